This is an optimization exercise on Yosys and OpenROAD, whose aim is small area, a short achievable clock period and few clock cycles, not a production implementation. In this exercise RTL edits were held to simulation tests only and were not proved equivalent to the original. The runs stand in the order in which they began. Some may have run side by side, so a run need not build on the results above it, and the first need not be the original design. Some runs may be left out. An edit can pass the tests and still lose a function that they never use. Power is estimated from default activity; no workload was simulated.

### flow/run.sh
#!/bin/bash
# synth_recipe.tcl (not shown) runs the flow's synth.tcl, then flattens the netlist and writes it again
# the make line also repeats each setting of config.mk as NAME=value (left out here)
make -C /OpenROAD-flow-scripts/flow DESIGN_CONFIG=/design/flow/config.mk WORK_HOME=/design/flow/orfs CLKGATE_MAP_FILE= SYNTH_SCRIPT=/design/flow/synth_recipe.tcl finish
### flow/config.mk
export PLATFORM = sky130hd
export DESIGN_NAME = LASER
export DESIGN_NICKNAME = LASER
export VERILOG_FILES = /design/flow/design.v
export SDC_FILE = /design/flow/constraint.sdc
export NUM_CORES = 4
export LEC_CHECK = 0
export CAP_MARGIN = 20
export CORE_MARGIN = 2
export CORE_UTILIZATION = 40
export SLEW_MARGIN = 20
### flow/constraint.sdc
create_clock -name core_clock -period 9.0 [get_ports {CLK}]
set_input_delay 1.8000 -clock core_clock [delete_from_list [all_inputs] [get_ports {CLK}]]
set_output_delay 1.8000 -clock core_clock [all_outputs]
set_load 0.01 [all_outputs]
### flow/design.v
module LASER (
	input				CLK,
	input				RST,
	input 		[3:0] 	X,
	input 		[3:0] 	Y,
	output	reg [3:0] 	C1X,
	output	reg [3:0] 	C1Y,
	output	reg [3:0] 	C2X,
	output	reg [3:0] 	C2Y,
	output	reg 		DONE
);
parameter ITEM_NUM 			= 40;
parameter PARALLEL			= 8;	 
parameter SUB_ITEM_NUM		= ITEM_NUM/PARALLEL;
parameter RADIUS 			= 4;
parameter PATTERN_HEIGHT 	= 16;
parameter PATTERN_WIDTH 	= 16;
parameter START_POINT_X 	= 4'd0;
parameter START_POINT_Y 	= 4'd0;
parameter END_POINT_X 		= PATTERN_HEIGHT-1-START_POINT_X;
parameter END_POINT_Y 		= PATTERN_WIDTH-1-START_POINT_Y;
parameter CONVERGE_TIMES	= 4;
localparam IDLE 	= 3'd0;
localparam DATA_IN 	= 3'd1;
localparam FIND_C1 	= 3'd2;
localparam FIND_C2 	= 3'd3;
localparam SYS_DONE = 3'd4;
reg [2:0]	state, next_state;
reg [3:0]	item_X [0:PARALLEL-1][0:SUB_ITEM_NUM-1];
reg [3:0]	item_Y [0:PARALLEL-1][0:SUB_ITEM_NUM-1];
reg [3:0] 	C_addr_X;
reg [3:0] 	C_addr_Y;
reg [3:0] 	item_addr [0:PARALLEL-1];
reg [3:0] 	C1_opt_addr_X;
reg [3:0] 	C1_opt_addr_Y;
reg [3:0] 	C2_opt_addr_X;
reg [3:0] 	C2_opt_addr_Y;
reg [4:0] 	parallel_ptr;	 
reg 		find_c1_done_reg;
reg	[5:0] 	opt_num;
reg	[5:0] 	opt_num_temp;
reg	[5:0] 	opt_num_pre;
reg [2:0] 	converge_times;
reg			iterate_reg;
wire IDLE_wire 			= state == IDLE;
wire DATA_IN_wire 		= state == DATA_IN;
wire FIND_C1_wire 		= state == FIND_C1;
wire FIND_C2_wire 		= state == FIND_C2;
wire DONE_wire 			= state == SYS_DONE;
wire [3:0] C1_X_in = FIND_C1_wire ? C_addr_X : C1_opt_addr_X;
wire [3:0] C1_Y_in = FIND_C1_wire ? C_addr_Y : C1_opt_addr_Y;
wire [3:0] C2_X_in = FIND_C2_wire ? C_addr_X : C2_opt_addr_X;
wire [3:0] C2_Y_in = FIND_C2_wire ? C_addr_Y : C2_opt_addr_Y;
wire is_inside [0:PARALLEL-1];
genvar p;
generate
    for (p=0; p<PARALLEL; p=p+1) begin : gen_determine_inside
        determine_inside #(
            .RADIUS(RADIUS)
        ) 
		determine_inside_inst (
            .C1_X_in	(C1_X_in				),
            .C1_Y_in	(C1_Y_in				),
            .C2_X_in	(C2_X_in				),
            .C2_Y_in	(C2_Y_in				),
            .item_X_in	(item_X[p][item_addr[p]]),
            .item_Y_in	(item_Y[p][item_addr[p]]),
            .is_inside	(is_inside[p]			)
        );
    end
endgenerate
wire [5:0]	next_opt_num_temp = opt_num_temp + is_inside[0] + is_inside[1] + is_inside[2] + is_inside[3]  
											 + is_inside[4] + is_inside[5] + is_inside[6] + is_inside[7];
wire iterate 			= next_opt_num_temp >= opt_num;
wire converge 			= converge_times == CONVERGE_TIMES-1;
wire item_addr_done 	= item_addr[0] == SUB_ITEM_NUM-1;
wire parallel_ptr_done	= parallel_ptr == PARALLEL-1;
wire C_addr_X_done 		= C_addr_X == END_POINT_X;
wire C_addr_Y_done 		= C_addr_Y == END_POINT_Y;
wire data_in_done 		= parallel_ptr_done & item_addr_done;
wire find_c_done 		= C_addr_X_done & C_addr_Y_done & item_addr_done;
wire find_c1_done 		= find_c_done & FIND_C1_wire;
wire find_c2_done 		= find_c_done & FIND_C2_wire;
wire iteration_done 	= converge;
always@(*) begin
	C1X = C1_opt_addr_X;
	C1Y = C1_opt_addr_Y;
	C2X = C2_opt_addr_X;
	C2Y = C2_opt_addr_Y;
	DONE= iteration_done;
end
always@(*) begin
	case(state)
		IDLE 	: next_state = DATA_IN;
		DATA_IN : next_state = data_in_done 	? FIND_C1 	: DATA_IN;
		FIND_C1 : next_state = iteration_done	? SYS_DONE 	: find_c1_done ? FIND_C2 : FIND_C1;
		FIND_C2 : next_state = iteration_done	? SYS_DONE 	: find_c2_done ? FIND_C1 : FIND_C2;
		SYS_DONE: next_state = IDLE;
		default	: next_state = IDLE;
	endcase
end
always@(posedge CLK) begin
	if(RST) begin
		state <= IDLE;
	end
	else begin
		state <= next_state;
	end
end
integer i, j, k;
always@(posedge CLK) begin
	if(RST) begin
		for(i=0; i<SUB_ITEM_NUM; i=i+1) begin
			for(j=0; j<PARALLEL; j=j+1) begin
				item_X[j][i] <= 4'd0;
				item_Y[j][i] <= 4'd0;
			end
		end
	end
	else if(IDLE_wire | DATA_IN_wire) begin
		item_X[parallel_ptr][item_addr[parallel_ptr]] <= X;
		item_Y[parallel_ptr][item_addr[parallel_ptr]] <= Y;
	end
end
always@(posedge CLK) begin
	if(RST) begin
		parallel_ptr <= 5'd0;
	end
	else if(item_addr_done) begin
		parallel_ptr <= parallel_ptr_done ? 5'd0 : parallel_ptr + 5'd1;
	end
end
always@(posedge CLK) begin
	if(RST) begin
		for(k=0; k<PARALLEL; k=k+1) begin
			item_addr[k] <= 4'd0;
			item_addr[k] <= 4'd0;
		end
	end
	else if(IDLE_wire | DATA_IN_wire | FIND_C1_wire | FIND_C2_wire) begin
		for(k=0; k<PARALLEL; k=k+1) begin
			item_addr[k] <= item_addr_done ? 4'd0 : (item_addr[k] + 4'd1);
			item_addr[k] <= item_addr_done ? 4'd0 : (item_addr[k] + 4'd1);
		end
	end
	else if(DONE_wire) begin
		for(k=0; k<PARALLEL; k=k+1) begin
			item_addr[k] <= 4'd0;
			item_addr[k] <= 4'd0;
		end
	end
end
always@(posedge CLK) begin
	if(RST) begin
		C_addr_X <= START_POINT_X;
		C_addr_Y <= START_POINT_Y;
	end
	else if(item_addr_done & (FIND_C1_wire | FIND_C2_wire)) begin
		C_addr_X <= C_addr_X_done ? START_POINT_X : (C_addr_X + 4'd1);
		C_addr_Y <= (C_addr_X_done & C_addr_Y_done) ? START_POINT_Y : (C_addr_X_done ? (C_addr_Y + 4'd1) : C_addr_Y);
	end
	else if(DONE_wire) begin
		C_addr_X <= START_POINT_X;
		C_addr_Y <= START_POINT_Y;
	end
end
always@(posedge CLK) begin
	if(RST) begin
		opt_num <= 6'd0;
	end
	else if(item_addr_done & iterate) begin	
		opt_num <= next_opt_num_temp;
	end
	else if(DONE) begin	
		opt_num <= 6'd0;
	end
end
always@(posedge CLK) begin
	if(RST) begin
		opt_num_temp <= 6'd0;
	end
	else if(item_addr_done | DONE) begin	
		opt_num_temp <= 6'd0;
	end
	else if(FIND_C1_wire | FIND_C2_wire) begin	
		opt_num_temp <= next_opt_num_temp;
	end
end
always@(posedge CLK) begin
	if(RST) begin
		opt_num_pre <= 6'd0;
	end
	else if(find_c1_done | find_c2_done) begin	
		opt_num_pre <= opt_num;
	end
	else if(DONE) begin	
		opt_num_pre <= 6'd0;
	end
end
always@(posedge CLK) begin
	if(RST) begin
		converge_times <= 3'd0;
	end
	else if(find_c1_done | find_c2_done) begin	
		converge_times <= (opt_num_pre == opt_num) ? converge_times + 3'd1 : 3'd0;
	end
	else if(DONE_wire) begin	
		converge_times <= 3'd0;
	end
end
always@(posedge CLK) begin
	if(RST) begin
		C1_opt_addr_X <= 4'd0;
		C1_opt_addr_Y <= 4'd0;
	end
	else if(FIND_C1_wire & iterate) begin	
		C1_opt_addr_X <= C1_X_in;
		C1_opt_addr_Y <= C1_Y_in;
	end
	else if(DONE) begin	
		C1_opt_addr_X <= 4'd0;
		C1_opt_addr_Y <= 4'd0;
	end
end
always@(posedge CLK) begin
	if(RST) begin
		C2_opt_addr_X <= 4'd0;
		C2_opt_addr_Y <= 4'd0;
	end
	else if(FIND_C2_wire & iterate) begin	
		C2_opt_addr_X <= C2_X_in;
		C2_opt_addr_Y <= C2_Y_in;
	end
	else if(DONE) begin	
		C2_opt_addr_X <= 4'd0;
		C2_opt_addr_Y <= 4'd0;
	end
end
always@(posedge CLK) begin
	if(RST) begin
		find_c1_done_reg <= 1'b0;
	end
	else if(find_c1_done) begin	
		find_c1_done_reg <= 1'b1;
	end
	else if(DONE) begin	
		find_c1_done_reg <= 1'b0;
	end
end
always@(posedge CLK) begin
	if(RST) begin
		iterate_reg <= 1'b0;
	end
	else if(find_c1_done | find_c2_done) begin	
		iterate_reg <= 1'b0;
	end
	else if(item_addr_done & iterate) begin	
		iterate_reg <= 1'b1;
	end
	else if(DONE) begin	
		iterate_reg <= 1'b0;
	end
end
endmodule
module determine_inside #(
	parameter RADIUS = 4
)
(
	input [3:0]	C1_X_in,
	input [3:0]	C1_Y_in,
	input [3:0]	C2_X_in,
	input [3:0]	C2_Y_in,
	input [3:0]	item_X_in,
	input [3:0]	item_Y_in,
	output		is_inside
);
wire signed [4:0] C1_X_dist = C1_X_in - item_X_in;
wire signed [4:0] C1_Y_dist = C1_Y_in - item_Y_in;
wire signed [4:0] C2_X_dist = C2_X_in - item_X_in;
wire signed [4:0] C2_Y_dist = C2_Y_in - item_Y_in;
wire [3:0] C1_X_dist_abs = C1_X_dist[4] ? ~C1_X_dist + 5'b1 : C1_X_dist;
wire [3:0] C1_Y_dist_abs = C1_Y_dist[4] ? ~C1_Y_dist + 5'b1 : C1_Y_dist;
wire [3:0] C2_X_dist_abs = C2_X_dist[4] ? ~C2_X_dist + 5'b1 : C2_X_dist;
wire [3:0] C2_Y_dist_abs = C2_Y_dist[4] ? ~C2_Y_dist + 5'b1 : C2_Y_dist;
wire is_inside_C1 = ((C1_X_dist_abs == RADIUS) & (C1_Y_dist_abs == 4'd0)) | 	 
					((C1_X_dist_abs == 4'd0) & (C1_Y_dist_abs == RADIUS)) | 	 
					(((C1_X_dist_abs <= RADIUS-1) & (C1_Y_dist_abs <= RADIUS-1)) & ~((C1_X_dist_abs == RADIUS-1) & (C1_Y_dist_abs == RADIUS-1)));
wire is_inside_C2 = ((C2_X_dist_abs == RADIUS) & (C2_Y_dist_abs == 4'd0)) | 	 
					((C2_X_dist_abs == 4'd0) & (C2_Y_dist_abs == RADIUS)) | 	 
					(((C2_X_dist_abs <= RADIUS-1) & (C2_Y_dist_abs <= RADIUS-1)) & ~((C2_X_dist_abs == RADIUS-1) & (C2_Y_dist_abs == RADIUS-1)));
assign is_inside 	= is_inside_C1 | is_inside_C2;	 
endmodule
==> results of run 1 <==
-- how the worst min path moves through the flow --
stage | startpoint | endpoint | slack (ps) | depth (start not counted)
floorplan | opt_num_temp[2] | opt_num_temp[2] | 440 | 2
global placement | opt_num_temp[3] | opt_num_temp[3] | 450 | 2
detailed placement | opt_num_temp[2] | opt_num_temp[2] | 460 | 2
CTS | opt_num_temp[2] | opt_num_temp[2] | 470 | 2
global route | opt_num_temp[3] | opt_num_temp[3] | 520 | 2
finish | opt_num_temp[2] | opt_num_temp[2] | 470 | 2
-- state kept, by name, summed over array words and instances (netlist names), 5 cells and up, named ones only --
register      count
item_Y          244
item_X          244
opt_num_temp      6
parallel_ptr      5
opt_num           6
opt_num_pre       6
item_addr        32
-- critical path, delay by kind of cell, from the launching register on --
| family | cells | cell delay (ps) |
|---|---|---|
| buffers and inverters | 8 | 980 |
| DFF | 1 | 430 |
| and+or+nand+nor | 4 | 940 |
| AOI/OAI and AO/OA | 7 | 1030 |
| xor gates and xnor gates | 1 | 180 |
| adders and majority gates | 9 | 3540 |
| muxes | 3 | 1310 |
-- cells by family after synthesis --
logic type	Yosys count
buf+inv	387
fa+ha+maj	249
flops	577
mux	642
xor+xnor	128
compound gates	620
simple gates	966
-- cell usage after synthesis (6+ instances only) --
library cell,instances,area share
nand2b_1,45,0.0065
nand2_1,166,0.014
o21bai_1,8,0.0014
o31ai_1,10,0.0017
nor2b_1,35,0.0051
a22oi_1,20,0.0035
o32ai_1,13,0.0026
a221oi_1,16,0.0032
xor2_1,40,0.0081
o21ai_0,109,0.013
mux2i_1,112,0.026
fa_1,39,0.018
a31oi_1,37,0.0053
a21oi_1,193,0.022
buf_2,76,0.0088
o22a_1,11,0.0022
clkbuf_1,149,0.013
dfxtp_1,161,0.074
and2_1,10,0.0014
edfxtp_1,416,0.29
o21ai_2,17,0.0034
o22ai_1,15,0.0022
o21ai_1,6,0.00069
o2bb2ai_1,6,0.0012
nand2_2,18,0.0026
nor2_1,446,0.039
buf_4,8,0.0014
mux2_2,19,0.0049
nand3b_1,84,0.015
nand3_1,64,0.0074
a211oi_1,65,0.011
or3_1,14,0.0020
nor3b_1,12,0.0021
a21o_1,41,0.0071
inv_1,137,0.012
mux4_2,506,0.26
xnor2_1,84,0.017
nor3_1,21,0.0024
and3_1,8,0.0012
a311oi_1,12,0.0024
buf_1,14,0.0012
nand4_1,18,0.0026
ha_1,205,0.059
-- where the power goes --
part,leakage (uW),internal [uW],switching (uW)
logic,0.0105,2570,3370
registers,0.00540,2930,169
clock network,0.00114,1760,1200
-- routing by layer --
layer	up-vias	share of wire	track usage
met4	12	0.053	0.115
met5	-	0.0011	0.00651
met1	16517	0.38	0.350
li1	13973	-	-
met3	414	0.12	0.0709
met2	2205	0.45	0.405
-- metrics by stage --
step | hold slack [ps] | cell area (um^2) | cells
finish | 470 | 48000 | 5015
global route | 516 | 48000 | 5013
floorplan | 441 | 43300 | 3569
global placement | 452 | 45500 | 4883
detailed placement | 463 | 45500 | 4883
CTS | 472 | 47900 | 5006
-- final cells by class --
class	count	area (um^2)	share of cell area
antenna	2	5.00	0.000104
tap	1403	1760	0.0365
multi-input combinational	2605	26100	0.544
inverter	137	514	0.0107
sequential	577	15700	0.328
clock inverter	48	593	0.0123
timing repair buffer	168	1550	0.0323
clock buffer	75	1750	0.0364
-- what timing repair did --
| action | in CTS | in global routing |
|---|---|---|
| endpoints found under the setup margin | 0 | 22 |
| gates resized for setup | 0 | 11 |
| buffers inserted | 0 | 5 |
==> results.ini, run 1 <==
[clock_network]
cts_tree=done
cts.sinks=577
h-tree-depth=3
cts_root_buf=clkbuf_16
insertion_delay_ps=640
cts_buffer_depth=3
clkTransAtPathRegs_ps=60
numCtsBuffers=68
ctsHoldBuffers=0

[die]
pin_count=27
die-area_um2=111000
fp.dieW_um=333
start_util=0.404
core_um2=107000
die-height_um=333
num_rows=120

[synthesis]
seq_area_frac_synth=0.363
synthArstFlopShare=0
syn_inst=3569
synth_fa_ha_area_frac=0.0784
synth_mux_area_frac=0.297
synthFlopType=edfxtp_1
synth_compound_area_frac=0.0917
synth-seq-cells=577
syn-num-nets=3823
synth_edf_count=416
synth_area_um2=43300
yosys.area_share.simple=0.106
synth_xor_area_frac=0.0266
syn_area_per_cell_um2=12.1
yosysWarnings=3
synth_cell_types=79
synth_top_family_by_area=multiplexers

[worst_setup_path]
rr_worst_depth=32
cpPeakStageDelay_ps=590
rrSetupSlack_ps=500
crit_fanout=14
crit_slowest_cell=mux4_2
r2r-end=C2_opt_addr_X[3]
crit_required_ps=9560
cp-start-kind=flip-flop
worstSetupPathType=reg2reg
end_kind=flip-flop
critPathCapture=C2_opt_addr_X[3]
cp.arrival_ps=9060

[cells_and_area]
fin_util=0.448
final_cell_mix=mux4_2 (506), nor2_1 (443), edfxtp_1 (416)
fill_cells=9752
final_layout_size_suffix_gt1_frac=0.239
nNetsFinal=3811
syn_to_final_growth_pct=10.9
layout_commonest_cell=mux4_2

[run_status]
status=timing/DRC/antenna clean

[timing]
setup_ws_ps=500
worstMarginPinSlew_ps=1200
fin_worst_skew_ps=32.4
relSlewSlack=0.191
setup_viol=0
fin_crit_ps=8500
fmax_mhz=118
drv_slew=0
hold_violations=0
fin_setup_tns_ps=0
post-route-period-util=0.944

[place]
numPortBuffers=26
dp_slack_ps=70.9
hpwl_mm=109
place_congestion=1.00

[routing]
drc_errors=0
via_per_inst=6.60
antenna_left=0
wl_mm=148
first_pass_iters=6
drt_iter0_drc=4433
vias=33121
wl_per_cell_um=29.5

[hold_path]
worstHoldPathType=reg2reg

[global_route]
grt_max_degree=69
grt.overflow.total=0
grt_pass1_vias=31321
grt_usage=0.264
grt_first_pass_wirelength_mm=217
antenna_found_initial=8

[power_and_ir_drop]
p_per_area_nw_per_um2=250
p_leak_uw=0.0170
irDropWorstVdd_mv=0.629
totalPowerFinal_uw=12000

[job]
cap_violations=0

Testbench counts, summed over its fixed seeds: cycles 997,368.
## Run 2: large edit since run 1, in outline
flow/design.v: 292 -> 2907 lines; modules unchanged: 0
  LASER: edited, 264 -> 2907 lines, shown in part
  removed: determine_inside
==> module LASER, changes in run 2, first 56 of 3153 lines <==
@@ -3,262 +3,2905 @@
 	input				RST,
 	input 		[3:0] 	X,
 	input 		[3:0] 	Y,
-	output	reg [3:0] 	C1X,
-	output	reg [3:0] 	C1Y,
-	output	reg [3:0] 	C2X,
-	output	reg [3:0] 	C2Y,
+	output	 	[3:0] 	C1X,
+	output	 	[3:0] 	C1Y,
+	output	 	[3:0] 	C2X,
+	output	 	[3:0] 	C2Y,
 	output	reg 		DONE
 );
-parameter ITEM_NUM 			= 40;
-parameter PARALLEL			= 8;	 
-parameter SUB_ITEM_NUM		= ITEM_NUM/PARALLEL;
-parameter RADIUS 			= 4;
-parameter PATTERN_HEIGHT 	= 16;
-parameter PATTERN_WIDTH 	= 16;
-parameter START_POINT_X 	= 4'd0;
-parameter START_POINT_Y 	= 4'd0;
-parameter END_POINT_X 		= PATTERN_HEIGHT-1-START_POINT_X;
-parameter END_POINT_Y 		= PATTERN_WIDTH-1-START_POINT_Y;
-parameter CONVERGE_TIMES	= 4;
-localparam IDLE 	= 3'd0;
-localparam DATA_IN 	= 3'd1;
-localparam FIND_C1 	= 3'd2;
-localparam FIND_C2 	= 3'd3;
-localparam SYS_DONE = 3'd4;
-reg [2:0]	state, next_state;
-reg [3:0]	item_X [0:PARALLEL-1][0:SUB_ITEM_NUM-1];
-reg [3:0]	item_Y [0:PARALLEL-1][0:SUB_ITEM_NUM-1];
-reg [3:0] 	C_addr_X;
-reg [3:0] 	C_addr_Y;
-reg [3:0] 	item_addr [0:PARALLEL-1];
-reg [3:0] 	C1_opt_addr_X;
-reg [3:0] 	C1_opt_addr_Y;
-reg [3:0] 	C2_opt_addr_X;
-reg [3:0] 	C2_opt_addr_Y;
-reg [4:0] 	parallel_ptr;	 
-reg 		find_c1_done_reg;
-reg	[5:0] 	opt_num;
-reg	[5:0] 	opt_num_temp;
-reg	[5:0] 	opt_num_pre;
-reg [2:0] 	converge_times;
-reg			iterate_reg;
-wire IDLE_wire 			= state == IDLE;
-wire DATA_IN_wire 		= state == DATA_IN;
-wire FIND_C1_wire 		= state == FIND_C1;
-wire FIND_C2_wire 		= state == FIND_C2;
-wire DONE_wire 			= state == SYS_DONE;
-wire [3:0] C1_X_in = FIND_C1_wire ? C_addr_X : C1_opt_addr_X;
-wire [3:0] C1_Y_in = FIND_C1_wire ? C_addr_Y : C1_opt_addr_Y;
-wire [3:0] C2_X_in = FIND_C2_wire ? C_addr_X : C2_opt_addr_X;
-wire [3:0] C2_Y_in = FIND_C2_wire ? C_addr_Y : C2_opt_addr_Y;
==> run 2 against run 1 <==
Flip-flop and latch count grew 129. Combinational power rose by 120%. Fmax increased by 4.7%. Largest cell class unchanged. Final cell count grew 110%. Utilization shrank 1.9 points. Clock-buffer cell count up 34. Register-to-register slack gained 380 ps. Cell area up 53%. Global-route usage grew 5.6 points. Synthesized cell count grew 140%.
==> results.ini, run 2 <==
[synthesis]
synth_area_um2=68800  ; +59%
synthTopCellsByCount=nand2_1 (1007), nor2_1 (887), inv_1 (701), fa_1 (668), dfxtp_1 (650)
syn-num-nets=9615  ; +150%
syn_inst=8689  ; +140%
synth_cell_types=102  ; +29%
synth-seq-cells=706  ; +22%
synthFlopType=dfxtp_1
yosysTopAreaCell=fa_1
synth_edf_count=56  ; -87%
yosysWarnings=4  ; +1
syn_area_per_cell_um2=7.92  ; -35%
synthArstFlopShare=0  ; unchanged
seq_area_frac_synth=0.214  ; -0.149
synth_area_leaders=fa_1 (19%), dfxtp_1 (19%), nand2_1 (5.5%)
yosysTopAreaCellShare=0.194  ; -0.0941
synth_most_common_cell=nand2_1

[cells_and_area]
stdcell_count=10585  ; +110%
final_layout_size_suffix_gt1_frac=0.0472  ; -0.192
layout_commonest_cell=nand2_1
reg.largest.list=px (160), py (160), ycr (160)
fill_cells=17075  ; +75%
syn_to_final_growth_pct=6.67
multi_input_area_um2=49200  ; +89%
regArea_um2=14700  ; -6.7%
fin_area_um2=73400  ; +53%
final_cell_mix=nand2_1 (1004), nor2_1 (878), inv_1 (698)
nNetsFinal=9206  ; +140%

[worst_setup_path]
rrSetupSlack_ps=880  ; +380 ps
cp-start-kind=flip-flop
cp.arrival_ps=8580  ; -480 ps
path_cells=nor3_1, nand4_4, o21bai_1, a2111oi_0, and3_2, o22a_1, a2111oi_0, and4_1, o21a_1, a2111oi_0, and4b_1, o221ai_1, o2111ai_1, nor4_2, buf_4, o21ai_0, nand4_1, nor3_1, xor2_1, a21oi_1, a21boi_2, buf_12, mux2i_1
rr_worst_depth=23  ; -28%
crit_fanout=28  ; +14
crit_slowest_cell=and4b_1
crit_required_ps=9460  ; -100 ps
timing.rr.start=c6[5]
cp_common_cell=a2111oi_0
r2r-end=mv
cpPeakStageDelay_ps=850  ; +260 ps
worstSetupPathType=reg2reg
end_kind=flip-flop

[timing]
drv_slew=0  ; unchanged
fmax_mhz=123  ; +4.7%
fin_worst_skew_ps=70.9  ; +38.5 ps
worstMarginPinSlew_ps=1140  ; -55.9 ps
relSlewSlack=0.227  ; +0.0360
setup_viol=0  ; unchanged
post-route-period-util=0.902  ; -0.0426
fin_crit_ps=8120  ; -383 ps
hold_violations=0  ; unchanged
rsz0062_at_grt=false
fin_setup_tns_ps=0  ; unchanged

[clock_network]
cts_root_buf=clkbuf_16
cts_setup_buffers=0  ; unchanged
insertion_delay_ps=770  ; +130 ps
clkTransAtPathRegs_ps=60  ; about the same
cts_tree=done
cts_buffer_depth=3  ; unchanged
cts.sinks=706  ; +22%
h-tree-depth=3  ; unchanged
numCtsBuffers=89  ; +31%

[place]
place_congestion=1.03  ; +2.9%
place_inst=10422  ; +110%
dpl_cell_area_um2=70300  ; +54%
hpwl_mm=219  ; +100%
numPortBuffers=26  ; unchanged

[die]
pin_count=27  ; unchanged
core_um2=171000  ; +60%
fp.dieW_um=419  ; +26%
die-area_um2=175000  ; +58%
die-height_um=419  ; +26%
num_rows=152  ; +27%
start_util=0.402  ; -0.00194

[global_route]
grt_max_degree=42  ; -39%
antenna_found_initial=3  ; -5
grt_usage=0.320  ; +0.0559
grt.overflow.total=0  ; unchanged
grt_first_pass_wirelength_mm=421  ; +94%
grt_pass1_vias=63948  ; +100%

[hold_path]
worstHoldPathType=reg2reg
min_from=y1[1]
holdPathStages=0  ; -2
holdPathEnd=y2[1]

[routing]
first_pass_iters=8  ; +2
drt_iter0_drc=9658  ; +120%
wl_per_cell_um=27.1  ; -8.3%
drc_errors=0  ; unchanged
antenna_left=0  ; unchanged
via_per_inst=6.33  ; -4.1%
wl_mm=286  ; +93%
vias=67018  ; +100%

[power_and_ir_drop]
totalPowerFinal_uw=21200  ; +76%
p_per_area_nw_per_um2=288  ; +15%
irDropWorstVdd_mv=0.337  ; -47%
p_leak_uw=0.0311  ; +83%

[job]
cap_violations=0  ; unchanged

[run_status]
status=timing/DRC/antenna clean

-- run 2: final cells by class --
type	instances	area share
clock inverter	52	0.00948
timing repair buffer	100	0.0116
clock buffer	109	0.0330
sequential	706	0.200
tap	2233	0.0381
inverter	712	0.0365
antenna	2	0.0000682
multi-input combinational	6671	0.671
-- run 2: repair_timing --
action	4_1_cts	5_1_grt
resized for setup	0	1
hold buffers	0	0
setup endpoints to repair	0	1
-- run 2: how the worst max path moves through the flow --
stage | start | to | cells past startpoint
final | c6[5] | mv | 23
after global placement | c6[5] | mv | 23
after floorplan | s1c | c2[4] | 25
after detailed placement | c6[5] | mv | 23
after global routing | c6[5] | B[2] | 23
after CTS | c6[5] | mv | 23
-- run 2: routing by layer --
metal  GRT usage  share of wire
met2       0.481           0.43
met1       0.408           0.40
met4       0.189          0.069
met5     0.00139              0
met3      0.0881           0.10
-- run 2: where the power goes --
part / switching (uW) / total, uW / internal, uW / leakage, uW
Sequential: 871 / 4500 / 3630 / 0.00593
Clock: 1600 / 3840 / 2230 / 0.00150
Combinational: 8300 / 12800 / 4510 / 0.0237
-- run 2: logic make-up after synthesis --
group                      after synthesis  share of synthesized area
DFF                                    706                      0.214
and+or+nand+nor                       2848                      0.188
AOI/OAI and AO/OA                     2778                      0.268
adders and majority gates              916                      0.239
muxes                                   51                    0.00773
buffers and inverters                 1312                     0.0728
xor gates and xnor gates                78                    0.00993
-- run 2: stage by stage --
step                      setup WS, ps  hold slack, ps  utilization
after detailed placement           749             313        0.411
final                              884             325        0.429
after floorplan                   2550             310            -
after global placement             833             310        0.411
after global routing               363             336        0.429
after CTS                          761             327        0.429
-- run 2: critical path, delay by kind of cell (launching register included) --
kind	cells	cell delay (ps)
AO/OA/AOI/OAI	11	3500
multiplexers	1	90
flip-flops	1	620
XOR/XNOR	1	160
buffers and inverters	2	390
AND/OR/NAND/NOR	8	3040
Testbench counts for the RTL of run 2, summed over its fixed seeds: cycles 15,755.
==> run 3, diff against run 2 <==
--- a/flow/design.v
+++ b/flow/design.v
@@ -12,7 +12,7 @@
 reg [3:0]  px [0:39];	 
 reg [3:0]  py [0:39];
 reg [3:0]  ycr [0:39];	 
-reg [39:0] cov;			 
+reg [39:0] en;			 
 reg        loading;		 
 reg [5:0]  lcnt;		 
 reg        s0c, s0v;	 
@@ -21,6 +21,11 @@
 reg [3:0]  y1;			 
 reg        s2c, s2v;	 
 reg [3:0]  y2;			 
+reg        s3v;			 
+reg [3:0]  y3;			 
+reg [5:0]  m16;			 
+reg [3:0]  x16;			 
+reg [5:0]  m15;			 
 reg [5:0]  K;			 
 reg [7:0]  A;			 
 reg [7:0]  B;			 
@@ -508,7 +513,7 @@
 wire [15:0] m3_15 = 16'hf000;
 wire [15:0] m4_15 = 16'hf800;
 wire [15:0] axoh = 16'd1 << A[7:4];
-wire [3:0] yc0 = ycr[0] & {4{s1c | ~cov[0]}};
+wire [3:0] yc0 = ycr[0];
 wire b0_0 = (yc0[3] & m4_0[px[0]]) | (yc0[2] & m3_0[px[0]]) | (yc0[1] & m2_0[px[0]]) | (yc0[0] & m0_0[px[0]]);
 wire b0_1 = (yc0[3] & m4_1[px[0]]) | (yc0[2] & m3_1[px[0]]) | (yc0[1] & m2_1[px[0]]) | (yc0[0] & m0_1[px[0]]);
 wire b0_2 = (yc0[3] & m4_2[px[0]]) | (yc0[2] & m3_2[px[0]]) | (yc0[1] & m2_2[px[0]]) | (yc0[0] & m0_2[px[0]]);
@@ -527,7 +532,7 @@
 wire b0_15 = (yc0[3] & m4_15[px[0]]) | (yc0[2] & m3_15[px[0]]) | (yc0[1] & m2_15[px[0]]) | (yc0[0] & m0_15[px[0]]);
 wire [15:0] bv0 = {b0_15, b0_14, b0_13, b0_12, b0_11, b0_10, b0_9, b0_8, b0_7, b0_6, b0_5, b0_4, b0_3, b0_2, b0_1, b0_0};
 wire cap0 = |(bv0 & axoh);
-wire [3:0] yc1 = ycr[1] & {4{s1c | ~cov[1]}};
+wire [3:0] yc1 = ycr[1];
 wire b1_0 = (yc1[3] & m4_0[px[1]]) | (yc1[2] & m3_0[px[1]]) | (yc1[1] & m2_0[px[1]]) | (yc1[0] & m0_0[px[1]]);
 wire b1_1 = (yc1[3] & m4_1[px[1]]) | (yc1[2] & m3_1[px[1]]) | (yc1[1] & m2_1[px[1]]) | (yc1[0] & m0_1[px[1]]);
 wire b1_2 = (yc1[3] & m4_2[px[1]]) | (yc1[2] & m3_2[px[1]]) | (yc1[1] & m2_2[px[1]]) | (yc1[0] & m0_2[px[1]]);
@@ -546,7 +551,7 @@
 wire b1_15 = (yc1[3] & m4_15[px[1]]) | (yc1[2] & m3_15[px[1]]) | (yc1[1] & m2_15[px[1]]) | (yc1[0] & m0_15[px[1]]);
 wire [15:0] bv1 = {b1_15, b1_14, b1_13, b1_12, b1_11, b1_10, b1_9, b1_8, b1_7, b1_6, b1_5, b1_4, b1_3, b1_2, b1_1, b1_0};
 wire cap1 = |(bv1 & axoh);
-wire [3:0] yc2 = ycr[2] & {4{s1c | ~cov[2]}};
+wire [3:0] yc2 = ycr[2];
 wire b2_0 = (yc2[3] & m4_0[px[2]]) | (yc2[2] & m3_0[px[2]]) | (yc2[1] & m2_0[px[2]]) | (yc2[0] & m0_0[px[2]]);
 wire b2_1 = (yc2[3] & m4_1[px[2]]) | (yc2[2] & m3_1[px[2]]) | (yc2[1] & m2_1[px[2]]) | (yc2[0] & m0_1[px[2]]);
 wire b2_2 = (yc2[3] & m4_2[px[2]]) | (yc2[2] & m3_2[px[2]]) | (yc2[1] & m2_2[px[2]]) | (yc2[0] & m0_2[px[2]]);
@@ -565,7 +570,7 @@
 wire b2_15 = (yc2[3] & m4_15[px[2]]) | (yc2[2] & m3_15[px[2]]) | (yc2[1] & m2_15[px[2]]) | (yc2[0] & m0_15[px[2]]);
 wire [15:0] bv2 = {b2_15, b2_14, b2_13, b2_12, b2_11, b2_10, b2_9, b2_8, b2_7, b2_6, b2_5, b2_4, b2_3, b2_2, b2_1, b2_0};
 wire cap2 = |(bv2 & axoh);
-wire [3:0] yc3 = ycr[3] & {4{s1c | ~cov[3]}};
+wire [3:0] yc3 = ycr[3];
 wire b3_0 = (yc3[3] & m4_0[px[3]]) | (yc3[2] & m3_0[px[3]]) | (yc3[1] & m2_0[px[3]]) | (yc3[0] & m0_0[px[3]]);
 wire b3_1 = (yc3[3] & m4_1[px[3]]) | (yc3[2] & m3_1[px[3]]) | (yc3[1] & m2_1[px[3]]) | (yc3[0] & m0_1[px[3]]);
 wire b3_2 = (yc3[3] & m4_2[px[3]]) | (yc3[2] & m3_2[px[3]]) | (yc3[1] & m2_2[px[3]]) | (yc3[0] & m0_2[px[3]]);
@@ -584,7 +589,7 @@
 wire b3_15 = (yc3[3] & m4_15[px[3]]) | (yc3[2] & m3_15[px[3]]) | (yc3[1] & m2_15[px[3]]) | (yc3[0] & m0_15[px[3]]);
 wire [15:0] bv3 = {b3_15, b3_14, b3_13, b3_12, b3_11, b3_10, b3_9, b3_8, b3_7, b3_6, b3_5, b3_4, b3_3, b3_2, b3_1, b3_0};
 wire cap3 = |(bv3 & axoh);
-wire [3:0] yc4 = ycr[4] & {4{s1c | ~cov[4]}};
+wire [3:0] yc4 = ycr[4];
 wire b4_0 = (yc4[3] & m4_0[px[4]]) | (yc4[2] & m3_0[px[4]]) | (yc4[1] & m2_0[px[4]]) | (yc4[0] & m0_0[px[4]]);
 wire b4_1 = (yc4[3] & m4_1[px[4]]) | (yc4[2] & m3_1[px[4]]) | (yc4[1] & m2_1[px[4]]) | (yc4[0] & m0_1[px[4]]);
 wire b4_2 = (yc4[3] & m4_2[px[4]]) | (yc4[2] & m3_2[px[4]]) | (yc4[1] & m2_2[px[4]]) | (yc4[0] & m0_2[px[4]]);
@@ -603,7 +608,7 @@
 wire b4_15 = (yc4[3] & m4_15[px[4]]) | (yc4[2] & m3_15[px[4]]) | (yc4[1] & m2_15[px[4]]) | (yc4[0] & m0_15[px[4]]);
 wire [15:0] bv4 = {b4_15, b4_14, b4_13, b4_12, b4_11, b4_10, b4_9, b4_8, b4_7, b4_6, b4_5, b4_4, b4_3, b4_2, b4_1, b4_0};
 wire cap4 = |(bv4 & axoh);
-wire [3:0] yc5 = ycr[5] & {4{s1c | ~cov[5]}};
+wire [3:0] yc5 = ycr[5];
 wire b5_0 = (yc5[3] & m4_0[px[5]]) | (yc5[2] & m3_0[px[5]]) | (yc5[1] & m2_0[px[5]]) | (yc5[0] & m0_0[px[5]]);
 wire b5_1 = (yc5[3] & m4_1[px[5]]) | (yc5[2] & m3_1[px[5]]) | (yc5[1] & m2_1[px[5]]) | (yc5[0] & m0_1[px[5]]);
 wire b5_2 = (yc5[3] & m4_2[px[5]]) | (yc5[2] & m3_2[px[5]]) | (yc5[1] & m2_2[px[5]]) | (yc5[0] & m0_2[px[5]]);
@@ -622,7 +627,7 @@
 wire b5_15 = (yc5[3] & m4_15[px[5]]) | (yc5[2] & m3_15[px[5]]) | (yc5[1] & m2_15[px[5]]) | (yc5[0] & m0_15[px[5]]);
 wire [15:0] bv5 = {b5_15, b5_14, b5_13, b5_12, b5_11, b5_10, b5_9, b5_8, b5_7, b5_6, b5_5, b5_4, b5_3, b5_2, b5_1, b5_0};
 wire cap5 = |(bv5 & axoh);
-wire [3:0] yc6 = ycr[6] & {4{s1c | ~cov[6]}};
+wire [3:0] yc6 = ycr[6];
 wire b6_0 = (yc6[3] & m4_0[px[6]]) | (yc6[2] & m3_0[px[6]]) | (yc6[1] & m2_0[px[6]]) | (yc6[0] & m0_0[px[6]]);
 wire b6_1 = (yc6[3] & m4_1[px[6]]) | (yc6[2] & m3_1[px[6]]) | (yc6[1] & m2_1[px[6]]) | (yc6[0] & m0_1[px[6]]);
 wire b6_2 = (yc6[3] & m4_2[px[6]]) | (yc6[2] & m3_2[px[6]]) | (yc6[1] & m2_2[px[6]]) | (yc6[0] & m0_2[px[6]]);
@@ -641,7 +646,7 @@
 wire b6_15 = (yc6[3] & m4_15[px[6]]) | (yc6[2] & m3_15[px[6]]) | (yc6[1] & m2_15[px[6]]) | (yc6[0] & m0_15[px[6]]);
 wire [15:0] bv6 = {b6_15, b6_14, b6_13, b6_12, b6_11, b6_10, b6_9, b6_8, b6_7, b6_6, b6_5, b6_4, b6_3, b6_2, b6_1, b6_0};
 wire cap6 = |(bv6 & axoh);
-wire [3:0] yc7 = ycr[7] & {4{s1c | ~cov[7]}};
+wire [3:0] yc7 = ycr[7];
 wire b7_0 = (yc7[3] & m4_0[px[7]]) | (yc7[2] & m3_0[px[7]]) | (yc7[1] & m2_0[px[7]]) | (yc7[0] & m0_0[px[7]]);
 wire b7_1 = (yc7[3] & m4_1[px[7]]) | (yc7[2] & m3_1[px[7]]) | (yc7[1] & m2_1[px[7]]) | (yc7[0] & m0_1[px[7]]);
 wire b7_2 = (yc7[3] & m4_2[px[7]]) | (yc7[2] & m3_2[px[7]]) | (yc7[1] & m2_2[px[7]]) | (yc7[0] & m0_2[px[7]]);
@@ -660,7 +665,7 @@
 wire b7_15 = (yc7[3] & m4_15[px[7]]) | (yc7[2] & m3_15[px[7]]) | (yc7[1] & m2_15[px[7]]) | (yc7[0] & m0_15[px[7]]);
 wire [15:0] bv7 = {b7_15, b7_14, b7_13, b7_12, b7_11, b7_10, b7_9, b7_8, b7_7, b7_6, b7_5, b7_4, b7_3, b7_2, b7_1, b7_0};
 wire cap7 = |(bv7 & axoh);
-wire [3:0] yc8 = ycr[8] & {4{s1c | ~cov[8]}};
+wire [3:0] yc8 = ycr[8];
 wire b8_0 = (yc8[3] & m4_0[px[8]]) | (yc8[2] & m3_0[px[8]]) | (yc8[1] & m2_0[px[8]]) | (yc8[0] & m0_0[px[8]]);
 wire b8_1 = (yc8[3] & m4_1[px[8]]) | (yc8[2] & m3_1[px[8]]) | (yc8[1] & m2_1[px[8]]) | (yc8[0] & m0_1[px[8]]);
 wire b8_2 = (yc8[3] & m4_2[px[8]]) | (yc8[2] & m3_2[px[8]]) | (yc8[1] & m2_2[px[8]]) | (yc8[0] & m0_2[px[8]]);
@@ -679,7 +684,7 @@
 wire b8_15 = (yc8[3] & m4_15[px[8]]) | (yc8[2] & m3_15[px[8]]) | (yc8[1] & m2_15[px[8]]) | (yc8[0] & m0_15[px[8]]);
 wire [15:0] bv8 = {b8_15, b8_14, b8_13, b8_12, b8_11, b8_10, b8_9, b8_8, b8_7, b8_6, b8_5, b8_4, b8_3, b8_2, b8_1, b8_0};
 wire cap8 = |(bv8 & axoh);
-wire [3:0] yc9 = ycr[9] & {4{s1c | ~cov[9]}};
+wire [3:0] yc9 = ycr[9];
 wire b9_0 = (yc9[3] & m4_0[px[9]]) | (yc9[2] & m3_0[px[9]]) | (yc9[1] & m2_0[px[9]]) | (yc9[0] & m0_0[px[9]]);
 wire b9_1 = (yc9[3] & m4_1[px[9]]) | (yc9[2] & m3_1[px[9]]) | (yc9[1] & m2_1[px[9]]) | (yc9[0] & m0_1[px[9]]);
 wire b9_2 = (yc9[3] & m4_2[px[9]]) | (yc9[2] & m3_2[px[9]]) | (yc9[1] & m2_2[px[9]]) | (yc9[0] & m0_2[px[9]]);
@@ -698,7 +703,7 @@
 wire b9_15 = (yc9[3] & m4_15[px[9]]) | (yc9[2] & m3_15[px[9]]) | (yc9[1] & m2_15[px[9]]) | (yc9[0] & m0_15[px[9]]);
 wire [15:0] bv9 = {b9_15, b9_14, b9_13, b9_12, b9_11, b9_10, b9_9, b9_8, b9_7, b9_6, b9_5, b9_4, b9_3, b9_2, b9_1, b9_0};
 wire cap9 = |(bv9 & axoh);
-wire [3:0] yc10 = ycr[10] & {4{s1c | ~cov[10]}};
+wire [3:0] yc10 = ycr[10];
 wire b10_0 = (yc10[3] & m4_0[px[10]]) | (yc10[2] & m3_0[px[10]]) | (yc10[1] & m2_0[px[10]]) | (yc10[0] & m0_0[px[10]]);
 wire b10_1 = (yc10[3] & m4_1[px[10]]) | (yc10[2] & m3_1[px[10]]) | (yc10[1] & m2_1[px[10]]) | (yc10[0] & m0_1[px[10]]);
 wire b10_2 = (yc10[3] & m4_2[px[10]]) | (yc10[2] & m3_2[px[10]]) | (yc10[1] & m2_2[px[10]]) | (yc10[0] & m0_2[px[10]]);
@@ -717,7 +722,7 @@
 wire b10_15 = (yc10[3] & m4_15[px[10]]) | (yc10[2] & m3_15[px[10]]) | (yc10[1] & m2_15[px[10]]) | (yc10[0] & m0_15[px[10]]);
 wire [15:0] bv10 = {b10_15, b10_14, b10_13, b10_12, b10_11, b10_10, b10_9, b10_8, b10_7, b10_6, b10_5, b10_4, b10_3, b10_2, b10_1, b10_0};
 wire cap10 = |(bv10 & axoh);
-wire [3:0] yc11 = ycr[11] & {4{s1c | ~cov[11]}};
+wire [3:0] yc11 = ycr[11];
 wire b11_0 = (yc11[3] & m4_0[px[11]]) | (yc11[2] & m3_0[px[11]]) | (yc11[1] & m2_0[px[11]]) | (yc11[0] & m0_0[px[11]]);
 wire b11_1 = (yc11[3] & m4_1[px[11]]) | (yc11[2] & m3_1[px[11]]) | (yc11[1] & m2_1[px[11]]) | (yc11[0] & m0_1[px[11]]);
 wire b11_2 = (yc11[3] & m4_2[px[11]]) | (yc11[2] & m3_2[px[11]]) | (yc11[1] & m2_2[px[11]]) | (yc11[0] & m0_2[px[11]]);
@@ -736,7 +741,7 @@
 wire b11_15 = (yc11[3] & m4_15[px[11]]) | (yc11[2] & m3_15[px[11]]) | (yc11[1] & m2_15[px[11]]) | (yc11[0] & m0_15[px[11]]);
 wire [15:0] bv11 = {b11_15, b11_14, b11_13, b11_12, b11_11, b11_10, b11_9, b11_8, b11_7, b11_6, b11_5, b11_4, b11_3, b11_2, b11_1, b11_0};
 wire cap11 = |(bv11 & axoh);
-wire [3:0] yc12 = ycr[12] & {4{s1c | ~cov[12]}};
+wire [3:0] yc12 = ycr[12];
 wire b12_0 = (yc12[3] & m4_0[px[12]]) | (yc12[2] & m3_0[px[12]]) | (yc12[1] & m2_0[px[12]]) | (yc12[0] & m0_0[px[12]]);
 wire b12_1 = (yc12[3] & m4_1[px[12]]) | (yc12[2] & m3_1[px[12]]) | (yc12[1] & m2_1[px[12]]) | (yc12[0] & m0_1[px[12]]);
 wire b12_2 = (yc12[3] & m4_2[px[12]]) | (yc12[2] & m3_2[px[12]]) | (yc12[1] & m2_2[px[12]]) | (yc12[0] & m0_2[px[12]]);
@@ -755,7 +760,7 @@
 wire b12_15 = (yc12[3] & m4_15[px[12]]) | (yc12[2] & m3_15[px[12]]) | (yc12[1] & m2_15[px[12]]) | (yc12[0] & m0_15[px[12]]);
 wire [15:0] bv12 = {b12_15, b12_14, b12_13, b12_12, b12_11, b12_10, b12_9, b12_8, b12_7, b12_6, b12_5, b12_4, b12_3, b12_2, b12_1, b12_0};
 wire cap12 = |(bv12 & axoh);
-wire [3:0] yc13 = ycr[13] & {4{s1c | ~cov[13]}};
+wire [3:0] yc13 = ycr[13];
 wire b13_0 = (yc13[3] & m4_0[px[13]]) | (yc13[2] & m3_0[px[13]]) | (yc13[1] & m2_0[px[13]]) | (yc13[0] & m0_0[px[13]]);
 wire b13_1 = (yc13[3] & m4_1[px[13]]) | (yc13[2] & m3_1[px[13]]) | (yc13[1] & m2_1[px[13]]) | (yc13[0] & m0_1[px[13]]);
 wire b13_2 = (yc13[3] & m4_2[px[13]]) | (yc13[2] & m3_2[px[13]]) | (yc13[1] & m2_2[px[13]]) | (yc13[0] & m0_2[px[13]]);
@@ -774,7 +779,7 @@
 wire b13_15 = (yc13[3] & m4_15[px[13]]) | (yc13[2] & m3_15[px[13]]) | (yc13[1] & m2_15[px[13]]) | (yc13[0] & m0_15[px[13]]);
 wire [15:0] bv13 = {b13_15, b13_14, b13_13, b13_12, b13_11, b13_10, b13_9, b13_8, b13_7, b13_6, b13_5, b13_4, b13_3, b13_2, b13_1, b13_0};
 wire cap13 = |(bv13 & axoh);
-wire [3:0] yc14 = ycr[14] & {4{s1c | ~cov[14]}};
+wire [3:0] yc14 = ycr[14];
 wire b14_0 = (yc14[3] & m4_0[px[14]]) | (yc14[2] & m3_0[px[14]]) | (yc14[1] & m2_0[px[14]]) | (yc14[0] & m0_0[px[14]]);
 wire b14_1 = (yc14[3] & m4_1[px[14]]) | (yc14[2] & m3_1[px[14]]) | (yc14[1] & m2_1[px[14]]) | (yc14[0] & m0_1[px[14]]);
 wire b14_2 = (yc14[3] & m4_2[px[14]]) | (yc14[2] & m3_2[px[14]]) | (yc14[1] & m2_2[px[14]]) | (yc14[0] & m0_2[px[14]]);
@@ -793,7 +798,7 @@
 wire b14_15 = (yc14[3] & m4_15[px[14]]) | (yc14[2] & m3_15[px[14]]) | (yc14[1] & m2_15[px[14]]) | (yc14[0] & m0_15[px[14]]);
 wire [15:0] bv14 = {b14_15, b14_14, b14_13, b14_12, b14_11, b14_10, b14_9, b14_8, b14_7, b14_6, b14_5, b14_4, b14_3, b14_2, b14_1, b14_0};
 wire cap14 = |(bv14 & axoh);
-wire [3:0] yc15 = ycr[15] & {4{s1c | ~cov[15]}};
+wire [3:0] yc15 = ycr[15];
 wire b15_0 = (yc15[3] & m4_0[px[15]]) | (yc15[2] & m3_0[px[15]]) | (yc15[1] & m2_0[px[15]]) | (yc15[0] & m0_0[px[15]]);
 wire b15_1 = (yc15[3] & m4_1[px[15]]) | (yc15[2] & m3_1[px[15]]) | (yc15[1] & m2_1[px[15]]) | (yc15[0] & m0_1[px[15]]);
 wire b15_2 = (yc15[3] & m4_2[px[15]]) | (yc15[2] & m3_2[px[15]]) | (yc15[1] & m2_2[px[15]]) | (yc15[0] & m0_2[px[15]]);
@@ -812,7 +817,7 @@
 wire b15_15 = (yc15[3] & m4_15[px[15]]) | (yc15[2] & m3_15[px[15]]) | (yc15[1] & m2_15[px[15]]) | (yc15[0] & m0_15[px[15]]);
 wire [15:0] bv15 = {b15_15, b15_14, b15_13, b15_12, b15_11, b15_10, b15_9, b15_8, b15_7, b15_6, b15_5, b15_4, b15_3, b15_2, b15_1, b15_0};
 wire cap15 = |(bv15 & axoh);
-wire [3:0] yc16 = ycr[16] & {4{s1c | ~cov[16]}};
+wire [3:0] yc16 = ycr[16];
 wire b16_0 = (yc16[3] & m4_0[px[16]]) | (yc16[2] & m3_0[px[16]]) | (yc16[1] & m2_0[px[16]]) | (yc16[0] & m0_0[px[16]]);
 wire b16_1 = (yc16[3] & m4_1[px[16]]) | (yc16[2] & m3_1[px[16]]) | (yc16[1] & m2_1[px[16]]) | (yc16[0] & m0_1[px[16]]);
 wire b16_2 = (yc16[3] & m4_2[px[16]]) | (yc16[2] & m3_2[px[16]]) | (yc16[1] & m2_2[px[16]]) | (yc16[0] & m0_2[px[16]]);
@@ -831,7 +836,7 @@
 wire b16_15 = (yc16[3] & m4_15[px[16]]) | (yc16[2] & m3_15[px[16]]) | (yc16[1] & m2_15[px[16]]) | (yc16[0] & m0_15[px[16]]);
 wire [15:0] bv16 = {b16_15, b16_14, b16_13, b16_12, b16_11, b16_10, b16_9, b16_8, b16_7, b16_6, b16_5, b16_4, b16_3, b16_2, b16_1, b16_0};
 wire cap16 = |(bv16 & axoh);
-wire [3:0] yc17 = ycr[17] & {4{s1c | ~cov[17]}};
+wire [3:0] yc17 = ycr[17];
 wire b17_0 = (yc17[3] & m4_0[px[17]]) | (yc17[2] & m3_0[px[17]]) | (yc17[1] & m2_0[px[17]]) | (yc17[0] & m0_0[px[17]]);
 wire b17_1 = (yc17[3] & m4_1[px[17]]) | (yc17[2] & m3_1[px[17]]) | (yc17[1] & m2_1[px[17]]) | (yc17[0] & m0_1[px[17]]);
 wire b17_2 = (yc17[3] & m4_2[px[17]]) | (yc17[2] & m3_2[px[17]]) | (yc17[1] & m2_2[px[17]]) | (yc17[0] & m0_2[px[17]]);
@@ -850,7 +855,7 @@
 wire b17_15 = (yc17[3] & m4_15[px[17]]) | (yc17[2] & m3_15[px[17]]) | (yc17[1] & m2_15[px[17]]) | (yc17[0] & m0_15[px[17]]);
 wire [15:0] bv17 = {b17_15, b17_14, b17_13, b17_12, b17_11, b17_10, b17_9, b17_8, b17_7, b17_6, b17_5, b17_4, b17_3, b17_2, b17_1, b17_0};
 wire cap17 = |(bv17 & axoh);
-wire [3:0] yc18 = ycr[18] & {4{s1c | ~cov[18]}};
+wire [3:0] yc18 = ycr[18];
 wire b18_0 = (yc18[3] & m4_0[px[18]]) | (yc18[2] & m3_0[px[18]]) | (yc18[1] & m2_0[px[18]]) | (yc18[0] & m0_0[px[18]]);
 wire b18_1 = (yc18[3] & m4_1[px[18]]) | (yc18[2] & m3_1[px[18]]) | (yc18[1] & m2_1[px[18]]) | (yc18[0] & m0_1[px[18]]);
 wire b18_2 = (yc18[3] & m4_2[px[18]]) | (yc18[2] & m3_2[px[18]]) | (yc18[1] & m2_2[px[18]]) | (yc18[0] & m0_2[px[18]]);
@@ -869,7 +874,7 @@
 wire b18_15 = (yc18[3] & m4_15[px[18]]) | (yc18[2] & m3_15[px[18]]) | (yc18[1] & m2_15[px[18]]) | (yc18[0] & m0_15[px[18]]);
 wire [15:0] bv18 = {b18_15, b18_14, b18_13, b18_12, b18_11, b18_10, b18_9, b18_8, b18_7, b18_6, b18_5, b18_4, b18_3, b18_2, b18_1, b18_0};
 wire cap18 = |(bv18 & axoh);
-wire [3:0] yc19 = ycr[19] & {4{s1c | ~cov[19]}};
+wire [3:0] yc19 = ycr[19];
 wire b19_0 = (yc19[3] & m4_0[px[19]]) | (yc19[2] & m3_0[px[19]]) | (yc19[1] & m2_0[px[19]]) | (yc19[0] & m0_0[px[19]]);
 wire b19_1 = (yc19[3] & m4_1[px[19]]) | (yc19[2] & m3_1[px[19]]) | (yc19[1] & m2_1[px[19]]) | (yc19[0] & m0_1[px[19]]);
 wire b19_2 = (yc19[3] & m4_2[px[19]]) | (yc19[2] & m3_2[px[19]]) | (yc19[1] & m2_2[px[19]]) | (yc19[0] & m0_2[px[19]]);
@@ -888,7 +893,7 @@
 wire b19_15 = (yc19[3] & m4_15[px[19]]) | (yc19[2] & m3_15[px[19]]) | (yc19[1] & m2_15[px[19]]) | (yc19[0] & m0_15[px[19]]);
 wire [15:0] bv19 = {b19_15, b19_14, b19_13, b19_12, b19_11, b19_10, b19_9, b19_8, b19_7, b19_6, b19_5, b19_4, b19_3, b19_2, b19_1, b19_0};
 wire cap19 = |(bv19 & axoh);
-wire [3:0] yc20 = ycr[20] & {4{s1c | ~cov[20]}};
+wire [3:0] yc20 = ycr[20];
 wire b20_0 = (yc20[3] & m4_0[px[20]]) | (yc20[2] & m3_0[px[20]]) | (yc20[1] & m2_0[px[20]]) | (yc20[0] & m0_0[px[20]]);
 wire b20_1 = (yc20[3] & m4_1[px[20]]) | (yc20[2] & m3_1[px[20]]) | (yc20[1] & m2_1[px[20]]) | (yc20[0] & m0_1[px[20]]);
 wire b20_2 = (yc20[3] & m4_2[px[20]]) | (yc20[2] & m3_2[px[20]]) | (yc20[1] & m2_2[px[20]]) | (yc20[0] & m0_2[px[20]]);
@@ -907,7 +912,7 @@
 wire b20_15 = (yc20[3] & m4_15[px[20]]) | (yc20[2] & m3_15[px[20]]) | (yc20[1] & m2_15[px[20]]) | (yc20[0] & m0_15[px[20]]);
 wire [15:0] bv20 = {b20_15, b20_14, b20_13, b20_12, b20_11, b20_10, b20_9, b20_8, b20_7, b20_6, b20_5, b20_4, b20_3, b20_2, b20_1, b20_0};
 wire cap20 = |(bv20 & axoh);
-wire [3:0] yc21 = ycr[21] & {4{s1c | ~cov[21]}};
+wire [3:0] yc21 = ycr[21];
 wire b21_0 = (yc21[3] & m4_0[px[21]]) | (yc21[2] & m3_0[px[21]]) | (yc21[1] & m2_0[px[21]]) | (yc21[0] & m0_0[px[21]]);
 wire b21_1 = (yc21[3] & m4_1[px[21]]) | (yc21[2] & m3_1[px[21]]) | (yc21[1] & m2_1[px[21]]) | (yc21[0] & m0_1[px[21]]);
 wire b21_2 = (yc21[3] & m4_2[px[21]]) | (yc21[2] & m3_2[px[21]]) | (yc21[1] & m2_2[px[21]]) | (yc21[0] & m0_2[px[21]]);
@@ -926,7 +931,7 @@
 wire b21_15 = (yc21[3] & m4_15[px[21]]) | (yc21[2] & m3_15[px[21]]) | (yc21[1] & m2_15[px[21]]) | (yc21[0] & m0_15[px[21]]);
 wire [15:0] bv21 = {b21_15, b21_14, b21_13, b21_12, b21_11, b21_10, b21_9, b21_8, b21_7, b21_6, b21_5, b21_4, b21_3, b21_2, b21_1, b21_0};
 wire cap21 = |(bv21 & axoh);
-wire [3:0] yc22 = ycr[22] & {4{s1c | ~cov[22]}};
+wire [3:0] yc22 = ycr[22];
 wire b22_0 = (yc22[3] & m4_0[px[22]]) | (yc22[2] & m3_0[px[22]]) | (yc22[1] & m2_0[px[22]]) | (yc22[0] & m0_0[px[22]]);
 wire b22_1 = (yc22[3] & m4_1[px[22]]) | (yc22[2] & m3_1[px[22]]) | (yc22[1] & m2_1[px[22]]) | (yc22[0] & m0_1[px[22]]);
 wire b22_2 = (yc22[3] & m4_2[px[22]]) | (yc22[2] & m3_2[px[22]]) | (yc22[1] & m2_2[px[22]]) | (yc22[0] & m0_2[px[22]]);
@@ -945,7 +950,7 @@
 wire b22_15 = (yc22[3] & m4_15[px[22]]) | (yc22[2] & m3_15[px[22]]) | (yc22[1] & m2_15[px[22]]) | (yc22[0] & m0_15[px[22]]);
 wire [15:0] bv22 = {b22_15, b22_14, b22_13, b22_12, b22_11, b22_10, b22_9, b22_8, b22_7, b22_6, b22_5, b22_4, b22_3, b22_2, b22_1, b22_0};
 wire cap22 = |(bv22 & axoh);
-wire [3:0] yc23 = ycr[23] & {4{s1c | ~cov[23]}};
+wire [3:0] yc23 = ycr[23];
 wire b23_0 = (yc23[3] & m4_0[px[23]]) | (yc23[2] & m3_0[px[23]]) | (yc23[1] & m2_0[px[23]]) | (yc23[0] & m0_0[px[23]]);
 wire b23_1 = (yc23[3] & m4_1[px[23]]) | (yc23[2] & m3_1[px[23]]) | (yc23[1] & m2_1[px[23]]) | (yc23[0] & m0_1[px[23]]);
 wire b23_2 = (yc23[3] & m4_2[px[23]]) | (yc23[2] & m3_2[px[23]]) | (yc23[1] & m2_2[px[23]]) | (yc23[0] & m0_2[px[23]]);
@@ -964,7 +969,7 @@
 wire b23_15 = (yc23[3] & m4_15[px[23]]) | (yc23[2] & m3_15[px[23]]) | (yc23[1] & m2_15[px[23]]) | (yc23[0] & m0_15[px[23]]);
 wire [15:0] bv23 = {b23_15, b23_14, b23_13, b23_12, b23_11, b23_10, b23_9, b23_8, b23_7, b23_6, b23_5, b23_4, b23_3, b23_2, b23_1, b23_0};
 wire cap23 = |(bv23 & axoh);
-wire [3:0] yc24 = ycr[24] & {4{s1c | ~cov[24]}};
+wire [3:0] yc24 = ycr[24];
 wire b24_0 = (yc24[3] & m4_0[px[24]]) | (yc24[2] & m3_0[px[24]]) | (yc24[1] & m2_0[px[24]]) | (yc24[0] & m0_0[px[24]]);
 wire b24_1 = (yc24[3] & m4_1[px[24]]) | (yc24[2] & m3_1[px[24]]) | (yc24[1] & m2_1[px[24]]) | (yc24[0] & m0_1[px[24]]);
 wire b24_2 = (yc24[3] & m4_2[px[24]]) | (yc24[2] & m3_2[px[24]]) | (yc24[1] & m2_2[px[24]]) | (yc24[0] & m0_2[px[24]]);
@@ -983,7 +988,7 @@
 wire b24_15 = (yc24[3] & m4_15[px[24]]) | (yc24[2] & m3_15[px[24]]) | (yc24[1] & m2_15[px[24]]) | (yc24[0] & m0_15[px[24]]);
 wire [15:0] bv24 = {b24_15, b24_14, b24_13, b24_12, b24_11, b24_10, b24_9, b24_8, b24_7, b24_6, b24_5, b24_4, b24_3, b24_2, b24_1, b24_0};
 wire cap24 = |(bv24 & axoh);
-wire [3:0] yc25 = ycr[25] & {4{s1c | ~cov[25]}};
+wire [3:0] yc25 = ycr[25];
 wire b25_0 = (yc25[3] & m4_0[px[25]]) | (yc25[2] & m3_0[px[25]]) | (yc25[1] & m2_0[px[25]]) | (yc25[0] & m0_0[px[25]]);
 wire b25_1 = (yc25[3] & m4_1[px[25]]) | (yc25[2] & m3_1[px[25]]) | (yc25[1] & m2_1[px[25]]) | (yc25[0] & m0_1[px[25]]);
 wire b25_2 = (yc25[3] & m4_2[px[25]]) | (yc25[2] & m3_2[px[25]]) | (yc25[1] & m2_2[px[25]]) | (yc25[0] & m0_2[px[25]]);
@@ -1002,7 +1007,7 @@
 wire b25_15 = (yc25[3] & m4_15[px[25]]) | (yc25[2] & m3_15[px[25]]) | (yc25[1] & m2_15[px[25]]) | (yc25[0] & m0_15[px[25]]);
 wire [15:0] bv25 = {b25_15, b25_14, b25_13, b25_12, b25_11, b25_10, b25_9, b25_8, b25_7, b25_6, b25_5, b25_4, b25_3, b25_2, b25_1, b25_0};
 wire cap25 = |(bv25 & axoh);
-wire [3:0] yc26 = ycr[26] & {4{s1c | ~cov[26]}};
+wire [3:0] yc26 = ycr[26];
 wire b26_0 = (yc26[3] & m4_0[px[26]]) | (yc26[2] & m3_0[px[26]]) | (yc26[1] & m2_0[px[26]]) | (yc26[0] & m0_0[px[26]]);
 wire b26_1 = (yc26[3] & m4_1[px[26]]) | (yc26[2] & m3_1[px[26]]) | (yc26[1] & m2_1[px[26]]) | (yc26[0] & m0_1[px[26]]);
 wire b26_2 = (yc26[3] & m4_2[px[26]]) | (yc26[2] & m3_2[px[26]]) | (yc26[1] & m2_2[px[26]]) | (yc26[0] & m0_2[px[26]]);
@@ -1021,7 +1026,7 @@
 wire b26_15 = (yc26[3] & m4_15[px[26]]) | (yc26[2] & m3_15[px[26]]) | (yc26[1] & m2_15[px[26]]) | (yc26[0] & m0_15[px[26]]);
 wire [15:0] bv26 = {b26_15, b26_14, b26_13, b26_12, b26_11, b26_10, b26_9, b26_8, b26_7, b26_6, b26_5, b26_4, b26_3, b26_2, b26_1, b26_0};
 wire cap26 = |(bv26 & axoh);
-wire [3:0] yc27 = ycr[27] & {4{s1c | ~cov[27]}};
+wire [3:0] yc27 = ycr[27];
 wire b27_0 = (yc27[3] & m4_0[px[27]]) | (yc27[2] & m3_0[px[27]]) | (yc27[1] & m2_0[px[27]]) | (yc27[0] & m0_0[px[27]]);
 wire b27_1 = (yc27[3] & m4_1[px[27]]) | (yc27[2] & m3_1[px[27]]) | (yc27[1] & m2_1[px[27]]) | (yc27[0] & m0_1[px[27]]);
 wire b27_2 = (yc27[3] & m4_2[px[27]]) | (yc27[2] & m3_2[px[27]]) | (yc27[1] & m2_2[px[27]]) | (yc27[0] & m0_2[px[27]]);
@@ -1040,7 +1045,7 @@
 wire b27_15 = (yc27[3] & m4_15[px[27]]) | (yc27[2] & m3_15[px[27]]) | (yc27[1] & m2_15[px[27]]) | (yc27[0] & m0_15[px[27]]);
 wire [15:0] bv27 = {b27_15, b27_14, b27_13, b27_12, b27_11, b27_10, b27_9, b27_8, b27_7, b27_6, b27_5, b27_4, b27_3, b27_2, b27_1, b27_0};
 wire cap27 = |(bv27 & axoh);
-wire [3:0] yc28 = ycr[28] & {4{s1c | ~cov[28]}};
+wire [3:0] yc28 = ycr[28];
 wire b28_0 = (yc28[3] & m4_0[px[28]]) | (yc28[2] & m3_0[px[28]]) | (yc28[1] & m2_0[px[28]]) | (yc28[0] & m0_0[px[28]]);
 wire b28_1 = (yc28[3] & m4_1[px[28]]) | (yc28[2] & m3_1[px[28]]) | (yc28[1] & m2_1[px[28]]) | (yc28[0] & m0_1[px[28]]);
 wire b28_2 = (yc28[3] & m4_2[px[28]]) | (yc28[2] & m3_2[px[28]]) | (yc28[1] & m2_2[px[28]]) | (yc28[0] & m0_2[px[28]]);
@@ -1059,7 +1064,7 @@
 wire b28_15 = (yc28[3] & m4_15[px[28]]) | (yc28[2] & m3_15[px[28]]) | (yc28[1] & m2_15[px[28]]) | (yc28[0] & m0_15[px[28]]);
 wire [15:0] bv28 = {b28_15, b28_14, b28_13, b28_12, b28_11, b28_10, b28_9, b28_8, b28_7, b28_6, b28_5, b28_4, b28_3, b28_2, b28_1, b28_0};
 wire cap28 = |(bv28 & axoh);
-wire [3:0] yc29 = ycr[29] & {4{s1c | ~cov[29]}};
+wire [3:0] yc29 = ycr[29];
 wire b29_0 = (yc29[3] & m4_0[px[29]]) | (yc29[2] & m3_0[px[29]]) | (yc29[1] & m2_0[px[29]]) | (yc29[0] & m0_0[px[29]]);
 wire b29_1 = (yc29[3] & m4_1[px[29]]) | (yc29[2] & m3_1[px[29]]) | (yc29[1] & m2_1[px[29]]) | (yc29[0] & m0_1[px[29]]);
 wire b29_2 = (yc29[3] & m4_2[px[29]]) | (yc29[2] & m3_2[px[29]]) | (yc29[1] & m2_2[px[29]]) | (yc29[0] & m0_2[px[29]]);
@@ -1078,7 +1083,7 @@
 wire b29_15 = (yc29[3] & m4_15[px[29]]) | (yc29[2] & m3_15[px[29]]) | (yc29[1] & m2_15[px[29]]) | (yc29[0] & m0_15[px[29]]);
 wire [15:0] bv29 = {b29_15, b29_14, b29_13, b29_12, b29_11, b29_10, b29_9, b29_8, b29_7, b29_6, b29_5, b29_4, b29_3, b29_2, b29_1, b29_0};
 wire cap29 = |(bv29 & axoh);
-wire [3:0] yc30 = ycr[30] & {4{s1c | ~cov[30]}};
+wire [3:0] yc30 = ycr[30];
 wire b30_0 = (yc30[3] & m4_0[px[30]]) | (yc30[2] & m3_0[px[30]]) | (yc30[1] & m2_0[px[30]]) | (yc30[0] & m0_0[px[30]]);
 wire b30_1 = (yc30[3] & m4_1[px[30]]) | (yc30[2] & m3_1[px[30]]) | (yc30[1] & m2_1[px[30]]) | (yc30[0] & m0_1[px[30]]);
 wire b30_2 = (yc30[3] & m4_2[px[30]]) | (yc30[2] & m3_2[px[30]]) | (yc30[1] & m2_2[px[30]]) | (yc30[0] & m0_2[px[30]]);
@@ -1097,7 +1102,7 @@
 wire b30_15 = (yc30[3] & m4_15[px[30]]) | (yc30[2] & m3_15[px[30]]) | (yc30[1] & m2_15[px[30]]) | (yc30[0] & m0_15[px[30]]);
 wire [15:0] bv30 = {b30_15, b30_14, b30_13, b30_12, b30_11, b30_10, b30_9, b30_8, b30_7, b30_6, b30_5, b30_4, b30_3, b30_2, b30_1, b30_0};
 wire cap30 = |(bv30 & axoh);
-wire [3:0] yc31 = ycr[31] & {4{s1c | ~cov[31]}};
+wire [3:0] yc31 = ycr[31];
 wire b31_0 = (yc31[3] & m4_0[px[31]]) | (yc31[2] & m3_0[px[31]]) | (yc31[1] & m2_0[px[31]]) | (yc31[0] & m0_0[px[31]]);
 wire b31_1 = (yc31[3] & m4_1[px[31]]) | (yc31[2] & m3_1[px[31]]) | (yc31[1] & m2_1[px[31]]) | (yc31[0] & m0_1[px[31]]);
 wire b31_2 = (yc31[3] & m4_2[px[31]]) | (yc31[2] & m3_2[px[31]]) | (yc31[1] & m2_2[px[31]]) | (yc31[0] & m0_2[px[31]]);
@@ -1116,7 +1121,7 @@
 wire b31_15 = (yc31[3] & m4_15[px[31]]) | (yc31[2] & m3_15[px[31]]) | (yc31[1] & m2_15[px[31]]) | (yc31[0] & m0_15[px[31]]);
 wire [15:0] bv31 = {b31_15, b31_14, b31_13, b31_12, b31_11, b31_10, b31_9, b31_8, b31_7, b31_6, b31_5, b31_4, b31_3, b31_2, b31_1, b31_0};
 wire cap31 = |(bv31 & axoh);
-wire [3:0] yc32 = ycr[32] & {4{s1c | ~cov[32]}};
+wire [3:0] yc32 = ycr[32];
 wire b32_0 = (yc32[3] & m4_0[px[32]]) | (yc32[2] & m3_0[px[32]]) | (yc32[1] & m2_0[px[32]]) | (yc32[0] & m0_0[px[32]]);
 wire b32_1 = (yc32[3] & m4_1[px[32]]) | (yc32[2] & m3_1[px[32]]) | (yc32[1] & m2_1[px[32]]) | (yc32[0] & m0_1[px[32]]);
 wire b32_2 = (yc32[3] & m4_2[px[32]]) | (yc32[2] & m3_2[px[32]]) | (yc32[1] & m2_2[px[32]]) | (yc32[0] & m0_2[px[32]]);
@@ -1135,7 +1140,7 @@
 wire b32_15 = (yc32[3] & m4_15[px[32]]) | (yc32[2] & m3_15[px[32]]) | (yc32[1] & m2_15[px[32]]) | (yc32[0] & m0_15[px[32]]);
 wire [15:0] bv32 = {b32_15, b32_14, b32_13, b32_12, b32_11, b32_10, b32_9, b32_8, b32_7, b32_6, b32_5, b32_4, b32_3, b32_2, b32_1, b32_0};
 wire cap32 = |(bv32 & axoh);
-wire [3:0] yc33 = ycr[33] & {4{s1c | ~cov[33]}};
+wire [3:0] yc33 = ycr[33];
 wire b33_0 = (yc33[3] & m4_0[px[33]]) | (yc33[2] & m3_0[px[33]]) | (yc33[1] & m2_0[px[33]]) | (yc33[0] & m0_0[px[33]]);
 wire b33_1 = (yc33[3] & m4_1[px[33]]) | (yc33[2] & m3_1[px[33]]) | (yc33[1] & m2_1[px[33]]) | (yc33[0] & m0_1[px[33]]);
 wire b33_2 = (yc33[3] & m4_2[px[33]]) | (yc33[2] & m3_2[px[33]]) | (yc33[1] & m2_2[px[33]]) | (yc33[0] & m0_2[px[33]]);
@@ -1154,7 +1159,7 @@
 wire b33_15 = (yc33[3] & m4_15[px[33]]) | (yc33[2] & m3_15[px[33]]) | (yc33[1] & m2_15[px[33]]) | (yc33[0] & m0_15[px[33]]);
 wire [15:0] bv33 = {b33_15, b33_14, b33_13, b33_12, b33_11, b33_10, b33_9, b33_8, b33_7, b33_6, b33_5, b33_4, b33_3, b33_2, b33_1, b33_0};
 wire cap33 = |(bv33 & axoh);
-wire [3:0] yc34 = ycr[34] & {4{s1c | ~cov[34]}};
+wire [3:0] yc34 = ycr[34];
 wire b34_0 = (yc34[3] & m4_0[px[34]]) | (yc34[2] & m3_0[px[34]]) | (yc34[1] & m2_0[px[34]]) | (yc34[0] & m0_0[px[34]]);
 wire b34_1 = (yc34[3] & m4_1[px[34]]) | (yc34[2] & m3_1[px[34]]) | (yc34[1] & m2_1[px[34]]) | (yc34[0] & m0_1[px[34]]);
 wire b34_2 = (yc34[3] & m4_2[px[34]]) | (yc34[2] & m3_2[px[34]]) | (yc34[1] & m2_2[px[34]]) | (yc34[0] & m0_2[px[34]]);
@@ -1173,7 +1178,7 @@
 wire b34_15 = (yc34[3] & m4_15[px[34]]) | (yc34[2] & m3_15[px[34]]) | (yc34[1] & m2_15[px[34]]) | (yc34[0] & m0_15[px[34]]);
 wire [15:0] bv34 = {b34_15, b34_14, b34_13, b34_12, b34_11, b34_10, b34_9, b34_8, b34_7, b34_6, b34_5, b34_4, b34_3, b34_2, b34_1, b34_0};
 wire cap34 = |(bv34 & axoh);
-wire [3:0] yc35 = ycr[35] & {4{s1c | ~cov[35]}};
+wire [3:0] yc35 = ycr[35];
 wire b35_0 = (yc35[3] & m4_0[px[35]]) | (yc35[2] & m3_0[px[35]]) | (yc35[1] & m2_0[px[35]]) | (yc35[0] & m0_0[px[35]]);
 wire b35_1 = (yc35[3] & m4_1[px[35]]) | (yc35[2] & m3_1[px[35]]) | (yc35[1] & m2_1[px[35]]) | (yc35[0] & m0_1[px[35]]);
 wire b35_2 = (yc35[3] & m4_2[px[35]]) | (yc35[2] & m3_2[px[35]]) | (yc35[1] & m2_2[px[35]]) | (yc35[0] & m0_2[px[35]]);
@@ -1192,7 +1197,7 @@
 wire b35_15 = (yc35[3] & m4_15[px[35]]) | (yc35[2] & m3_15[px[35]]) | (yc35[1] & m2_15[px[35]]) | (yc35[0] & m0_15[px[35]]);
 wire [15:0] bv35 = {b35_15, b35_14, b35_13, b35_12, b35_11, b35_10, b35_9, b35_8, b35_7, b35_6, b35_5, b35_4, b35_3, b35_2, b35_1, b35_0};
 wire cap35 = |(bv35 & axoh);
-wire [3:0] yc36 = ycr[36] & {4{s1c | ~cov[36]}};
+wire [3:0] yc36 = ycr[36];
 wire b36_0 = (yc36[3] & m4_0[px[36]]) | (yc36[2] & m3_0[px[36]]) | (yc36[1] & m2_0[px[36]]) | (yc36[0] & m0_0[px[36]]);
 wire b36_1 = (yc36[3] & m4_1[px[36]]) | (yc36[2] & m3_1[px[36]]) | (yc36[1] & m2_1[px[36]]) | (yc36[0] & m0_1[px[36]]);
 wire b36_2 = (yc36[3] & m4_2[px[36]]) | (yc36[2] & m3_2[px[36]]) | (yc36[1] & m2_2[px[36]]) | (yc36[0] & m0_2[px[36]]);
@@ -1211,7 +1216,7 @@
 wire b36_15 = (yc36[3] & m4_15[px[36]]) | (yc36[2] & m3_15[px[36]]) | (yc36[1] & m2_15[px[36]]) | (yc36[0] & m0_15[px[36]]);
 wire [15:0] bv36 = {b36_15, b36_14, b36_13, b36_12, b36_11, b36_10, b36_9, b36_8, b36_7, b36_6, b36_5, b36_4, b36_3, b36_2, b36_1, b36_0};
 wire cap36 = |(bv36 & axoh);
-wire [3:0] yc37 = ycr[37] & {4{s1c | ~cov[37]}};
+wire [3:0] yc37 = ycr[37];
 wire b37_0 = (yc37[3] & m4_0[px[37]]) | (yc37[2] & m3_0[px[37]]) | (yc37[1] & m2_0[px[37]]) | (yc37[0] & m0_0[px[37]]);
 wire b37_1 = (yc37[3] & m4_1[px[37]]) | (yc37[2] & m3_1[px[37]]) | (yc37[1] & m2_1[px[37]]) | (yc37[0] & m0_1[px[37]]);
 wire b37_2 = (yc37[3] & m4_2[px[37]]) | (yc37[2] & m3_2[px[37]]) | (yc37[1] & m2_2[px[37]]) | (yc37[0] & m0_2[px[37]]);
@@ -1230,7 +1235,7 @@
 wire b37_15 = (yc37[3] & m4_15[px[37]]) | (yc37[2] & m3_15[px[37]]) | (yc37[1] & m2_15[px[37]]) | (yc37[0] & m0_15[px[37]]);
 wire [15:0] bv37 = {b37_15, b37_14, b37_13, b37_12, b37_11, b37_10, b37_9, b37_8, b37_7, b37_6, b37_5, b37_4, b37_3, b37_2, b37_1, b37_0};
 wire cap37 = |(bv37 & axoh);
-wire [3:0] yc38 = ycr[38] & {4{s1c | ~cov[38]}};
+wire [3:0] yc38 = ycr[38];
 wire b38_0 = (yc38[3] & m4_0[px[38]]) | (yc38[2] & m3_0[px[38]]) | (yc38[1] & m2_0[px[38]]) | (yc38[0] & m0_0[px[38]]);
 wire b38_1 = (yc38[3] & m4_1[px[38]]) | (yc38[2] & m3_1[px[38]]) | (yc38[1] & m2_1[px[38]]) | (yc38[0] & m0_1[px[38]]);
 wire b38_2 = (yc38[3] & m4_2[px[38]]) | (yc38[2] & m3_2[px[38]]) | (yc38[1] & m2_2[px[38]]) | (yc38[0] & m0_2[px[38]]);
@@ -1249,7 +1254,7 @@
 wire b38_15 = (yc38[3] & m4_15[px[38]]) | (yc38[2] & m3_15[px[38]]) | (yc38[1] & m2_15[px[38]]) | (yc38[0] & m0_15[px[38]]);
 wire [15:0] bv38 = {b38_15, b38_14, b38_13, b38_12, b38_11, b38_10, b38_9, b38_8, b38_7, b38_6, b38_5, b38_4, b38_3, b38_2, b38_1, b38_0};
 wire cap38 = |(bv38 & axoh);
-wire [3:0] yc39 = ycr[39] & {4{s1c | ~cov[39]}};
+wire [3:0] yc39 = ycr[39];
 wire b39_0 = (yc39[3] & m4_0[px[39]]) | (yc39[2] & m3_0[px[39]]) | (yc39[1] & m2_0[px[39]]) | (yc39[0] & m0_0[px[39]]);
 wire b39_1 = (yc39[3] & m4_1[px[39]]) | (yc39[2] & m3_1[px[39]]) | (yc39[1] & m2_1[px[39]]) | (yc39[0] & m0_1[px[39]]);
 wire b39_2 = (yc39[3] & m4_2[px[39]]) | (yc39[2] & m3_2[px[39]]) | (yc39[1] & m2_2[px[39]]) | (yc39[0] & m0_2[px[39]]);
@@ -2533,220 +2538,207 @@
 assign c[13] = c13;
 assign c[14] = c14;
 assign c[15] = c15;
-wire r1_any5 = brel[5] | c0[5] | c1[5] | c2[5] | c3[5] | c4[5] | c5[5] | c6[5] | c7[5] | c8[5] | c9[5] | c10[5] | c11[5] | c12[5] | c13[5] | c14[5] | c15[5];
-wire r1_al5_0 = (brel[5] | ~r1_any5);
-wire r1_al5_1 = (c0[5] | ~r1_any5);
-wire r1_al5_2 = (c1[5] | ~r1_any5);
-wire r1_al5_3 = (c2[5] | ~r1_any5);
-wire r1_al5_4 = (c3[5] | ~r1_any5);
-wire r1_al5_5 = (c4[5] | ~r1_any5);
-wire r1_al5_6 = (c5[5] | ~r1_any5);
-wire r1_al5_7 = (c6[5] | ~r1_any5);
-wire r1_al5_8 = (c7[5] | ~r1_any5);
-wire r1_al5_9 = (c8[5] | ~r1_any5);
-wire r1_al5_10 = (c9[5] | ~r1_any5);
-wire r1_al5_11 = (c10[5] | ~r1_any5);
-wire r1_al5_12 = (c11[5] | ~r1_any5);
-wire r1_al5_13 = (c12[5] | ~r1_any5);
-wire r1_al5_14 = (c13[5] | ~r1_any5);
-wire r1_al5_15 = (c14[5] | ~r1_any5);
-wire r1_al5_16 = (c15[5] | ~r1_any5);
-wire r1_any4 = (r1_al5_0 & brel[4]) | (r1_al5_1 & c0[4]) | (r1_al5_2 & c1[4]) | (r1_al5_3 & c2[4]) | (r1_al5_4 & c3[4]) | (r1_al5_5 & c4[4]) | (r1_al5_6 & c5[4]) | (r1_al5_7 & c6[4]) | (r1_al5_8 & c7[4]) | (r1_al5_9 & c8[4]) | (r1_al5_10 & c9[4]) | (r1_al5_11 & c10[4]) | (r1_al5_12 & c11[4]) | (r1_al5_13 & c12[4]) | (r1_al5_14 & c13[4]) | (r1_al5_15 & c14[4]) | (r1_al5_16 & c15[4]);
-wire r1_al4_0 = r1_al5_0 & (brel[4] | ~r1_any4);
-wire r1_al4_1 = r1_al5_1 & (c0[4] | ~r1_any4);
-wire r1_al4_2 = r1_al5_2 & (c1[4] | ~r1_any4);
-wire r1_al4_3 = r1_al5_3 & (c2[4] | ~r1_any4);
-wire r1_al4_4 = r1_al5_4 & (c3[4] | ~r1_any4);
-wire r1_al4_5 = r1_al5_5 & (c4[4] | ~r1_any4);
-wire r1_al4_6 = r1_al5_6 & (c5[4] | ~r1_any4);
-wire r1_al4_7 = r1_al5_7 & (c6[4] | ~r1_any4);
-wire r1_al4_8 = r1_al5_8 & (c7[4] | ~r1_any4);
-wire r1_al4_9 = r1_al5_9 & (c8[4] | ~r1_any4);
-wire r1_al4_10 = r1_al5_10 & (c9[4] | ~r1_any4);
-wire r1_al4_11 = r1_al5_11 & (c10[4] | ~r1_any4);
-wire r1_al4_12 = r1_al5_12 & (c11[4] | ~r1_any4);
-wire r1_al4_13 = r1_al5_13 & (c12[4] | ~r1_any4);
-wire r1_al4_14 = r1_al5_14 & (c13[4] | ~r1_any4);
-wire r1_al4_15 = r1_al5_15 & (c14[4] | ~r1_any4);
-wire r1_al4_16 = r1_al5_16 & (c15[4] | ~r1_any4);
-wire r1_any3 = (r1_al4_0 & brel[3]) | (r1_al4_1 & c0[3]) | (r1_al4_2 & c1[3]) | (r1_al4_3 & c2[3]) | (r1_al4_4 & c3[3]) | (r1_al4_5 & c4[3]) | (r1_al4_6 & c5[3]) | (r1_al4_7 & c6[3]) | (r1_al4_8 & c7[3]) | (r1_al4_9 & c8[3]) | (r1_al4_10 & c9[3]) | (r1_al4_11 & c10[3]) | (r1_al4_12 & c11[3]) | (r1_al4_13 & c12[3]) | (r1_al4_14 & c13[3]) | (r1_al4_15 & c14[3]) | (r1_al4_16 & c15[3]);
-wire r1_al3_0 = r1_al4_0 & (brel[3] | ~r1_any3);
-wire r1_al3_1 = r1_al4_1 & (c0[3] | ~r1_any3);
-wire r1_al3_2 = r1_al4_2 & (c1[3] | ~r1_any3);
-wire r1_al3_3 = r1_al4_3 & (c2[3] | ~r1_any3);
-wire r1_al3_4 = r1_al4_4 & (c3[3] | ~r1_any3);
-wire r1_al3_5 = r1_al4_5 & (c4[3] | ~r1_any3);
-wire r1_al3_6 = r1_al4_6 & (c5[3] | ~r1_any3);
-wire r1_al3_7 = r1_al4_7 & (c6[3] | ~r1_any3);
-wire r1_al3_8 = r1_al4_8 & (c7[3] | ~r1_any3);
-wire r1_al3_9 = r1_al4_9 & (c8[3] | ~r1_any3);
-wire r1_al3_10 = r1_al4_10 & (c9[3] | ~r1_any3);
-wire r1_al3_11 = r1_al4_11 & (c10[3] | ~r1_any3);
-wire r1_al3_12 = r1_al4_12 & (c11[3] | ~r1_any3);
-wire r1_al3_13 = r1_al4_13 & (c12[3] | ~r1_any3);
-wire r1_al3_14 = r1_al4_14 & (c13[3] | ~r1_any3);
-wire r1_al3_15 = r1_al4_15 & (c14[3] | ~r1_any3);
-wire r1_al3_16 = r1_al4_16 & (c15[3] | ~r1_any3);
-wire r1_any2 = (r1_al3_0 & brel[2]) | (r1_al3_1 & c0[2]) | (r1_al3_2 & c1[2]) | (r1_al3_3 & c2[2]) | (r1_al3_4 & c3[2]) | (r1_al3_5 & c4[2]) | (r1_al3_6 & c5[2]) | (r1_al3_7 & c6[2]) | (r1_al3_8 & c7[2]) | (r1_al3_9 & c8[2]) | (r1_al3_10 & c9[2]) | (r1_al3_11 & c10[2]) | (r1_al3_12 & c11[2]) | (r1_al3_13 & c12[2]) | (r1_al3_14 & c13[2]) | (r1_al3_15 & c14[2]) | (r1_al3_16 & c15[2]);
-wire r1_al2_0 = r1_al3_0 & (brel[2] | ~r1_any2);
-wire r1_al2_1 = r1_al3_1 & (c0[2] | ~r1_any2);
-wire r1_al2_2 = r1_al3_2 & (c1[2] | ~r1_any2);
-wire r1_al2_3 = r1_al3_3 & (c2[2] | ~r1_any2);
-wire r1_al2_4 = r1_al3_4 & (c3[2] | ~r1_any2);
-wire r1_al2_5 = r1_al3_5 & (c4[2] | ~r1_any2);
-wire r1_al2_6 = r1_al3_6 & (c5[2] | ~r1_any2);
-wire r1_al2_7 = r1_al3_7 & (c6[2] | ~r1_any2);
-wire r1_al2_8 = r1_al3_8 & (c7[2] | ~r1_any2);
-wire r1_al2_9 = r1_al3_9 & (c8[2] | ~r1_any2);
-wire r1_al2_10 = r1_al3_10 & (c9[2] | ~r1_any2);
-wire r1_al2_11 = r1_al3_11 & (c10[2] | ~r1_any2);
-wire r1_al2_12 = r1_al3_12 & (c11[2] | ~r1_any2);
-wire r1_al2_13 = r1_al3_13 & (c12[2] | ~r1_any2);
-wire r1_al2_14 = r1_al3_14 & (c13[2] | ~r1_any2);
-wire r1_al2_15 = r1_al3_15 & (c14[2] | ~r1_any2);
-wire r1_al2_16 = r1_al3_16 & (c15[2] | ~r1_any2);
-wire r1_any1 = (r1_al2_0 & brel[1]) | (r1_al2_1 & c0[1]) | (r1_al2_2 & c1[1]) | (r1_al2_3 & c2[1]) | (r1_al2_4 & c3[1]) | (r1_al2_5 & c4[1]) | (r1_al2_6 & c5[1]) | (r1_al2_7 & c6[1]) | (r1_al2_8 & c7[1]) | (r1_al2_9 & c8[1]) | (r1_al2_10 & c9[1]) | (r1_al2_11 & c10[1]) | (r1_al2_12 & c11[1]) | (r1_al2_13 & c12[1]) | (r1_al2_14 & c13[1]) | (r1_al2_15 & c14[1]) | (r1_al2_16 & c15[1]);
-wire r1_al1_0 = r1_al2_0 & (brel[1] | ~r1_any1);
-wire r1_al1_1 = r1_al2_1 & (c0[1] | ~r1_any1);
-wire r1_al1_2 = r1_al2_2 & (c1[1] | ~r1_any1);
-wire r1_al1_3 = r1_al2_3 & (c2[1] | ~r1_any1);
-wire r1_al1_4 = r1_al2_4 & (c3[1] | ~r1_any1);
-wire r1_al1_5 = r1_al2_5 & (c4[1] | ~r1_any1);
-wire r1_al1_6 = r1_al2_6 & (c5[1] | ~r1_any1);
-wire r1_al1_7 = r1_al2_7 & (c6[1] | ~r1_any1);
-wire r1_al1_8 = r1_al2_8 & (c7[1] | ~r1_any1);
-wire r1_al1_9 = r1_al2_9 & (c8[1] | ~r1_any1);
-wire r1_al1_10 = r1_al2_10 & (c9[1] | ~r1_any1);
-wire r1_al1_11 = r1_al2_11 & (c10[1] | ~r1_any1);
-wire r1_al1_12 = r1_al2_12 & (c11[1] | ~r1_any1);
-wire r1_al1_13 = r1_al2_13 & (c12[1] | ~r1_any1);
-wire r1_al1_14 = r1_al2_14 & (c13[1] | ~r1_any1);
-wire r1_al1_15 = r1_al2_15 & (c14[1] | ~r1_any1);
-wire r1_al1_16 = r1_al2_16 & (c15[1] | ~r1_any1);
-wire r1_any0 = (r1_al1_0 & brel[0]) | (r1_al1_1 & c0[0]) | (r1_al1_2 & c1[0]) | (r1_al1_3 & c2[0]) | (r1_al1_4 & c3[0]) | (r1_al1_5 & c4[0]) | (r1_al1_6 & c5[0]) | (r1_al1_7 & c6[0]) | (r1_al1_8 & c7[0]) | (r1_al1_9 & c8[0]) | (r1_al1_10 & c9[0]) | (r1_al1_11 & c10[0]) | (r1_al1_12 & c11[0]) | (r1_al1_13 & c12[0]) | (r1_al1_14 & c13[0]) | (r1_al1_15 & c14[0]) | (r1_al1_16 & c15[0]);
-wire r1_al0_0 = r1_al1_0 & (brel[0] | ~r1_any0);
-wire r1_al0_1 = r1_al1_1 & (c0[0] | ~r1_any0);
-wire r1_al0_2 = r1_al1_2 & (c1[0] | ~r1_any0);
-wire r1_al0_3 = r1_al1_3 & (c2[0] | ~r1_any0);
-wire r1_al0_4 = r1_al1_4 & (c3[0] | ~r1_any0);
-wire r1_al0_5 = r1_al1_5 & (c4[0] | ~r1_any0);
-wire r1_al0_6 = r1_al1_6 & (c5[0] | ~r1_any0);
-wire r1_al0_7 = r1_al1_7 & (c6[0] | ~r1_any0);
-wire r1_al0_8 = r1_al1_8 & (c7[0] | ~r1_any0);
-wire r1_al0_9 = r1_al1_9 & (c8[0] | ~r1_any0);
-wire r1_al0_10 = r1_al1_10 & (c9[0] | ~r1_any0);
-wire r1_al0_11 = r1_al1_11 & (c10[0] | ~r1_any0);
-wire r1_al0_12 = r1_al1_12 & (c11[0] | ~r1_any0);
-wire r1_al0_13 = r1_al1_13 & (c12[0] | ~r1_any0);
-wire r1_al0_14 = r1_al1_14 & (c13[0] | ~r1_any0);
-wire r1_al0_15 = r1_al1_15 & (c14[0] | ~r1_any0);
-wire r1_al0_16 = r1_al1_16 & (c15[0] | ~r1_any0);
-wire r2_any5 = brel[5] | c0[5] | c1[5] | c2[5] | c3[5] | c4[5] | c5[5] | c6[5] | c7[5] | c8[5] | c9[5] | c10[5] | c11[5] | c12[5] | c13[5] | c14[5];
-wire r2_al5_0 = (brel[5] | ~r2_any5);
-wire r2_al5_1 = (c0[5] | ~r2_any5);
-wire r2_al5_2 = (c1[5] | ~r2_any5);
-wire r2_al5_3 = (c2[5] | ~r2_any5);
-wire r2_al5_4 = (c3[5] | ~r2_any5);
-wire r2_al5_5 = (c4[5] | ~r2_any5);
-wire r2_al5_6 = (c5[5] | ~r2_any5);
-wire r2_al5_7 = (c6[5] | ~r2_any5);
-wire r2_al5_8 = (c7[5] | ~r2_any5);
-wire r2_al5_9 = (c8[5] | ~r2_any5);
-wire r2_al5_10 = (c9[5] | ~r2_any5);
-wire r2_al5_11 = (c10[5] | ~r2_any5);
-wire r2_al5_12 = (c11[5] | ~r2_any5);
-wire r2_al5_13 = (c12[5] | ~r2_any5);
-wire r2_al5_14 = (c13[5] | ~r2_any5);
-wire r2_al5_15 = (c14[5] | ~r2_any5);
-wire r2_any4 = (r2_al5_0 & brel[4]) | (r2_al5_1 & c0[4]) | (r2_al5_2 & c1[4]) | (r2_al5_3 & c2[4]) | (r2_al5_4 & c3[4]) | (r2_al5_5 & c4[4]) | (r2_al5_6 & c5[4]) | (r2_al5_7 & c6[4]) | (r2_al5_8 & c7[4]) | (r2_al5_9 & c8[4]) | (r2_al5_10 & c9[4]) | (r2_al5_11 & c10[4]) | (r2_al5_12 & c11[4]) | (r2_al5_13 & c12[4]) | (r2_al5_14 & c13[4]) | (r2_al5_15 & c14[4]);
-wire r2_al4_0 = r2_al5_0 & (brel[4] | ~r2_any4);
-wire r2_al4_1 = r2_al5_1 & (c0[4] | ~r2_any4);
-wire r2_al4_2 = r2_al5_2 & (c1[4] | ~r2_any4);
-wire r2_al4_3 = r2_al5_3 & (c2[4] | ~r2_any4);
-wire r2_al4_4 = r2_al5_4 & (c3[4] | ~r2_any4);
-wire r2_al4_5 = r2_al5_5 & (c4[4] | ~r2_any4);
-wire r2_al4_6 = r2_al5_6 & (c5[4] | ~r2_any4);
-wire r2_al4_7 = r2_al5_7 & (c6[4] | ~r2_any4);
-wire r2_al4_8 = r2_al5_8 & (c7[4] | ~r2_any4);
-wire r2_al4_9 = r2_al5_9 & (c8[4] | ~r2_any4);
-wire r2_al4_10 = r2_al5_10 & (c9[4] | ~r2_any4);
-wire r2_al4_11 = r2_al5_11 & (c10[4] | ~r2_any4);
-wire r2_al4_12 = r2_al5_12 & (c11[4] | ~r2_any4);
-wire r2_al4_13 = r2_al5_13 & (c12[4] | ~r2_any4);
-wire r2_al4_14 = r2_al5_14 & (c13[4] | ~r2_any4);
-wire r2_al4_15 = r2_al5_15 & (c14[4] | ~r2_any4);
-wire r2_any3 = (r2_al4_0 & brel[3]) | (r2_al4_1 & c0[3]) | (r2_al4_2 & c1[3]) | (r2_al4_3 & c2[3]) | (r2_al4_4 & c3[3]) | (r2_al4_5 & c4[3]) | (r2_al4_6 & c5[3]) | (r2_al4_7 & c6[3]) | (r2_al4_8 & c7[3]) | (r2_al4_9 & c8[3]) | (r2_al4_10 & c9[3]) | (r2_al4_11 & c10[3]) | (r2_al4_12 & c11[3]) | (r2_al4_13 & c12[3]) | (r2_al4_14 & c13[3]) | (r2_al4_15 & c14[3]);
-wire r2_al3_0 = r2_al4_0 & (brel[3] | ~r2_any3);
-wire r2_al3_1 = r2_al4_1 & (c0[3] | ~r2_any3);
-wire r2_al3_2 = r2_al4_2 & (c1[3] | ~r2_any3);
-wire r2_al3_3 = r2_al4_3 & (c2[3] | ~r2_any3);
-wire r2_al3_4 = r2_al4_4 & (c3[3] | ~r2_any3);
-wire r2_al3_5 = r2_al4_5 & (c4[3] | ~r2_any3);
-wire r2_al3_6 = r2_al4_6 & (c5[3] | ~r2_any3);
-wire r2_al3_7 = r2_al4_7 & (c6[3] | ~r2_any3);
-wire r2_al3_8 = r2_al4_8 & (c7[3] | ~r2_any3);
-wire r2_al3_9 = r2_al4_9 & (c8[3] | ~r2_any3);
-wire r2_al3_10 = r2_al4_10 & (c9[3] | ~r2_any3);
-wire r2_al3_11 = r2_al4_11 & (c10[3] | ~r2_any3);
-wire r2_al3_12 = r2_al4_12 & (c11[3] | ~r2_any3);
-wire r2_al3_13 = r2_al4_13 & (c12[3] | ~r2_any3);
-wire r2_al3_14 = r2_al4_14 & (c13[3] | ~r2_any3);
-wire r2_al3_15 = r2_al4_15 & (c14[3] | ~r2_any3);
-wire r2_any2 = (r2_al3_0 & brel[2]) | (r2_al3_1 & c0[2]) | (r2_al3_2 & c1[2]) | (r2_al3_3 & c2[2]) | (r2_al3_4 & c3[2]) | (r2_al3_5 & c4[2]) | (r2_al3_6 & c5[2]) | (r2_al3_7 & c6[2]) | (r2_al3_8 & c7[2]) | (r2_al3_9 & c8[2]) | (r2_al3_10 & c9[2]) | (r2_al3_11 & c10[2]) | (r2_al3_12 & c11[2]) | (r2_al3_13 & c12[2]) | (r2_al3_14 & c13[2]) | (r2_al3_15 & c14[2]);
-wire r2_al2_0 = r2_al3_0 & (brel[2] | ~r2_any2);
-wire r2_al2_1 = r2_al3_1 & (c0[2] | ~r2_any2);
-wire r2_al2_2 = r2_al3_2 & (c1[2] | ~r2_any2);
-wire r2_al2_3 = r2_al3_3 & (c2[2] | ~r2_any2);
-wire r2_al2_4 = r2_al3_4 & (c3[2] | ~r2_any2);
-wire r2_al2_5 = r2_al3_5 & (c4[2] | ~r2_any2);
-wire r2_al2_6 = r2_al3_6 & (c5[2] | ~r2_any2);
-wire r2_al2_7 = r2_al3_7 & (c6[2] | ~r2_any2);
-wire r2_al2_8 = r2_al3_8 & (c7[2] | ~r2_any2);
-wire r2_al2_9 = r2_al3_9 & (c8[2] | ~r2_any2);
-wire r2_al2_10 = r2_al3_10 & (c9[2] | ~r2_any2);
-wire r2_al2_11 = r2_al3_11 & (c10[2] | ~r2_any2);
-wire r2_al2_12 = r2_al3_12 & (c11[2] | ~r2_any2);
-wire r2_al2_13 = r2_al3_13 & (c12[2] | ~r2_any2);
-wire r2_al2_14 = r2_al3_14 & (c13[2] | ~r2_any2);
-wire r2_al2_15 = r2_al3_15 & (c14[2] | ~r2_any2);
-wire r2_any1 = (r2_al2_0 & brel[1]) | (r2_al2_1 & c0[1]) | (r2_al2_2 & c1[1]) | (r2_al2_3 & c2[1]) | (r2_al2_4 & c3[1]) | (r2_al2_5 & c4[1]) | (r2_al2_6 & c5[1]) | (r2_al2_7 & c6[1]) | (r2_al2_8 & c7[1]) | (r2_al2_9 & c8[1]) | (r2_al2_10 & c9[1]) | (r2_al2_11 & c10[1]) | (r2_al2_12 & c11[1]) | (r2_al2_13 & c12[1]) | (r2_al2_14 & c13[1]) | (r2_al2_15 & c14[1]);
-wire r2_al1_0 = r2_al2_0 & (brel[1] | ~r2_any1);
-wire r2_al1_1 = r2_al2_1 & (c0[1] | ~r2_any1);
-wire r2_al1_2 = r2_al2_2 & (c1[1] | ~r2_any1);
-wire r2_al1_3 = r2_al2_3 & (c2[1] | ~r2_any1);
-wire r2_al1_4 = r2_al2_4 & (c3[1] | ~r2_any1);
-wire r2_al1_5 = r2_al2_5 & (c4[1] | ~r2_any1);
-wire r2_al1_6 = r2_al2_6 & (c5[1] | ~r2_any1);
-wire r2_al1_7 = r2_al2_7 & (c6[1] | ~r2_any1);
-wire r2_al1_8 = r2_al2_8 & (c7[1] | ~r2_any1);
-wire r2_al1_9 = r2_al2_9 & (c8[1] | ~r2_any1);
-wire r2_al1_10 = r2_al2_10 & (c9[1] | ~r2_any1);
-wire r2_al1_11 = r2_al2_11 & (c10[1] | ~r2_any1);
-wire r2_al1_12 = r2_al2_12 & (c11[1] | ~r2_any1);
-wire r2_al1_13 = r2_al2_13 & (c12[1] | ~r2_any1);
-wire r2_al1_14 = r2_al2_14 & (c13[1] | ~r2_any1);
-wire r2_al1_15 = r2_al2_15 & (c14[1] | ~r2_any1);
-wire r2_any0 = (r2_al1_0 & brel[0]) | (r2_al1_1 & c0[0]) | (r2_al1_2 & c1[0]) | (r2_al1_3 & c2[0]) | (r2_al1_4 & c3[0]) | (r2_al1_5 & c4[0]) | (r2_al1_6 & c5[0]) | (r2_al1_7 & c6[0]) | (r2_al1_8 & c7[0]) | (r2_al1_9 & c8[0]) | (r2_al1_10 & c9[0]) | (r2_al1_11 & c10[0]) | (r2_al1_12 & c11[0]) | (r2_al1_13 & c12[0]) | (r2_al1_14 & c13[0]) | (r2_al1_15 & c14[0]);
-wire r2_al0_0 = r2_al1_0 & (brel[0] | ~r2_any0);
-wire r2_al0_1 = r2_al1_1 & (c0[0] | ~r2_any0);
-wire r2_al0_2 = r2_al1_2 & (c1[0] | ~r2_any0);
-wire r2_al0_3 = r2_al1_3 & (c2[0] | ~r2_any0);
-wire r2_al0_4 = r2_al1_4 & (c3[0] | ~r2_any0);
-wire r2_al0_5 = r2_al1_5 & (c4[0] | ~r2_any0);
-wire r2_al0_6 = r2_al1_6 & (c5[0] | ~r2_any0);
-wire r2_al0_7 = r2_al1_7 & (c6[0] | ~r2_any0);
-wire r2_al0_8 = r2_al1_8 & (c7[0] | ~r2_any0);
-wire r2_al0_9 = r2_al1_9 & (c8[0] | ~r2_any0);
-wire r2_al0_10 = r2_al1_10 & (c9[0] | ~r2_any0);
-wire r2_al0_11 = r2_al1_11 & (c10[0] | ~r2_any0);
-wire r2_al0_12 = r2_al1_12 & (c11[0] | ~r2_any0);
-wire r2_al0_13 = r2_al1_13 & (c12[0] | ~r2_any0);
-wire r2_al0_14 = r2_al1_14 & (c13[0] | ~r2_any0);
-wire r2_al0_15 = r2_al1_15 & (c14[0] | ~r2_any0);
-wire [5:0] mfull = {r1_any5, r1_any4, r1_any3, r1_any2, r1_any1, r1_any0};
-wire [5:0] mp = {r2_any5, r2_any4, r2_any3, r2_any2, r2_any1, r2_any0};    
-wire [15:0] alc = {r1_al0_16, r1_al0_15, r1_al0_14, r1_al0_13, r1_al0_12, r1_al0_11, r1_al0_10, r1_al0_9, r1_al0_8, r1_al0_7, r1_al0_6, r1_al0_5, r1_al0_4, r1_al0_3, r1_al0_2, r1_al0_1};
-wire       upd = |alc;
+wire r1_any5 = c0[5] | c1[5] | c2[5] | c3[5] | c4[5] | c5[5] | c6[5] | c7[5] | c8[5] | c9[5] | c10[5] | c11[5] | c12[5] | c13[5] | c14[5] | c15[5];
+wire r1_al5_0 = (c0[5] | ~r1_any5);
+wire r1_al5_1 = (c1[5] | ~r1_any5);
+wire r1_al5_2 = (c2[5] | ~r1_any5);
+wire r1_al5_3 = (c3[5] | ~r1_any5);
+wire r1_al5_4 = (c4[5] | ~r1_any5);
+wire r1_al5_5 = (c5[5] | ~r1_any5);
+wire r1_al5_6 = (c6[5] | ~r1_any5);
+wire r1_al5_7 = (c7[5] | ~r1_any5);
+wire r1_al5_8 = (c8[5] | ~r1_any5);
+wire r1_al5_9 = (c9[5] | ~r1_any5);
+wire r1_al5_10 = (c10[5] | ~r1_any5);
+wire r1_al5_11 = (c11[5] | ~r1_any5);
+wire r1_al5_12 = (c12[5] | ~r1_any5);
+wire r1_al5_13 = (c13[5] | ~r1_any5);
+wire r1_al5_14 = (c14[5] | ~r1_any5);
+wire r1_al5_15 = (c15[5] | ~r1_any5);
+wire r1_any4 = (r1_al5_0 & c0[4]) | (r1_al5_1 & c1[4]) | (r1_al5_2 & c2[4]) | (r1_al5_3 & c3[4]) | (r1_al5_4 & c4[4]) | (r1_al5_5 & c5[4]) | (r1_al5_6 & c6[4]) | (r1_al5_7 & c7[4]) | (r1_al5_8 & c8[4]) | (r1_al5_9 & c9[4]) | (r1_al5_10 & c10[4]) | (r1_al5_11 & c11[4]) | (r1_al5_12 & c12[4]) | (r1_al5_13 & c13[4]) | (r1_al5_14 & c14[4]) | (r1_al5_15 & c15[4]);
+wire r1_al4_0 = r1_al5_0 & (c0[4] | ~r1_any4);
+wire r1_al4_1 = r1_al5_1 & (c1[4] | ~r1_any4);
+wire r1_al4_2 = r1_al5_2 & (c2[4] | ~r1_any4);
+wire r1_al4_3 = r1_al5_3 & (c3[4] | ~r1_any4);
+wire r1_al4_4 = r1_al5_4 & (c4[4] | ~r1_any4);
+wire r1_al4_5 = r1_al5_5 & (c5[4] | ~r1_any4);
+wire r1_al4_6 = r1_al5_6 & (c6[4] | ~r1_any4);
+wire r1_al4_7 = r1_al5_7 & (c7[4] | ~r1_any4);
+wire r1_al4_8 = r1_al5_8 & (c8[4] | ~r1_any4);
+wire r1_al4_9 = r1_al5_9 & (c9[4] | ~r1_any4);
+wire r1_al4_10 = r1_al5_10 & (c10[4] | ~r1_any4);
+wire r1_al4_11 = r1_al5_11 & (c11[4] | ~r1_any4);
+wire r1_al4_12 = r1_al5_12 & (c12[4] | ~r1_any4);
+wire r1_al4_13 = r1_al5_13 & (c13[4] | ~r1_any4);
+wire r1_al4_14 = r1_al5_14 & (c14[4] | ~r1_any4);
+wire r1_al4_15 = r1_al5_15 & (c15[4] | ~r1_any4);
+wire r1_any3 = (r1_al4_0 & c0[3]) | (r1_al4_1 & c1[3]) | (r1_al4_2 & c2[3]) | (r1_al4_3 & c3[3]) | (r1_al4_4 & c4[3]) | (r1_al4_5 & c5[3]) | (r1_al4_6 & c6[3]) | (r1_al4_7 & c7[3]) | (r1_al4_8 & c8[3]) | (r1_al4_9 & c9[3]) | (r1_al4_10 & c10[3]) | (r1_al4_11 & c11[3]) | (r1_al4_12 & c12[3]) | (r1_al4_13 & c13[3]) | (r1_al4_14 & c14[3]) | (r1_al4_15 & c15[3]);
+wire r1_al3_0 = r1_al4_0 & (c0[3] | ~r1_any3);
+wire r1_al3_1 = r1_al4_1 & (c1[3] | ~r1_any3);
+wire r1_al3_2 = r1_al4_2 & (c2[3] | ~r1_any3);
+wire r1_al3_3 = r1_al4_3 & (c3[3] | ~r1_any3);
+wire r1_al3_4 = r1_al4_4 & (c4[3] | ~r1_any3);
+wire r1_al3_5 = r1_al4_5 & (c5[3] | ~r1_any3);
+wire r1_al3_6 = r1_al4_6 & (c6[3] | ~r1_any3);
+wire r1_al3_7 = r1_al4_7 & (c7[3] | ~r1_any3);
+wire r1_al3_8 = r1_al4_8 & (c8[3] | ~r1_any3);
+wire r1_al3_9 = r1_al4_9 & (c9[3] | ~r1_any3);
+wire r1_al3_10 = r1_al4_10 & (c10[3] | ~r1_any3);
+wire r1_al3_11 = r1_al4_11 & (c11[3] | ~r1_any3);
+wire r1_al3_12 = r1_al4_12 & (c12[3] | ~r1_any3);
+wire r1_al3_13 = r1_al4_13 & (c13[3] | ~r1_any3);
+wire r1_al3_14 = r1_al4_14 & (c14[3] | ~r1_any3);
+wire r1_al3_15 = r1_al4_15 & (c15[3] | ~r1_any3);
+wire r1_any2 = (r1_al3_0 & c0[2]) | (r1_al3_1 & c1[2]) | (r1_al3_2 & c2[2]) | (r1_al3_3 & c3[2]) | (r1_al3_4 & c4[2]) | (r1_al3_5 & c5[2]) | (r1_al3_6 & c6[2]) | (r1_al3_7 & c7[2]) | (r1_al3_8 & c8[2]) | (r1_al3_9 & c9[2]) | (r1_al3_10 & c10[2]) | (r1_al3_11 & c11[2]) | (r1_al3_12 & c12[2]) | (r1_al3_13 & c13[2]) | (r1_al3_14 & c14[2]) | (r1_al3_15 & c15[2]);
+wire r1_al2_0 = r1_al3_0 & (c0[2] | ~r1_any2);
+wire r1_al2_1 = r1_al3_1 & (c1[2] | ~r1_any2);
+wire r1_al2_2 = r1_al3_2 & (c2[2] | ~r1_any2);
+wire r1_al2_3 = r1_al3_3 & (c3[2] | ~r1_any2);
+wire r1_al2_4 = r1_al3_4 & (c4[2] | ~r1_any2);
+wire r1_al2_5 = r1_al3_5 & (c5[2] | ~r1_any2);
+wire r1_al2_6 = r1_al3_6 & (c6[2] | ~r1_any2);
+wire r1_al2_7 = r1_al3_7 & (c7[2] | ~r1_any2);
+wire r1_al2_8 = r1_al3_8 & (c8[2] | ~r1_any2);
+wire r1_al2_9 = r1_al3_9 & (c9[2] | ~r1_any2);
+wire r1_al2_10 = r1_al3_10 & (c10[2] | ~r1_any2);
+wire r1_al2_11 = r1_al3_11 & (c11[2] | ~r1_any2);
+wire r1_al2_12 = r1_al3_12 & (c12[2] | ~r1_any2);
+wire r1_al2_13 = r1_al3_13 & (c13[2] | ~r1_any2);
+wire r1_al2_14 = r1_al3_14 & (c14[2] | ~r1_any2);
+wire r1_al2_15 = r1_al3_15 & (c15[2] | ~r1_any2);
+wire r1_any1 = (r1_al2_0 & c0[1]) | (r1_al2_1 & c1[1]) | (r1_al2_2 & c2[1]) | (r1_al2_3 & c3[1]) | (r1_al2_4 & c4[1]) | (r1_al2_5 & c5[1]) | (r1_al2_6 & c6[1]) | (r1_al2_7 & c7[1]) | (r1_al2_8 & c8[1]) | (r1_al2_9 & c9[1]) | (r1_al2_10 & c10[1]) | (r1_al2_11 & c11[1]) | (r1_al2_12 & c12[1]) | (r1_al2_13 & c13[1]) | (r1_al2_14 & c14[1]) | (r1_al2_15 & c15[1]);
+wire r1_al1_0 = r1_al2_0 & (c0[1] | ~r1_any1);
+wire r1_al1_1 = r1_al2_1 & (c1[1] | ~r1_any1);
+wire r1_al1_2 = r1_al2_2 & (c2[1] | ~r1_any1);
+wire r1_al1_3 = r1_al2_3 & (c3[1] | ~r1_any1);
+wire r1_al1_4 = r1_al2_4 & (c4[1] | ~r1_any1);
+wire r1_al1_5 = r1_al2_5 & (c5[1] | ~r1_any1);
+wire r1_al1_6 = r1_al2_6 & (c6[1] | ~r1_any1);
+wire r1_al1_7 = r1_al2_7 & (c7[1] | ~r1_any1);
+wire r1_al1_8 = r1_al2_8 & (c8[1] | ~r1_any1);
+wire r1_al1_9 = r1_al2_9 & (c9[1] | ~r1_any1);
+wire r1_al1_10 = r1_al2_10 & (c10[1] | ~r1_any1);
+wire r1_al1_11 = r1_al2_11 & (c11[1] | ~r1_any1);
+wire r1_al1_12 = r1_al2_12 & (c12[1] | ~r1_any1);
+wire r1_al1_13 = r1_al2_13 & (c13[1] | ~r1_any1);
+wire r1_al1_14 = r1_al2_14 & (c14[1] | ~r1_any1);
+wire r1_al1_15 = r1_al2_15 & (c15[1] | ~r1_any1);
+wire r1_any0 = (r1_al1_0 & c0[0]) | (r1_al1_1 & c1[0]) | (r1_al1_2 & c2[0]) | (r1_al1_3 & c3[0]) | (r1_al1_4 & c4[0]) | (r1_al1_5 & c5[0]) | (r1_al1_6 & c6[0]) | (r1_al1_7 & c7[0]) | (r1_al1_8 & c8[0]) | (r1_al1_9 & c9[0]) | (r1_al1_10 & c10[0]) | (r1_al1_11 & c11[0]) | (r1_al1_12 & c12[0]) | (r1_al1_13 & c13[0]) | (r1_al1_14 & c14[0]) | (r1_al1_15 & c15[0]);
+wire r1_al0_0 = r1_al1_0 & (c0[0] | ~r1_any0);
+wire r1_al0_1 = r1_al1_1 & (c1[0] | ~r1_any0);
+wire r1_al0_2 = r1_al1_2 & (c2[0] | ~r1_any0);
+wire r1_al0_3 = r1_al1_3 & (c3[0] | ~r1_any0);
+wire r1_al0_4 = r1_al1_4 & (c4[0] | ~r1_any0);
+wire r1_al0_5 = r1_al1_5 & (c5[0] | ~r1_any0);
+wire r1_al0_6 = r1_al1_6 & (c6[0] | ~r1_any0);
+wire r1_al0_7 = r1_al1_7 & (c7[0] | ~r1_any0);
+wire r1_al0_8 = r1_al1_8 & (c8[0] | ~r1_any0);
+wire r1_al0_9 = r1_al1_9 & (c9[0] | ~r1_any0);
+wire r1_al0_10 = r1_al1_10 & (c10[0] | ~r1_any0);
+wire r1_al0_11 = r1_al1_11 & (c11[0] | ~r1_any0);
+wire r1_al0_12 = r1_al1_12 & (c12[0] | ~r1_any0);
+wire r1_al0_13 = r1_al1_13 & (c13[0] | ~r1_any0);
+wire r1_al0_14 = r1_al1_14 & (c14[0] | ~r1_any0);
+wire r1_al0_15 = r1_al1_15 & (c15[0] | ~r1_any0);
+wire r2_any5 = c0[5] | c1[5] | c2[5] | c3[5] | c4[5] | c5[5] | c6[5] | c7[5] | c8[5] | c9[5] | c10[5] | c11[5] | c12[5] | c13[5] | c14[5];
+wire r2_al5_0 = (c0[5] | ~r2_any5);
+wire r2_al5_1 = (c1[5] | ~r2_any5);
+wire r2_al5_2 = (c2[5] | ~r2_any5);
+wire r2_al5_3 = (c3[5] | ~r2_any5);
+wire r2_al5_4 = (c4[5] | ~r2_any5);
+wire r2_al5_5 = (c5[5] | ~r2_any5);
+wire r2_al5_6 = (c6[5] | ~r2_any5);
+wire r2_al5_7 = (c7[5] | ~r2_any5);
+wire r2_al5_8 = (c8[5] | ~r2_any5);
+wire r2_al5_9 = (c9[5] | ~r2_any5);
+wire r2_al5_10 = (c10[5] | ~r2_any5);
+wire r2_al5_11 = (c11[5] | ~r2_any5);
+wire r2_al5_12 = (c12[5] | ~r2_any5);
+wire r2_al5_13 = (c13[5] | ~r2_any5);
+wire r2_al5_14 = (c14[5] | ~r2_any5);
+wire r2_any4 = (r2_al5_0 & c0[4]) | (r2_al5_1 & c1[4]) | (r2_al5_2 & c2[4]) | (r2_al5_3 & c3[4]) | (r2_al5_4 & c4[4]) | (r2_al5_5 & c5[4]) | (r2_al5_6 & c6[4]) | (r2_al5_7 & c7[4]) | (r2_al5_8 & c8[4]) | (r2_al5_9 & c9[4]) | (r2_al5_10 & c10[4]) | (r2_al5_11 & c11[4]) | (r2_al5_12 & c12[4]) | (r2_al5_13 & c13[4]) | (r2_al5_14 & c14[4]);
+wire r2_al4_0 = r2_al5_0 & (c0[4] | ~r2_any4);
+wire r2_al4_1 = r2_al5_1 & (c1[4] | ~r2_any4);
+wire r2_al4_2 = r2_al5_2 & (c2[4] | ~r2_any4);
+wire r2_al4_3 = r2_al5_3 & (c3[4] | ~r2_any4);
+wire r2_al4_4 = r2_al5_4 & (c4[4] | ~r2_any4);
+wire r2_al4_5 = r2_al5_5 & (c5[4] | ~r2_any4);
+wire r2_al4_6 = r2_al5_6 & (c6[4] | ~r2_any4);
+wire r2_al4_7 = r2_al5_7 & (c7[4] | ~r2_any4);
+wire r2_al4_8 = r2_al5_8 & (c8[4] | ~r2_any4);
+wire r2_al4_9 = r2_al5_9 & (c9[4] | ~r2_any4);
+wire r2_al4_10 = r2_al5_10 & (c10[4] | ~r2_any4);
+wire r2_al4_11 = r2_al5_11 & (c11[4] | ~r2_any4);
+wire r2_al4_12 = r2_al5_12 & (c12[4] | ~r2_any4);
+wire r2_al4_13 = r2_al5_13 & (c13[4] | ~r2_any4);
+wire r2_al4_14 = r2_al5_14 & (c14[4] | ~r2_any4);
+wire r2_any3 = (r2_al4_0 & c0[3]) | (r2_al4_1 & c1[3]) | (r2_al4_2 & c2[3]) | (r2_al4_3 & c3[3]) | (r2_al4_4 & c4[3]) | (r2_al4_5 & c5[3]) | (r2_al4_6 & c6[3]) | (r2_al4_7 & c7[3]) | (r2_al4_8 & c8[3]) | (r2_al4_9 & c9[3]) | (r2_al4_10 & c10[3]) | (r2_al4_11 & c11[3]) | (r2_al4_12 & c12[3]) | (r2_al4_13 & c13[3]) | (r2_al4_14 & c14[3]);
+wire r2_al3_0 = r2_al4_0 & (c0[3] | ~r2_any3);
+wire r2_al3_1 = r2_al4_1 & (c1[3] | ~r2_any3);
+wire r2_al3_2 = r2_al4_2 & (c2[3] | ~r2_any3);
+wire r2_al3_3 = r2_al4_3 & (c3[3] | ~r2_any3);
+wire r2_al3_4 = r2_al4_4 & (c4[3] | ~r2_any3);
+wire r2_al3_5 = r2_al4_5 & (c5[3] | ~r2_any3);
+wire r2_al3_6 = r2_al4_6 & (c6[3] | ~r2_any3);
+wire r2_al3_7 = r2_al4_7 & (c7[3] | ~r2_any3);
+wire r2_al3_8 = r2_al4_8 & (c8[3] | ~r2_any3);
+wire r2_al3_9 = r2_al4_9 & (c9[3] | ~r2_any3);
+wire r2_al3_10 = r2_al4_10 & (c10[3] | ~r2_any3);
+wire r2_al3_11 = r2_al4_11 & (c11[3] | ~r2_any3);
+wire r2_al3_12 = r2_al4_12 & (c12[3] | ~r2_any3);
+wire r2_al3_13 = r2_al4_13 & (c13[3] | ~r2_any3);
+wire r2_al3_14 = r2_al4_14 & (c14[3] | ~r2_any3);
+wire r2_any2 = (r2_al3_0 & c0[2]) | (r2_al3_1 & c1[2]) | (r2_al3_2 & c2[2]) | (r2_al3_3 & c3[2]) | (r2_al3_4 & c4[2]) | (r2_al3_5 & c5[2]) | (r2_al3_6 & c6[2]) | (r2_al3_7 & c7[2]) | (r2_al3_8 & c8[2]) | (r2_al3_9 & c9[2]) | (r2_al3_10 & c10[2]) | (r2_al3_11 & c11[2]) | (r2_al3_12 & c12[2]) | (r2_al3_13 & c13[2]) | (r2_al3_14 & c14[2]);
+wire r2_al2_0 = r2_al3_0 & (c0[2] | ~r2_any2);
+wire r2_al2_1 = r2_al3_1 & (c1[2] | ~r2_any2);
+wire r2_al2_2 = r2_al3_2 & (c2[2] | ~r2_any2);
+wire r2_al2_3 = r2_al3_3 & (c3[2] | ~r2_any2);
+wire r2_al2_4 = r2_al3_4 & (c4[2] | ~r2_any2);
+wire r2_al2_5 = r2_al3_5 & (c5[2] | ~r2_any2);
+wire r2_al2_6 = r2_al3_6 & (c6[2] | ~r2_any2);
+wire r2_al2_7 = r2_al3_7 & (c7[2] | ~r2_any2);
+wire r2_al2_8 = r2_al3_8 & (c8[2] | ~r2_any2);
+wire r2_al2_9 = r2_al3_9 & (c9[2] | ~r2_any2);
+wire r2_al2_10 = r2_al3_10 & (c10[2] | ~r2_any2);
+wire r2_al2_11 = r2_al3_11 & (c11[2] | ~r2_any2);
+wire r2_al2_12 = r2_al3_12 & (c12[2] | ~r2_any2);
+wire r2_al2_13 = r2_al3_13 & (c13[2] | ~r2_any2);
+wire r2_al2_14 = r2_al3_14 & (c14[2] | ~r2_any2);
+wire r2_any1 = (r2_al2_0 & c0[1]) | (r2_al2_1 & c1[1]) | (r2_al2_2 & c2[1]) | (r2_al2_3 & c3[1]) | (r2_al2_4 & c4[1]) | (r2_al2_5 & c5[1]) | (r2_al2_6 & c6[1]) | (r2_al2_7 & c7[1]) | (r2_al2_8 & c8[1]) | (r2_al2_9 & c9[1]) | (r2_al2_10 & c10[1]) | (r2_al2_11 & c11[1]) | (r2_al2_12 & c12[1]) | (r2_al2_13 & c13[1]) | (r2_al2_14 & c14[1]);
+wire r2_al1_0 = r2_al2_0 & (c0[1] | ~r2_any1);
+wire r2_al1_1 = r2_al2_1 & (c1[1] | ~r2_any1);
+wire r2_al1_2 = r2_al2_2 & (c2[1] | ~r2_any1);
+wire r2_al1_3 = r2_al2_3 & (c3[1] | ~r2_any1);
+wire r2_al1_4 = r2_al2_4 & (c4[1] | ~r2_any1);
+wire r2_al1_5 = r2_al2_5 & (c5[1] | ~r2_any1);
+wire r2_al1_6 = r2_al2_6 & (c6[1] | ~r2_any1);
+wire r2_al1_7 = r2_al2_7 & (c7[1] | ~r2_any1);
+wire r2_al1_8 = r2_al2_8 & (c8[1] | ~r2_any1);
+wire r2_al1_9 = r2_al2_9 & (c9[1] | ~r2_any1);
+wire r2_al1_10 = r2_al2_10 & (c10[1] | ~r2_any1);
+wire r2_al1_11 = r2_al2_11 & (c11[1] | ~r2_any1);
+wire r2_al1_12 = r2_al2_12 & (c12[1] | ~r2_any1);
+wire r2_al1_13 = r2_al2_13 & (c13[1] | ~r2_any1);
+wire r2_al1_14 = r2_al2_14 & (c14[1] | ~r2_any1);
+wire r2_any0 = (r2_al1_0 & c0[0]) | (r2_al1_1 & c1[0]) | (r2_al1_2 & c2[0]) | (r2_al1_3 & c3[0]) | (r2_al1_4 & c4[0]) | (r2_al1_5 & c5[0]) | (r2_al1_6 & c6[0]) | (r2_al1_7 & c7[0]) | (r2_al1_8 & c8[0]) | (r2_al1_9 & c9[0]) | (r2_al1_10 & c10[0]) | (r2_al1_11 & c11[0]) | (r2_al1_12 & c12[0]) | (r2_al1_13 & c13[0]) | (r2_al1_14 & c14[0]);
+wire r2_al0_0 = r2_al1_0 & (c0[0] | ~r2_any0);
+wire r2_al0_1 = r2_al1_1 & (c1[0] | ~r2_any0);
+wire r2_al0_2 = r2_al1_2 & (c2[0] | ~r2_any0);
+wire r2_al0_3 = r2_al1_3 & (c3[0] | ~r2_any0);
+wire r2_al0_4 = r2_al1_4 & (c4[0] | ~r2_any0);
+wire r2_al0_5 = r2_al1_5 & (c5[0] | ~r2_any0);
+wire r2_al0_6 = r2_al1_6 & (c6[0] | ~r2_any0);
+wire r2_al0_7 = r2_al1_7 & (c7[0] | ~r2_any0);
+wire r2_al0_8 = r2_al1_8 & (c8[0] | ~r2_any0);
+wire r2_al0_9 = r2_al1_9 & (c9[0] | ~r2_any0);
+wire r2_al0_10 = r2_al1_10 & (c10[0] | ~r2_any0);
+wire r2_al0_11 = r2_al1_11 & (c11[0] | ~r2_any0);
+wire r2_al0_12 = r2_al1_12 & (c12[0] | ~r2_any0);
+wire r2_al0_13 = r2_al1_13 & (c13[0] | ~r2_any0);
+wire r2_al0_14 = r2_al1_14 & (c14[0] | ~r2_any0);
+wire [5:0] mrow = {r1_any5, r1_any4, r1_any3, r1_any2, r1_any1, r1_any0};
+wire [5:0] mr15 = {r2_any5, r2_any4, r2_any3, r2_any2, r2_any1, r2_any0};
+wire [15:0] alc = {r1_al0_15, r1_al0_14, r1_al0_13, r1_al0_12, r1_al0_11, r1_al0_10, r1_al0_9, r1_al0_8, r1_al0_7, r1_al0_6, r1_al0_5, r1_al0_4, r1_al0_3, r1_al0_2, r1_al0_1, r1_al0_0};
 reg  [3:0] xrow;
 integer pj;
 always @(*) begin
@@ -2754,17 +2746,22 @@
 	for (pj = 0; pj < 16; pj = pj + 1)
 		if (alc[pj]) xrow = pj[3:0];
 end
-wire [7:0] np_new = upd ? {xrow, y2} : NP;
+wire       upd    = m16 >= brel;
+wire [5:0] mfull  = m16;
+wire [5:0] mp     = (m15 > brel) ? m15 : brel;    
+wire [7:0] np_new = upd ? {x16, y3} : NP;
 wire [1:0] same_n = (prevrel == {1'b0, mp}) ? same + 2'd1 : 2'd0;
-wire       last   = s2v && (&y2);
+wire       last   = s3v && (&y3);
 wire       finish = last && (same_n == 2'd3 || np_new == B);
 wire [5:0] kn     = c[A[7:4]];
 wire [6:0] bsub   = {1'b0, best} - {1'b0, kn};
 wire [6:0] psub   = {1'b0, prev} - {1'b0, kn};
-assign C1X = mv ? A[7:4]  : NP[7:4];
-assign C1Y = mv ? A[3:0]  : NP[3:0];
-assign C2X = mv ? NP[7:4] : A[7:4];
-assign C2Y = mv ? NP[3:0] : A[3:0];
+assign C1X = mv ? NP[7:4] : B[7:4];
+assign C1Y = mv ? NP[3:0] : B[3:0];
+assign C2X = mv ? B[7:4]  : NP[7:4];
+assign C2Y = mv ? B[3:0]  : NP[3:0];
+wire [39:0] en_n = s0c ? 40'hff_ffff_ffff : s1c ? ~{cap38, cap37, cap36, cap35, cap34, cap33, cap32, cap31, cap30, cap29, cap28, cap27, cap26, cap25, cap24, cap23, cap22, cap21, cap20, cap19, cap18, cap17, cap16, cap15, cap14, cap13, cap12, cap11, cap10, cap9, cap8, cap7, cap6, cap5, cap4, cap3, cap2, cap1, cap0, cap39}
+                            : {en[38:0], en[39]};
 integer i;
 always @(posedge CLK) begin
 	for (i = 1; i < 40; i = i + 1) begin
@@ -2773,48 +2770,47 @@
 	end
 	px[0] <= loading ? X : px[39];
 	py[0] <= loading ? Y : py[39];
-	ycr[0] <= ycn0;
-	ycr[1] <= ycn1;
-	ycr[2] <= ycn2;
-	ycr[3] <= ycn3;
-	ycr[4] <= ycn4;
-	ycr[5] <= ycn5;
-	ycr[6] <= ycn6;
-	ycr[7] <= ycn7;
-	ycr[8] <= ycn8;
-	ycr[9] <= ycn9;
-	ycr[10] <= ycn10;
-	ycr[11] <= ycn11;
-	ycr[12] <= ycn12;
-	ycr[13] <= ycn13;
-	ycr[14] <= ycn14;
-	ycr[15] <= ycn15;
-	ycr[16] <= ycn16;
-	ycr[17] <= ycn17;
-	ycr[18] <= ycn18;
-	ycr[19] <= ycn19;
-	ycr[20] <= ycn20;
-	ycr[21] <= ycn21;
-	ycr[22] <= ycn22;
-	ycr[23] <= ycn23;
-	ycr[24] <= ycn24;
-	ycr[25] <= ycn25;
-	ycr[26] <= ycn26;
-	ycr[27] <= ycn27;
-	ycr[28] <= ycn28;
-	ycr[29] <= ycn29;
-	ycr[30] <= ycn30;
-	ycr[31] <= ycn31;
-	ycr[32] <= ycn32;
-	ycr[33] <= ycn33;
-	ycr[34] <= ycn34;
-	ycr[35] <= ycn35;
-	ycr[36] <= ycn36;
-	ycr[37] <= ycn37;
-	ycr[38] <= ycn38;
-	ycr[39] <= ycn39;
-	cov <= s1c ? {cap38, cap37, cap36, cap35, cap34, cap33, cap32, cap31, cap30, cap29, cap28, cap27, cap26, cap25, cap24, cap23, cap22, cap21, cap20, cap19, cap18, cap17, cap16, cap15, cap14, cap13, cap12, cap11, cap10, cap9, cap8, cap7, cap6, cap5, cap4, cap3, cap2, cap1, cap0, cap39}
-	            : {cov[38:0], cov[39]};
+	ycr[0] <= ycn0 & {4{en_n[0]}};
+	ycr[1] <= ycn1 & {4{en_n[1]}};
+	ycr[2] <= ycn2 & {4{en_n[2]}};
+	ycr[3] <= ycn3 & {4{en_n[3]}};
+	ycr[4] <= ycn4 & {4{en_n[4]}};
+	ycr[5] <= ycn5 & {4{en_n[5]}};
+	ycr[6] <= ycn6 & {4{en_n[6]}};
+	ycr[7] <= ycn7 & {4{en_n[7]}};
+	ycr[8] <= ycn8 & {4{en_n[8]}};
+	ycr[9] <= ycn9 & {4{en_n[9]}};
+	ycr[10] <= ycn10 & {4{en_n[10]}};
+	ycr[11] <= ycn11 & {4{en_n[11]}};
+	ycr[12] <= ycn12 & {4{en_n[12]}};
+	ycr[13] <= ycn13 & {4{en_n[13]}};
+	ycr[14] <= ycn14 & {4{en_n[14]}};
+	ycr[15] <= ycn15 & {4{en_n[15]}};
+	ycr[16] <= ycn16 & {4{en_n[16]}};
+	ycr[17] <= ycn17 & {4{en_n[17]}};
+	ycr[18] <= ycn18 & {4{en_n[18]}};
+	ycr[19] <= ycn19 & {4{en_n[19]}};
+	ycr[20] <= ycn20 & {4{en_n[20]}};
+	ycr[21] <= ycn21 & {4{en_n[21]}};
+	ycr[22] <= ycn22 & {4{en_n[22]}};
+	ycr[23] <= ycn23 & {4{en_n[23]}};
+	ycr[24] <= ycn24 & {4{en_n[24]}};
+	ycr[25] <= ycn25 & {4{en_n[25]}};
+	ycr[26] <= ycn26 & {4{en_n[26]}};
+	ycr[27] <= ycn27 & {4{en_n[27]}};
+	ycr[28] <= ycn28 & {4{en_n[28]}};
+	ycr[29] <= ycn29 & {4{en_n[29]}};
+	ycr[30] <= ycn30 & {4{en_n[30]}};
+	ycr[31] <= ycn31 & {4{en_n[31]}};
+	ycr[32] <= ycn32 & {4{en_n[32]}};
+	ycr[33] <= ycn33 & {4{en_n[33]}};
+	ycr[34] <= ycn34 & {4{en_n[34]}};
+	ycr[35] <= ycn35 & {4{en_n[35]}};
+	ycr[36] <= ycn36 & {4{en_n[36]}};
+	ycr[37] <= ycn37 & {4{en_n[37]}};
+	ycr[38] <= ycn38 & {4{en_n[38]}};
+	ycr[39] <= ycn39 & {4{en_n[39]}};
+	en <= en_n;
 	c0 <= cnt0;
 	c1 <= cnt1;
 	c2 <= cnt2;
@@ -2833,6 +2829,10 @@
 	c15 <= cnt15;
 	y1 <= yreg;
 	y2 <= y1;
+	y3 <= y2;
+	m16 <= mrow;
+	x16 <= xrow;
+	m15 <= mr15;
 	if (s2c) begin
 		K       <= kn;
 		brel    <= bsub[6] ? 6'd0 : bsub[5:0];
@@ -2851,13 +2851,15 @@
 		s1v     <= 1'b0;
 		s2c     <= 1'b0;
 		s2v     <= 1'b0;
+		s3v     <= 1'b0;
 		DONE    <= 1'b0;
 	end else begin
 		DONE <= finish;
-		s1c  <= s0c;
+		s1c  <= s0c & ~DONE;	 
 		s1v  <= s0v;
 		s2c  <= s1c;
 		s2v  <= s1v;
+		s3v  <= s2v;
 		s0c  <= 1'b0;
 		if (DONE) begin
 			loading <= 1'b1;
@@ -2878,7 +2880,7 @@
 				same    <= 2'd0;
 			end
 		end
-		if (s0c) begin
+		if (s0c && !DONE) begin
 			s0v  <= 1'b1;
 			yreg <= 4'd0;
 		end
@@ -2887,20 +2889,18 @@
 			if (&yreg)
 				s0v <= 1'b0;
 		end
-		if (s2v && upd) begin
+		if (s3v && upd) begin
 			brel <= mfull;
-			NP   <= {xrow, y2};
+			NP   <= {x16, y3};
 		end
 		if (last) begin
 			mprel <= mp;
 			same  <= same_n;
-			if (!finish) begin
-				B    <= A;
-				A    <= np_new;
-				mv   <= ~mv;
-				s0c  <= 1'b1;
-				yreg <= np_new[3:0];
-			end
+			B     <= A;
+			A     <= np_new;
+			mv    <= ~mv;
+			s0c   <= 1'b1;
+			yreg  <= np_new[3:0];
 		end
 	end
 end
--- a/flow/config.mk
+++ b/flow/config.mk
@@ -8,4 +8,5 @@
 export CAP_MARGIN = 20
 export CORE_MARGIN = 2
 export CORE_UTILIZATION = 40
+export SETUP_SLACK_MARGIN = 4
 export SLEW_MARGIN = 20
==> run 3 against run 2 <==
Via count rose by 1.8%. First-iteration DRC count down 4.3%. Cell area up 11%. Power shrank 25%. Non-clock buffer count increased by 410. Sequential share of layout area is 0.56 points lower. Register-to-register slack better by 2500 ps. Critical path type unchanged.
==> results.ini, run 3 <==
[run_status]
status=timing/DRC/antenna clean

[timing]
fin_worst_skew_ps=49.6  ; -21.3 ps
drv_slew=0  ; unchanged
post-route-period-util=0.622  ; -0.280
fmax_mhz=179  ; +45%
relSlewSlack=0.244  ; +0.0168
hold_violations=0  ; unchanged
worstMarginPinSlew_ps=1130  ; -12.0 ps
fin_crit_ps=5600  ; -2520 ps
fin_setup_tns_ps=0  ; unchanged
rsz0062_at_grt=true
setup_viol=0  ; unchanged

[synthesis]
synthFlopType=dfxtp_1
yosysWarnings=4  ; unchanged
yosys.area_share.simple=0.163  ; -0.0254
synthArstFlopShare=0  ; unchanged
synth_top_family_by_area=compound AO/OA/AOI/OAI gates
synth_compound_area_frac=0.273  ; +0.00512
yosysTopAreaCellShare=0.197  ; +0.00285
seq_area_frac_synth=0.222  ; +0.00833
synth_cell_types=105  ; +2.9%
synth_xor_area_frac=0.00964  ; -0.000285
synth_most_common_cell=nor2_1
syn-num-nets=9449  ; -1.7%
synthTopCellsByCount=nor2_1 (905), a21oi_1 (833), inv_1 (783), nand2_1 (679), dfxtp_1 (671)
synth_mux_area_frac=0.00944  ; +0.00171
synth_fa_ha_area_frac=0.244  ; +0.00462
syn_area_per_cell_um2=8.00  ; +1.1%
yosysTopAreaCell=dfxtp_1
synth_area_um2=68100  ; -1.0%
synth-seq-cells=727  ; +3.0%
synth_edf_count=56  ; unchanged
synth_area_leaders=dfxtp_1 (20%), fa_1 (20%), a21oi_1 (6.1%)
syn_inst=8511  ; -2.0%

[cells_and_area]
reg.largest.list=px (160), py (160), ycr (160)
layout_commonest_cell=nor2_1
final_cell_mix=nor2_1 (803), a21oi_1 (708), nand2_1 (646)
syn_to_final_growth_pct=19.3
fill_cells=16190  ; -5.2%
final_layout_size_suffix_gt1_frac=0.235  ; +0.188
fin_area_um2=81200  ; +11%
nNetsFinal=9463  ; +2.8%

[worst_setup_path]
crit_required_ps=9640  ; +180 ps
crit_slowest_cell=fa_2
path_buf_inv=6  ; +4
worstSetupPathType=reg2reg
cp-start-kind=flip-flop
path_cells=buf_4, buf_6, a21oi_4, nor2_1, a2111oi_4, a21oi_2, fa_2, fa_2, fa_2, fa_2, inv_2, fa_1, inv_2, fa_2, fa_2, inv_2, fa_2, inv_2, ha_4
end_kind=flip-flop
crit_fanout=5  ; -82%
cpPeakStageDelay_ps=640  ; -210 ps
cp.arrival_ps=6230  ; -2350 ps
cp_common_cell=fa_2
path_delay_family=adder cells

[clock_network]
h-tree-depth=3  ; unchanged
ctsHoldBuffers=0  ; unchanged
cts_buffer_depth=3  ; unchanged
cts.sinks=727  ; +3.0%
cts_root_buf=clkbuf_16
numCtsBuffers=90  ; +1.1%
clkTransAtPathRegs_ps=60  ; about the same
cts_tree=done
insertion_delay_ps=780  ; about the same

[die]
num_rows=151  ; -0.66%
die-height_um=417  ; -0.50%
fp.dieW_um=417  ; -0.50%
pin_count=27  ; unchanged
die-area_um2=174000  ; -0.99%
core_um2=169000  ; -1.1%
start_util=0.402  ; +0.000403

[power_and_ir_drop]
power_frac_seq=0.267  ; +0.054
p_per_area_nw_per_um2=195  ; -32%
irDropWorstVdd_mv=0.212  ; -37%
clock_power_share=0.254  ; +0.073
p_leak_uw=0.0326  ; +4.6%
internal-power_uw=9190  ; -11%
switching_share=0.419  ; -0.0903
p_comb_frac=0.479  ; -0.127
switchingPower_uw=6630  ; -38%

[routing]
drc_errors=0  ; unchanged
wl_per_cell_um=27.0  ; about the same
drt_iter0_drc=9239  ; -4.3%
antenna_left=0  ; unchanged
wl_mm=293  ; +2.1%
vias=68194  ; +1.8%
first_pass_iters=7  ; -1
via_per_inst=6.30  ; -0.46%

[place]
numPortBuffers=26  ; unchanged
hpwl_mm=210  ; -4.2%
dpl_cell_area_um2=70200  ; about the same
place_congestion=1.04  ; +1.2%

[global_route]
grt.overflow.total=0  ; unchanged
grt_first_pass_wirelength_mm=425  ; +0.92%
grt_pass1_vias=64436  ; +0.76%
antenna_found_initial=3  ; unchanged
grt_usage=0.324  ; +0.00442
grt_max_degree=35  ; -17%

[job]
cap_violations=0  ; unchanged

[hold_path]
worstHoldPathType=reg2reg

[run 3: cell count changes in the layout (fill, tap and decap cells not counted), moves of 75 or more]
cell,delta
nand2_1,-358
buf_4,+337
fa_1,-298
fa_2,+298
dfxtp_1,-200
dfxtp_4,+169
inv_2,+123
a21oi_2,+110
o21ai_0,-83
inv_1,-80
a22o_1,-77
and2_1,-77
nor2_1,-75
[run 3: per-stage QoR]
stage               hold slack [ps]  utilization  instances  setup WS [ps]  power [uW]
floorplan                       310            -       8511           3890        8200
global placement                310        0.415      10211           1700       10200
detailed placement              313        0.415      10211           1780       10200
CTS                             329        0.463      10658           3500       15100
global route                    331        0.480      10816           3290       16500
finish                          327        0.480      10821           3400       15800
[run 3: final timing paths]
check	start	endpoint	slack, ps	cells after the start
worst min-delay path	y2[0]	y3[0]	330	0
worst max-delay path	px[19][0]	c5[4]	3400	19
worst max register to register	px[19][0]	c5[4]	3400	19
worst min register to register	y2[0]	y3[0]	330	0
[run 3: final cells by class]
cell class | instances | area (um^2) | share of cell area
Tap cell | 2218 | 2780 | 0.0342
Clock inverter | 55 | 802 | 0.00987
Timing Repair Buffer | 510 | 4300 | 0.0530
Multi-Input combinational cell | 6388 | 51800 | 0.638
Sequential cell | 727 | 15800 | 0.195
Antenna cell | 5 | 12.5 | 0.000154
Clock buffer | 110 | 2470 | 0.0304
Inverter | 808 | 3240 | 0.0399
[run 3: cells by family after synthesis]
| kind of cell | Yosys count |
|---|---|
| DFF | 727 |
| and+or+nand+nor | 2407 |
| AOI/OAI and AO/OA | 2909 |
| muxes | 61 |
| adders and majority gates | 928 |
| xor gates and xnor gates | 75 |
| buffers and inverters | 1404 |
[run 3: what timing repair did]
| item | CTS | global route |
|---|---|---|
| pin swaps | 232 | 278 |
| setup endpoints to repair | 96 | 77 |
| resized for setup | 968 | 471 |
| gates cloned | 10 | 3 |
| buffers inserted | 272 | 155 |
[run 3: power by group through the flow]
stage | Clock [uW] | Sequential (uW) | Combinational, uW
2_1_floorplan | 0 | 3820 | 4380
3_3_place_gp | 0 | 4330 | 5840
3_5_place_dp | 0 | 4310 | 5850
4_1_cts | 4090 | 4190 | 6820
5_1_grt | 4230 | 4240 | 8060
6_report | 4020 | 4230 | 7580
[run 3: routing by layer]
metal	track usage	routed length, um	vias up
met1	0.421	116000	32915
met3	0.0906	31500	955
met4	0.182	19200	4
met5	0	27	-
met2	0.484	126000	4263
li1	-	-	30057
Testbench counts for the RTL of run 3, summed over its fixed seeds: cycles 16,308.

-- separate check: timing with driven ports --
Ports are ideal in the flow. The routed layouts listed here were re-timed in OpenROAD. Step 1 assumes that a clkbuf_16 drives the clock port and a buf_2 every other input. Step 2 also shifts input and output timing later by t, the mid clock arrival at the registers, as if the neighbouring blocks saw the same clock. a / b / c = no drivers / after step 1 / after step 2; a / b = the first two.
run | shift t [ns] | slack for setup (ns) | clock arrival spread, ns | worst register clock-pin slew, ns | pins driven straight from the clock port
run 1 | 0.689 | 0.500 / 0.500 / 0.500 | 0.039 / 0.039 | 0.07 / 0.07 | 1
run 2 | 0.825 | 0.884 / 0.884 / 0.884 | 0.071 / 0.071 | 0.07 / 0.07 | 1
run 3 | 0.841 | 3.404 / 3.404 / 3.404 | 0.050 / 0.050 | 0.08 / 0.08 | 1
After both steps setup and hold are still met in every run listed.
